Context: an optimization exercise on an open-source flow, tuned for small area and a short achievable clock period. The choices shown serve that exercise and are no tape-out recipe.
Where RTL was checked, it was by simulation tests only, not by an equivalence proof against the original.
The runs stand in the order in which they began. Some may have run side by side, so a run need not build on the results above it, and the first need not be the original design.
The series may have gaps, and a smaller design here may also do less where the tests do not look.
For runs 2 and 3, only the layout was checked, not whether the RTL still works.
No activity file was given, so power comes from the tool's default toggle rates.

## config.mk

```make
export PLATFORM = sky130hd
export DESIGN_NAME = processor
export DESIGN_NICKNAME = processor
export VERILOG_FILES = /design/flow/design.v
export SDC_FILE = /design/flow/constraint.sdc
export NUM_CORES = 4
export LEC_CHECK = 0
export CAP_MARGIN = 20
export CORE_MARGIN = 2
export CORE_UTILIZATION = 40
export SETUP_SLACK_MARGIN = 0.5
export SLEW_MARGIN = 20
```

## constraint.sdc

```tcl
create_clock -name core_clock -period 16.0 [get_ports {clk}]
set_input_delay 3.2000 -clock core_clock [delete_from_list [all_inputs] [get_ports {clk}]]
set_output_delay 3.2000 -clock core_clock [all_outputs]
set_load 0.01 [all_outputs]
```

## design.v

```verilog
module processor(clk, clear_n, load, dload, laddr, insload,
                 pc, rf_we, rf_waddr, rf_wdata, dm_we, dm_addr, dm_wdata);
input clk, clear_n, load, dload;
input [15:0] laddr, insload;
output [15:0] pc;
output rf_we;
output [3:0] rf_waddr;
output [15:0] rf_wdata;
output dm_we;
output [4:0] dm_addr;
output [15:0] dm_wdata;
wire [15:0] pc_old,out_alu1,out_alu2,out_m3,out_m2,out_jump,A,B,w_extend,out_m0,out_alu0;
wire [15:0] mem_read,insout,out_m1,i2,i3;
wire cout,lt,eq,gt,of,s0,c_m2,c_m3,eqbit,c_m0,c_read,c_write,c_m1,lt1,eq1,gt1,of1,cout1;
wire cout0,lt0,gt0,of0,c_load;
wire [2:0]c_alu;
wire run_load, run_write;
	assign i2 = 16'd0;
	assign i3 = 16'd0;
	assign run_load = c_load & clear_n;
	assign run_write = c_write & clear_n;
	controller control({c_m2,c_m1,c_m0},c_m3,c_alu,c_read,c_write,c_load,insout[15:12]);
	pc progcounter(pc_old,out_m2,clear_n,clk);
	alu ALU1(out_alu1,cout,lt,eq,gt,of,pc_old,16'd2,1'b0,3'b010);
	alu ALU2(out_alu2,cout1,lt1,eq1,gt1,of1,out_alu1,w_extend,1'b0,3'b010);
	MUX M3(out_m3, out_alu1, out_alu2, i2, i3, 1'b0, s0);
	MUX M2(out_m2, out_m3, out_jump, i2, i3, 1'b0, c_m2);
	and m3(s0,c_m3,~eqbit);
	insmemory instrucmem(insout,insload,laddr,pc_old,load,clk);
	registerfile regfile(A,B,insout[11:8],insout[7:4],insout[3:0],out_m1,run_load,clear_n,clk);
	signextender signword(w_extend,{1'b0,insout[3:0]});
	MUX M0(out_m0,B,w_extend, i2, i3, 1'b0, c_m0);
	alu ALU0(out_alu0,cout0,lt0,eqbit,gt0,of0,A,out_m0,1'b0,c_alu);
	memory datamem(mem_read,out_alu0[4:0],B,laddr[4:0],insload,dload,run_write,clk);
	MUX M1(out_m1,mem_read,out_alu0, i2, i3, 1'b0, c_m1);
	jump jumpaddr(out_jump,insout[11:0],pc_old[15:13]);
	assign pc = pc_old;
	assign rf_we = run_load;
	assign rf_waddr = insout[3:0];
	assign rf_wdata = out_m1;
	assign dm_we = run_write;
	assign dm_addr = out_alu0[4:0];
	assign dm_wdata = B;
endmodule
module insmemory(ins_out,ins_load,l_addr,pc_addr,load,clock);
input  clock,load;
input  [15:0]ins_load;   
input  [15:0]l_addr;      
input  [15:0]pc_addr;     
output [15:0]ins_out;    
reg [7:0]mem_file[0:63];    
wire [5:0] la0, la1, pa0, pa1;
integer i;
assign la0 = l_addr[5:0];
assign la1 = l_addr[5:0] + 6'd1;
assign pa0 = pc_addr[5:0];
assign pa1 = pc_addr[5:0] + 6'd1;
always @(posedge clock)
begin
	for (i = 0; i < 64; i = i + 1)
	begin
		if (load && la0 == i[5:0]) mem_file[i] <= ins_load[15:8];
		if (load && la1 == i[5:0]) mem_file[i] <= ins_load[7:0];
	end
end
assign ins_out[15:0] = {mem_file[pa0],mem_file[pa1]};
endmodule
module registerfile(A,B,Aaddr,Baddr,Caddr,C,load,clear,clock);
input [3:0] Aaddr,Baddr,Caddr;
input [15:0]C;
input load,clear,clock;
output [15:0] A,B;
reg [15:0]reg_file[0:15];
integer count;
always @(posedge clock)
begin
	for ( count=0; count < 16; count = count + 1)
		begin
			if (!clear)
				reg_file[count] <= 16'd0;
			else if (load && Caddr == count[3:0])
				reg_file[count] <= C;
		end
end
assign A = reg_file[Aaddr];
assign B = reg_file[Baddr];
endmodule
module MUX(out, i0, i1, i2, i3, s1, s0);
	output [15:0]out;
	input [15:0]i0, i1, i2, i3;
	input s1, s0;
	reg [15:0]tempout;
	always @(*)
	begin	
		case ({s1,s0})
			2'd0 : tempout = i0;
			2'd1 : tempout = i1;
			2'd2 : tempout = i2;
			default : tempout = i3;
		endcase
	end	
	assign out=tempout;
endmodule
module signextender(out,in);
input [4:0]in;
output reg [15:0] out;
always @(*)
begin
	case(in[4])
		1'd0 : 	out = {11'b0,in};
		default :	out = {11'b11111111111,in};
	endcase	
end
endmodule
module alu(z,c_out,lt,eq,gt,overflow,x,y,c_in,c);
input c_in;
input [2:0] c;
input [15:0]x,y;
output reg [15:0] z;
output reg c_out,lt,eq,gt,overflow;
always @(*)
begin
	z = 16'd0;
	c_out = 1'b0;
	overflow = 1'b0;
	case(c)
		3'd0:	z = x & y;
		3'd1:	z = x | y;
		3'd2:	begin
				{c_out,z} = x + y + c_in; 	
				overflow = c_out;
			end
		3'd3:	z = x - y;
		3'd4:
		begin
        if(x[15]==0 && y[15]==0)
		   begin
           {c_out,z} = x + y + c_in ;
		   overflow = z[15]; 
           end  
        else if (x[15]==1 && y[15]==1)
           begin
           {c_out,overflow,z[14:0]} = x[14:0] + y[14:0] + c_in;
		   z[15] = 1'b1;  
           end  
        else if(x[15]==0 && y[15]==1)
           begin
                if(y[14:0] > x[14:0])   
                  begin 
                   z = {1'b1,y[14:0] - x[14:0] + c_in};
                   end  
                else if(y[14:0] == x[14:0])
		  begin
			z = 16'd0 + c_in;
		  end
		else
                   begin 
                   z = {1'b0,x[14:0] - y[14:0] + c_in};
                   end                       
           end
		else
           begin
                if(y[14:0] > x[14:0])   
                  begin 
                   z = {1'b0,y[14:0] - x[14:0] + c_in};
                   end 
		else if(y[14:0] == x[14:0])
		  begin
			z = 16'd0 + c_in;
		  end 
                else
                   begin 
                   z = {1'b1,x[14:0] - y[14:0] + c_in};
                   end                      
            end   
		end
		3'd5:
		begin
        if(x[15]==0 && y[15]==0)
		   begin
                if(y[14:0] > x[14:0])   
                  begin 
                   z = {1'b1,x[14:0] - y[14:0]};
                   end 
		else if(y[14:0] == x[14:0])
		  begin
			z = 16'd0;
		  end 
                else
                   begin 
                   z = {1'b0,x[14:0] - y[14:0]};
                   end                       
           end 
        else if (x[15]==1 && y[15]==1)
           begin
                if(y[14:0] > x[14:0])   
                  begin 
                   z = {1'b0,x[14:0] - y[14:0]};
                   end 
		else if(y[14:0] == x[14:0])
		  begin
			z = 16'd0;
		  end 
                else
                   begin 
                   z = {1'b1,x[14:0] - y[14:0]};
                   end                       
           end 
        else if(x[15]==0 && y[15]==1)
           begin
                {c_out,overflow,z[14:0]} = x[14:0] + y[14:0];   
				z[15] = 1'b0;
           end
		else
           begin
                {c_out,overflow,z[14:0]} = x[14:0] + y[14:0];   
				z[15] = 1'b1;                    
            end   
		end
		3'd7:	
			begin
				if(x < y)
					begin
					z = 16'd1;
					end
				else
					begin
					z = 16'd0;
					end
			end
		default: z = 16'd0;
	endcase
end
always @(*)
begin
	lt = (x < y);
	gt = (x > y);
	eq = (x == y);
end
endmodule 
module memory(read,addr,write,laddr,lwrite,lload,memwrite,clock);
input [4:0] addr, laddr;
input [15:0] write, lwrite;
input lload,memwrite,clock;
output [15:0] read;
reg [15:0]reg_file[0:31];
always @(posedge clock)
begin
	if(lload == 1)
		reg_file[laddr] <= lwrite;
	else if(memwrite == 1)
		reg_file[addr] <= write;
end
assign read = reg_file[addr];
endmodule
module pc(pc_old,pc_new,clear,clock);
input clock,clear;
input [15:0]pc_new;
output reg[15:0]pc_old;
always@(posedge clock)
begin
   if (!clear)
      pc_old <= 16'd0;
   else
      pc_old <= pc_new; 
  end
endmodule
module jump(out,offset,pc);
input [11:0] offset;
input [2:0] pc;
output [15:0] out;
assign out = {pc,offset,1'b0};
endmodule
module controller(muxinput,inputofand,aluinput,memread,memwrite,regload,opcode);
input [3:0] opcode;
output reg [2:0] muxinput;	 
output reg inputofand,memread,memwrite,regload;	 
output reg [2:0] aluinput;	 
always @(*)
begin
	regload = 0;
	memread = 0;
	memwrite = 0;
	inputofand = 0;
	aluinput = 3'd0;
	muxinput = 3'b000;
	case(opcode)
	4'd0:	begin
				regload = 1;
				aluinput = 3'd0;
				muxinput[1] = 1;
			end
	4'd1:	begin
				regload = 1;
				aluinput = 3'd1;
				muxinput[1] = 1;
			end
	4'd2:	begin
				regload = 1;
				aluinput = 3'd4;
				muxinput[1] = 1;
			end
	4'd6:	begin
				regload = 1;
				aluinput = 3'd5;
				muxinput[1] = 1;
			end
	4'd7:	begin
				regload = 1;
				aluinput = 3'd7;
				muxinput[1] = 1;
			end
	4'd8:	begin
				regload = 1;
				aluinput = 3'd2;
				memread = 1;
				muxinput[0] = 1;
			end
	4'd10:	begin
				aluinput = 3'd2;
				memwrite = 1;
				muxinput[0] = 1;
			end
	4'd14:	begin
				inputofand = 1;
				aluinput = 3'd7;
			end		
	4'd15:	begin
				muxinput[2] = 1;
			end	
	default: ;
	endcase
end
endmodule
```

## run.sh

```bash
#!/bin/bash
# synth_recipe.tcl (not shown) runs the flow's synth.tcl, then flattens the netlist and writes it again
# the make line also repeats each setting of config.mk as NAME=value (left out here)
make -C /OpenROAD-flow-scripts/flow DESIGN_CONFIG=/design/flow/config.mk WORK_HOME=/design/flow/orfs CLKGATE_MAP_FILE= SYNTH_SCRIPT=/design/flow/synth_recipe.tcl finish
```

==> results.toml, run 1 <==
[finish]
fin_util = 0.458
nets = 6231
synthToLayoutAreaGrowth_pct = 13.8
layout_commonest_cell = "edfxtp_1"
fin_area_um2 = 77500
layout_common_cells = "edfxtp_1 (1024), mux2_2 (531), nand2_1 (452), a22oi_1 (380), buf_4 (350)"
drive_gt1_frac = 0.218

[clock_network]
clk-insertion-delay-late_ns = 0.85
path_clk_slew_ns = 0.06
ctsHoldBuffers = 0
cts_tree = "built"
cts-root-buf = "clkbuf_16"
clockBufferDepth = 3
cts_sinks = 1296
cts_inserted_buffers = 146
cts_max_level = 4

[worst_setup_path]
reg2reg_slack_ns = 4.40
cp.arrival_ns = 12.29
r2r_cells = 33
critPathSlowestCell = "nand2b_1"
critPathMaxStageDelay_ns = 0.79
cpMostUsedCell = "buf_4"
crit_fanout = 35
critPathKind = "register to output pin"
r2r-end = "regfile.reg_file[6][8]"
required_ns = 12.80
startpoint = "progcounter.pc_old[1]"
start_kind = "register"
crit_path_end_kind = "output pin"
rr_startpoint = "progcounter.pc_old[1]"
critPathBufInv = 7
cp_top_family = "simple AND/OR/NAND/NOR gates"

[drt]
vias = 59789
drc = 0
via_per_inst = 7.06
ant_nets = 0
wl_per_cell_um = 41.8
first_iter_violations = 11488
routed_wl_um = 354000
drt_first_pass_iters = 9

[floorplan]
num_rows = 151
die_h_um = 417
die_area_um2 = 174000
ioPinCount = 95
fp.coreArea_um2 = 169000
start_util = 0.402
die_w_um = 417

[worst_hold_path]
hold_end = "regfile.reg_file[1][2]"
hp-start = "regfile.reg_file[1][2]"
hold_path_depth = 2
hp-class = "register to register"

[global_route]
globalRouteMet3Util = 0.140
grt.met2_usage = 0.552
grt_busiest_layer = "met2"
grt_pass1_wl_um = 471000
grt_pass1_vias = 53997
grt_use_total = 0.394
antenna_found_initial = 28
grt.overflow.total = 0
use_met1 = 0.542
grt_start_max_net_pins = 96

[timing]
setup_viol = 0
fmax_mhz = 64.5
relSlewSlack = 0.101
rsz0062_at_grt = "no"
worst_pin_slew_ns = 1.34
fin_worst_skew_ns = 0.0696
hold_viol = 0
layout_setup_ws_ns = 0.508
min_period_ns = 15.49
setup_tns_ns = 0
min_period_over_period = 0.968
finalMaxSlewViolations = 0

[yosys]
synth_area_um2 = 68100
synth_top_cell_area_share = 0.451
synth_area_per_cell_um2 = 11.2
netlist_top_cells_area = "edfxtp_1 (45%), mux2_2 (8.8%), dfxtp_1 (8.0%)"
ys.flop_type = "edfxtp_1"
async_flop_share = 0
synth_edf_count = 1024
synth.distinct_cells = 114
synth-seq-cells = 1296
synth_seq_area_share = 0.531
ys_warn_count = 10
syn_inst = 6063
synth_area_leader_cell = "edfxtp_1"

[run]
maxCapViolCount = 0

[place]
place.gp.congestion = 1.14
pre_cts_slack_ns = 0.981
hpwl_um = 249000
io_buffers = 84
placed_area_um2 = 72500

[run_status]
outcome = "no timing/DRC/antenna violations"
-- cells in the mapped netlist, types with 23 or more instances --
| master | count |
|---|---|
| edfxtp_1 | 1024 |
| mux2_2 | 531 |
| nand2_1 | 452 |
| clkbuf_1 | 391 |
| a22oi_1 | 380 |
| a21oi_1 | 338 |
| nor2_1 | 289 |
| o21ai_0 | 286 |
| dfxtp_1 | 272 |
| nand3_1 | 245 |
| and3_1 | 219 |
| mux2i_1 | 140 |
| a211oi_1 | 114 |
| nand4_1 | 106 |
| a221oi_1 | 96 |
| buf_2 | 71 |
| inv_1 | 71 |
| a22o_1 | 70 |
| ha_1 | 69 |
| nor3_1 | 65 |
| o22ai_1 | 47 |
| a2111oi_0 | 40 |
| a222oi_1 | 39 |
| and2_1 | 36 |
| a31oi_1 | 35 |
| xnor2_1 | 35 |
| buf_4 | 29 |
| buf_6 | 28 |
| o31ai_1 | 28 |
| a211o_1 | 25 |
| nand3b_1 | 24 |
| nand2b_1 | 23 |
-- registers in the layout, summed over array words and instances (netlist names) --
| signal | flops |
|---|---|
| datamem.reg_file | 512 |
| progcounter.pc_old | 16 |
| regfile.reg_file | 256 |
| instrucmem.mem_file | 512 |
-- layer usage --
layer  up-vias  share of wire
met4        22          0.056
met2      4741           0.41
li1      23813              -
met3       947           0.14
met1     30266           0.40
met5         -        0.00044
-- worst register-to-register path, delay by kind of cell (launching register included) --
kind,cells,cell delay [ns]
simple gates,11,4.87
compound gates,15,3.77
buf+inv,5,1.49
fa+ha+maj,2,0.81
flops,1,0.51
-- what timing repair did --
| item | in CTS | in global routing |
|---|---|---|
| endpoints found under the hold margin | 0 | 0 |
| gates resized for setup | 11 | 19 |
| pin swaps | 1 | 8 |
| setup endpoints to repair | 16 | 16 |
| setup buffers | 1 | 11 |
-- how the worst max path moves through the flow --
stage / slack, ns / end / cells after the start
floorplan: 3.92 / rf_wdata[8] / 38
global placement: 0.84 / rf_wdata[4] / 40
detailed placement: 0.98 / rf_wdata[4] / 36
CTS: 0.53 / rf_wdata[9] / 40
global route: 0.50 / rf_wdata[15] / 35
finish: 0.51 / rf_wdata[15] / 34
-- final cells by class --
| type | count | area, µm² |
|---|---|---|
| timing repair buffer | 449 | 3670 |
| tap | 2218 | 2780 |
| multi-input combinational | 4147 | 29900 |
| fill | 15578 | 91800 |
| inverter | 82 | 319 |
| sequential | 1296 | 36200 |
| clock inverter | 73 | 753 |
| antenna | 25 | 62.6 |
| clock buffer | 182 | 3870 |
-- cells by family (layout without fill, tap and decap cells) --
logic type	after synthesis	count (layout)	synth area share
compound gates	1732	1732	0.177
flops	1296	1296	0.531
xor+xnor	54	54	0.00694
fa+ha+maj	73	73	0.0138
simple gates	1613	1613	0.121
other cells	0	25	0
mux	675	675	0.110
buf+inv	620	786	0.0402
-- per-stage QoR --
step	hold WS (ns)	cells
after detailed placement	0.473	8176
after global routing	0.504	8447
after floorplan	0.449	6063
after global placement	0.464	8176
final	0.487	8472
after CTS	0.483	8432
Power of run 1 is left out: the tool's default activity adds up to more than one toggle a clock period on the data nets, which glitch-free logic cannot reach.
==> run 2: changes to the inputs <==
==> design.v (replaced) <==
module aoi22(a1, a2, b1, b2, y);
input a1, a2, b1, b2;
output y;
assign y = ~((a1 & a2) | (b1 & b2));
endmodule
module aoi222(a1, a2, b1, b2, c1, c2, y);
input a1, a2, b1, b2, c1, c2;
output y;
assign y = ~((a1 & a2) | (b1 & b2) | (c1 & c2));
endmodule
module sel32(s, d, y);
input [31:0] s, d;
output [10:0] y;
genvar g;
generate
	for (g = 0; g < 10; g = g + 1) begin : t
		aoi222 u(.a1(s[3*g]), .a2(d[3*g]), .b1(s[3*g+1]), .b2(d[3*g+1]),
		         .c1(s[3*g+2]), .c2(d[3*g+2]), .y(y[g]));
	end
endgenerate
aoi22 u10(.a1(s[30]), .a2(d[30]), .b1(s[31]), .b2(d[31]), .y(y[10]));
endmodule
module sel17(s, d, y);
input [16:0] s, d;
output [5:0] y;
genvar g;
generate
	for (g = 0; g < 5; g = g + 1) begin : t
		aoi222 u(.a1(s[3*g]), .a2(d[3*g]), .b1(s[3*g+1]), .b2(d[3*g+1]),
		         .c1(s[3*g+2]), .c2(d[3*g+2]), .y(y[g]));
	end
endgenerate
aoi22 u5(.a1(s[15]), .a2(d[15]), .b1(s[16]), .b2(d[16]), .y(y[5]));
endmodule
module processor(clk, clear_n, load, dload, laddr, insload,
                 pc, rf_we, rf_waddr, rf_wdata, dm_we, dm_addr, dm_wdata);
input clk, clear_n, load, dload;
input [15:0] laddr, insload;
output [15:0] pc;
output rf_we;
output [3:0] rf_waddr;
output [15:0] rf_wdata;
output dm_we;
output [4:0] dm_addr;
output [15:0] dm_wdata;
integer i;
genvar b, k;
reg [15:0] pc_r;      
reg [15:0] ir;        
reg [15:0] a_r, b_r;  
reg [7:0]  ime [0:31];  
reg [7:0]  imo [0:31];  
reg [15:0] rf  [0:15];  
reg [15:0] rvalid;      
reg [15:0] dm  [0:31];  
wire [3:0] op = ir[15:12];
wire [3:0] rd = ir[3:0];
wire is_add = (op == 4'd2);
wire is_sw  = (op == 4'd10);
wire is_bne = (op == 4'd14);
wire is_jmp = (op == 4'd15);
wire writes = (op == 4'd0) | (op == 4'd1) | is_add | (op == 4'd6) | (op == 4'd7) | (op == 4'd8);
wire rf_wen = writes & clear_n;
wire dm_wen = is_sw & clear_n;
wire [4:0]  daddr = a_r[4:0] + {1'b0, rd};
wire [31:0] dsel = 32'd1 << daddr;
wire [15:0] mrd;
generate
	for (b = 0; b < 16; b = b + 1) begin : dmr
		wire [31:0] col;
		wire [10:0] y;
		for (k = 0; k < 32; k = k + 1) begin : c
			assign col[k] = dm[k][b];
		end
		sel32 u(.s(dsel), .d(col), .y(y));
		assign mrd[b] = ~&y;
	end
endgenerate
wire        xs = a_r[15], ys = b_r[15];
wire [14:0] xm = a_r[14:0], ym = b_r[14:0];
wire        eff_add = is_add ^ xs ^ ys;          
wire [15:0] msum = {1'b0, xm} + {1'b0, ym};
wire [15:0] mdif = {1'b0, xm} - {1'b0, ym};      
wire [14:0] mrev = ym - xm;
wire        mgt = mdif[15];
wire        meq = (xm == ym);
wire [15:0] smres = eff_add ? {xs | (is_add & msum[15]), msum[14:0]}
                            : {~meq & (xs ^ mgt), (is_add & mgt) ? mrev : mdif[14:0]};
wire        ult = (a_r < b_r);
reg [15:0] wdata;
always @(*) begin
	case (op)
		4'd0: wdata = a_r & b_r;
		4'd1: wdata = a_r | b_r;
		4'd2, 4'd6: wdata = smres;
		4'd7: wdata = {15'd0, ult};
		default: wdata = mrd;
	endcase
end
wire taken = is_bne & (a_r != b_r);
wire [15:0] pc2 = pc_r + 16'd2;
wire [15:0] pcb = pc_r + 16'd2 + {12'd0, rd};
wire [15:0] pcj = {pc_r[15:13], ir[11:0], 1'b0};
wire [15:0] npc = is_jmp ? pcj : taken ? pcb : pc2;
wire [5:0] c3 = pc_r[5:0] + 6'd3;
wire [5:0] cb3 = pc_r[5:0] + 6'd3 + {2'd0, rd};
wire [4:0] oi = npc[5:1];
wire [4:0] ei = is_jmp ? ir[4:0] : taken ? cb3[5:1] : c3[5:1];
wire       swap = npc[0];
wire [31:0] esel = 32'd1 << ei;
wire [31:0] osel = 32'd1 << oi;
wire [7:0] ev, ov;
generate
	for (b = 0; b < 8; b = b + 1) begin : imr
		wire [31:0] ecol, ocol;
		wire [10:0] ey, oy;
		for (k = 0; k < 32; k = k + 1) begin : c
			assign ecol[k] = ime[k][b];
			assign ocol[k] = imo[k][b];
		end
		sel32 ue(.s(esel), .d(ecol), .y(ey));
		sel32 uo(.s(osel), .d(ocol), .y(oy));
		assign ev[b] = ~&ey;
		assign ov[b] = ~&oy;
	end
endgenerate
wire [5:0] la1 = laddr[5:0] + 6'd1;
wire [4:0] lo = laddr[5:1];
wire [4:0] le = la1[5:1];
wire [7:0] odat = laddr[0] ? insload[15:8] : insload[7:0];
wire [7:0] edat = laddr[0] ? insload[7:0] : insload[15:8];
wire [7:0] e0 = (load && le == 5'd0) ? edat : ime[0];
wire [7:0] o0 = (load && lo == 5'd0) ? odat : imo[0];
wire [15:0] ir_run = swap ? {ov, ev} : {ev, ov};
wire [15:0] ir_n = clear_n ? ir_run : {e0, o0};
wire [3:0]  rs_n = ir_run[11:8];
wire [3:0]  rt_n = ir_run[7:4];
wire [15:0] wm = writes ? (16'd1 << rd) : 16'd0;
wire [15:0] vm = rvalid & ~wm;
wire [15:0] das = 16'd1 << rs_n;
wire [15:0] dbs = 16'd1 << rt_n;
wire [16:0] asel = {|(das & wm), das & vm};
wire [16:0] bsel = {|(dbs & wm), dbs & vm};
wire [15:0] a_n, b_n;
generate
	for (b = 0; b < 16; b = b + 1) begin : rfr
		wire [16:0] col;
		wire [5:0] ay, by;
		for (k = 0; k < 16; k = k + 1) begin : c
			assign col[k] = rf[k][b];
		end
		assign col[16] = wdata[b];
		sel17 ua(.s(asel), .d(col), .y(ay));
		sel17 ub(.s(bsel), .d(col), .y(by));
		assign a_n[b] = clear_n & ~&ay;
		assign b_n[b] = clear_n & ~&by;
	end
endgenerate
always @(posedge clk) begin
	pc_r <= clear_n ? npc : 16'd0;
	ir <= ir_n;
	a_r <= a_n;
	b_r <= b_n;
end
always @(posedge clk) begin
	for (i = 0; i < 32; i = i + 1) begin
		if (load && le == i[4:0]) ime[i] <= edat;
		if (load && lo == i[4:0]) imo[i] <= odat;
	end
end
always @(posedge clk) begin
	for (i = 0; i < 16; i = i + 1)
		if (rf_wen && rd == i[3:0]) rf[i] <= wdata;
end
always @(posedge clk) begin
	if (!clear_n)
		rvalid <= 16'd0;
	else if (rf_wen)
		rvalid[rd] <= 1'b1;
end
always @(posedge clk) begin
	for (i = 0; i < 32; i = i + 1) begin
		if (dload) begin
			if (laddr[4:0] == i[4:0]) dm[i] <= insload;
		end else if (dm_wen && daddr == i[4:0])
			dm[i] <= b_r;
	end
end
assign pc = pc_r;
assign rf_we = rf_wen;
assign rf_waddr = rd;
assign rf_wdata = wdata;
assign dm_we = dm_wen;
assign dm_addr = daddr;
assign dm_wdata = b_r;
endmodule
==> flow/run.sh (new file) <==
#!/bin/bash
# The standard layout (standard.sh, unchanged synthesis and steps), with
# repair_timing aiming for more setup slack than the design's 0.5 ns, so the
# design is sized for a shorter achieved period. Clock period and SDC unchanged.
set -euo pipefail
export SETUP_SLACK_MARGIN=9.0
bash standard.sh > standard_make.log 2>&1
==> standard.sh (new file) <==
#!/bin/bash
# synth_recipe.tcl (not shown) runs the flow's synth.tcl, then flattens the netlist and writes it again
# the make line also repeats each setting of config.mk as NAME=value (left out here)
make -C /OpenROAD-flow-scripts/flow DESIGN_CONFIG=/design/flow/config.mk WORK_HOME=/design/flow/orfs CLKGATE_MAP_FILE= SYNTH_SCRIPT=/design/flow/synth_recipe.tcl "${@:-finish}"
--- a/config.mk
+++ b/config.mk
@@ -9,4 +9,5 @@
 export CORE_MARGIN = 2
 export CORE_UTILIZATION = 40
-export SETUP_SLACK_MARGIN = 0.5
 export SLEW_MARGIN = 20
+export SYNTH_HIERARCHICAL = 1
+export SYNTH_MINIMUM_KEEP_SIZE = 0
removed: run.sh
==> results.toml, run 2 <==
[floorplan]
start_util = 0.404
die_w_um = 375
ioPinCount = 95
die_h_um = 375
die_area_um2 = 140000
num_rows = 135
fp.coreArea_um2 = 136000

[drt]
met1_length_um = 66100
drt_first_pass_iters = 9
drc = 0
first_iter_violations = 6018
via_per_inst = 6.36
routed_wl_um = 166000
vias = 36549
met2WireLength_um = 77600
ant_nets = 0
wl_met3_um = 16400
dr.max_layer_used = "met5"
wl_per_cell_um = 28.9

[timing]
relSlewSlack = 0.222
fmax_mhz = 124
setup_tns_ns = 0
layout_setup_ws_ns = 7.90
finalMaxSlewViolations = 0
hold_viol = 0
fin_worst_skew_ns = 0.0376
rsz0062_at_grt = "yes"
worst_pin_slew_ns = 1.17
min_period_ns = 8.10
setup_viol = 0
min_period_over_period = 0.506

[finish]
layout_common_cells = "edfxtp_1 (1264), a222oi_1 (480), nor2_1 (215), buf_4 (185), nand2_1 (153)"
drive_gt1_frac = 0.208
largest_reg_flops = 512
nets = 3988
synthToLayoutAreaGrowth_pct = 20.4
fin_util = 0.487
num_antenna_cells = 0
regMostFlops = "dm"
layout_commonest_cell = "edfxtp_1"
num-fill-cells = 11439

[worst_hold_path]
hp-class = "register to register"
hold_path_depth = 2

[clock_network]
clockBufferDepth = 3
cts_inserted_buffers = 141
cts-root-buf = "clkbuf_16"
ctsHoldBuffers = 0
cts_max_level = 4
path_clk_slew_ns = 0.06
cts_tree = "built"
cts_sinks = 1360
clk-insertion-delay-late_ns = 0.79

[yosys]
synth_seq_area_share = 0.726
synth_area_um2 = 54900
synth-seq-cells = 1360
syn_inst = 3474
synth_edf_count = 1264
async_flop_share = 0
ys.flop_type = "edfxtp_1"
synth_area_leader_cell = "edfxtp_1"
netlist_top_cells_area = "edfxtp_1 (69%), a222oi_1 (8.7%), dfxtp_1 (3.5%)"
ys_warn_count = 11
synth_most_common_cell = "edfxtp_1"
synth_commonest_cells = "edfxtp_1 (1264), a222oi_1 (480), nor2_1 (278), nand2_1 (176), dfxtp_1 (96)"
synth.distinct_cells = 81
synth_area_per_cell_um2 = 15.8
synth_top_cell_area_share = 0.691

[worst_setup_path]
required_ns = 12.80
crit_path_end_kind = "output pin"
start_kind = "register"
crit_fanout = 6
r2r_cells = 23
cp.arrival_ns = 4.90
critPathKind = "register to output pin"

[global_route]
antenna_found_initial = 2
grt_use_total = 0.230
grt_pass1_vias = 35448
grt_start_max_net_pins = 44
grt.overflow.total = 0
grt_pass1_wl_um = 240000

[run_status]
outcome = "no timing/DRC/antenna violations"

[pwr]
powerDensity_nw_per_um2 = 179
leakage_nw = 20.9
vdd_drop_max_mv = 0.127

[place]
pre_cts_slack_ns = 6.95
hpwl_um = 105000
io_buffers = 84
place.gp.congestion = 0.922

[run]
maxCapViolCount = 0
## run 2: cell count changes in the layout (fill, tap and decap cells not counted), moves of 240 or more
cell,before,now
nand2_1,452,153
o21ai_0,284,36
mux2_2,531,41
edfxtp_1,1024,1264
a222oi_1,39,480
a21oi_1,332,83
a22oi_1,380,0
## run 2: area by class of cell
type                       instances  area (µm²)  area share
clock buffer                     172        3720      0.0562
clock inverter                    85         915      0.0138
inverter                          76         288     0.00435
multi-input combinational       1958       16100       0.243
sequential                      1360       39900       0.604
tap                             1781        2230      0.0337
timing repair buffer             319        2990      0.0452
## run 2: worst paths after layout
path | from | endpoint | slack, ns
max reg2reg | b_r[13] | a_r[8] | 9.06
min reg2reg | ir[8] | pc_r[9] | 0.44
min | ir[8] | pc_r[9] | 0.44
max | ir[0] | rf_wdata[10] | 7.90
## run 2: timing repair
item | in CTS | in global routing
resized for setup | 280 | 53
setup endpoints to repair | 51 | 49
cloned | 3 | 2
buffers inserted | 84 | 18
pin swaps | 96 | 76
## run 2: report_power, final
group | total (mW) | internal (mW) | switching, mW
logic | 4.08 | 1.37 | 2.71
clock network | 3.26 | 1.87 | 1.40
registers | 4.48 | 4.39 | 0.0892
## run 2: stage by stage
stage | total power [mW] | cell area, µm² | hold WS, ns | cells
floorplan | 6.35 | 54900 | 0.417 | 3474
global placement | 7.84 | 59200 | 0.436 | 5382
detailed placement | 7.87 | 59200 | 0.444 | 5385
CTS | 11.6 | 65700 | 0.452 | 5729
global route | 12.2 | 66100 | 0.483 | 5751
finish | 11.8 | 66100 | 0.444 | 5751
## run 2: per-layer routing
metal,global-route usage,vias to the layer above
li1,-,15749
met1,0.314,18442
met2,0.368,2024
met3,0.0461,332
met4,0.0790,2
met5,0,-
## run 2: kinds of logic (layout without fill, tap and decap cells)
kind of cell    count (synthesis)  in the layout  share of synthesized area
flops                        1360           1360                      0.726
compound gates                908            910                      0.145
simple gates                  840            840                     0.0737
buf+inv                       158            652                     0.0115
fa+ha+maj                      96             96                     0.0227
mux                            62             62                     0.0126
xor+xnor                       50             50                    0.00797
## run 2: critical path, stage by stage, from the launching register on
cell and delay (ns):
dfxtp_4 0.36, ha_4 0.16, fa_2 0.33, a21o_1 0.19
a21oi_4 0.22, xnor2_4 0.20, inv_4 0.11, nand3_4 0.10
nor2_4 0.04, buf_6 0.13, a222oi_1 0.66, nand4_1 0.45
nor3_4 0.39, a41oi_2 0.19, a31oi_1 0.18, nand2_1 0.12
buf_8 0.16, buf_6 0.11
## run 2: modules after synthesis (local to each module, per instance), a selection
module,times used,area [µm²],cells inside
aoi22,64,12.5,1
processor,1,49300,2930
aoi222,480,10.0,1
==> run 3: changes to the inputs <==
--- a/design.v
+++ b/design.v
@@ -1,6 +1,6 @@
-module aoi22(a1, a2, b1, b2, y);
-input a1, a2, b1, b2;
+module nd2(a, b, y);
+input a, b;
 output y;
-assign y = ~((a1 & a2) | (b1 & b2));
+assign y = ~(a & b);
 endmodule
 module aoi222(a1, a2, b1, b2, c1, c2, y);
@@ -11,5 +11,5 @@
 module sel32(s, d, y);
 input [31:0] s, d;
-output [10:0] y;
+output [11:0] y;
 genvar g;
 generate
@@ -19,9 +19,10 @@
 	end
 endgenerate
-aoi22 u10(.a1(s[30]), .a2(d[30]), .b1(s[31]), .b2(d[31]), .y(y[10]));
+nd2 u10(.a(s[30]), .b(d[30]), .y(y[10]));
+nd2 u11(.a(s[31]), .b(d[31]), .y(y[11]));
 endmodule
 module sel17(s, d, y);
 input [16:0] s, d;
-output [5:0] y;
+output [6:0] y;
 genvar g;
 generate
@@ -31,5 +32,6 @@
 	end
 endgenerate
-aoi22 u5(.a1(s[15]), .a2(d[15]), .b1(s[16]), .b2(d[16]), .y(y[5]));
+nd2 u5(.a(s[15]), .b(d[15]), .y(y[5]));
+nd2 u6(.a(s[16]), .b(d[16]), .y(y[6]));
 endmodule
 module processor(clk, clear_n, load, dload, laddr, insload,
@@ -57,17 +59,32 @@
 wire [3:0] rd = ir[3:0];
 wire is_add = (op == 4'd2);
+wire is_sub = (op == 4'd6);
 wire is_sw  = (op == 4'd10);
 wire is_bne = (op == 4'd14);
 wire is_jmp = (op == 4'd15);
-wire writes = (op == 4'd0) | (op == 4'd1) | is_add | (op == 4'd6) | (op == 4'd7) | (op == 4'd8);
+wire writes = (op == 4'd0) | (op == 4'd1) | is_add | is_sub | (op == 4'd7) | (op == 4'd8);
 wire rf_wen = writes & clear_n;
 wire dm_wen = is_sw & clear_n;
 wire [4:0]  daddr = a_r[4:0] + {1'b0, rd};
-wire [31:0] dsel = 32'd1 << daddr;
+wire [4:0]  dx = a_r[4:0] ^ {1'b0, rd};
+wire [4:0]  dand = a_r[4:0] & {1'b0, rd};
+wire [4:0]  dor = a_r[4:0] | {1'b0, rd};
+wire [31:0] dsel;
+generate
+	for (k = 0; k < 32; k = k + 1) begin : dsa
+		wire [4:0] kk = k;
+		wire [4:0] t;
+		assign t[0] = dx[0] ^ ~kk[0];
+		for (b = 1; b < 5; b = b + 1) begin : bt
+			assign t[b] = dx[b] ^ ~kk[b] ^ (kk[b-1] ? dand[b-1] : dor[b-1]);
+		end
+		assign dsel[k] = &t;
+	end
+endgenerate
 wire [15:0] mrd;
 generate
 	for (b = 0; b < 16; b = b + 1) begin : dmr
 		wire [31:0] col;
-		wire [10:0] y;
+		wire [11:0] y;
 		for (k = 0; k < 32; k = k + 1) begin : c
 			assign col[k] = dm[k][b];
@@ -79,13 +96,48 @@
 wire        xs = a_r[15], ys = b_r[15];
 wire [14:0] xm = a_r[14:0], ym = b_r[14:0];
-wire        eff_add = is_add ^ xs ^ ys;          
-wire [15:0] msum = {1'b0, xm} + {1'b0, ym};
-wire [15:0] mdif = {1'b0, xm} - {1'b0, ym};      
-wire [14:0] mrev = ym - xm;
-wire        mgt = mdif[15];
-wire        meq = (xm == ym);
-wire [15:0] smres = eff_add ? {xs | (is_add & msum[15]), msum[14:0]}
-                            : {~meq & (xs ^ mgt), (is_add & mgt) ? mrev : mdif[14:0]};
-wire        ult = (a_r < b_r);
+wire        sx = xs ^ ys;
+wire        sub = ~((is_add & ~sx) | (is_sub & sx));
+wire [14:0] bb = ym ^ {15{sub}};
+wire [14:0] g0 = xm & bb, p0 = xm ^ bb;
+wire [14:0] g1, p1, g2, p2, g3, p3, G, P;  
+generate
+	for (k = 0; k < 15; k = k + 1) begin : pf
+		if (k % 2 == 1) begin : a1
+			assign g1[k] = g0[k] | p0[k] & g0[k-1];
+			assign p1[k] = p0[k] & p0[k-1];
+		end else begin : b1
+			assign g1[k] = g0[k];
+			assign p1[k] = p0[k];
+		end
+		if (k % 4 >= 2) begin : a2
+			assign g2[k] = g1[k] | p1[k] & g1[(k/4)*4+1];
+			assign p2[k] = p1[k] & p1[(k/4)*4+1];
+		end else begin : b2
+			assign g2[k] = g1[k];
+			assign p2[k] = p1[k];
+		end
+		if (k % 8 >= 4) begin : a3
+			assign g3[k] = g2[k] | p2[k] & g2[(k/8)*8+3];
+			assign p3[k] = p2[k] & p2[(k/8)*8+3];
+		end else begin : b3
+			assign g3[k] = g2[k];
+			assign p3[k] = p2[k];
+		end
+		if (k >= 8) begin : a4
+			assign G[k] = g3[k] | p3[k] & g3[7];
+			assign P[k] = p3[k] & p3[7];
+		end else begin : b4
+			assign G[k] = g3[k];
+			assign P[k] = p3[k];
+		end
+	end
+endgenerate
+wire [14:0] s0 = p0 ^ {G[13:0], 1'b0};
+wire [14:0] s1 = p0 ^ {G[13:0] | P[13:0], 1'b1};
+wire        mgt = ~(G[14] | P[14]);    
+wire        meq = P[14];               
+wire [15:0] smres = ~sub ? {xs | (is_add & G[14]), s0}
+                         : {~meq & (xs ^ mgt), (is_add & mgt) ? ~s0 : s1};
+wire        ult = sx ? ys : mgt;       
 reg [15:0] wdata;
 always @(*) begin
@@ -114,5 +166,5 @@
 	for (b = 0; b < 8; b = b + 1) begin : imr
 		wire [31:0] ecol, ocol;
-		wire [10:0] ey, oy;
+		wire [11:0] ey, oy;
 		for (k = 0; k < 32; k = k + 1) begin : c
 			assign ecol[k] = ime[k][b];
@@ -146,5 +198,5 @@
 	for (b = 0; b < 16; b = b + 1) begin : rfr
 		wire [16:0] col;
-		wire [5:0] ay, by;
+		wire [6:0] ay, by;
 		for (k = 0; k < 16; k = k + 1) begin : c
 			assign col[k] = rf[k][b];
@@ -183,5 +235,5 @@
 		if (dload) begin
 			if (laddr[4:0] == i[4:0]) dm[i] <= insload;
-		end else if (dm_wen && daddr == i[4:0])
+		end else if (dm_wen && dsel[i])
 			dm[i] <= b_r;
 	end
==> flow/run.sh (replaced) <==
#!/bin/bash
# The standard layout (standard.sh: unchanged synthesis and steps) with two
# additions: repair_timing aims for more setup slack than the design's 0.5 ns,
# so the design is sized for a shorter achieved period (clock period and SDC are
# unchanged), and the reset input is placed next to the outputs it gates.
set -euo pipefail
here=$(pwd)
export SETUP_SLACK_MARGIN=9.0
export IO_CONSTRAINTS=$here/flow/io.tcl
bash standard.sh > standard_make.log 2>&1
==> flow/io.tcl (new file) <==
# keep the reset input next to the two write-enable outputs it gates
set_io_pin_constraint -group -order -pin_names {rf_we clear_n dm_we}
--- a/config.mk
+++ b/config.mk
@@ -8,5 +8,7 @@
 export CAP_MARGIN = 20
 export CORE_MARGIN = 2
-export CORE_UTILIZATION = 40
+export CORE_UTILIZATION = 60
+export CTS_BUF_LIST = sky130_fd_sc_hd__clkbuf_8
+export PLACE_DENSITY = 0.7
 export SLEW_MARGIN = 20
 export SYNTH_HIERARCHICAL = 1
==> results.toml, run 3 <==
[pwr]
powerDensity_nw_per_um2 = 180
leakage_nw = 20.3
vdd_drop_max_mv = 0.198

[finish]
synthToLayoutAreaGrowth_pct = 17.4
drive_gt1_frac = 0.205
largest_reg_flops = 512
layout_commonest_cell = "edfxtp_1"
final-instance-count-excl-fill = 5168
fin_area_um2 = 63200
layout_common_cells = "edfxtp_1 (1264), a222oi_1 (480), nand2_1 (277), buf_4 (218), clkbuf_8 (216)"
regMostFlops = "dm"
num-fill-cells = 5697
nets = 3965

[clock_network]
cts_sinks = 1360
cts-root-buf = "clkbuf_8"
path_clk_slew_ns = 0.06
clk-insertion-delay-late_ns = 0.89
ctsHoldBuffers = 0
clockBufferDepth = 3
cts_tree = "built"
cts_inserted_buffers = 201
cts_max_level = 4

[place]
placed_area_um2 = 57400
io_buffers = 84
hpwl_um = 102000
pre_cts_slack_ns = 6.97
dp.cells = 4688
place.gp.congestion = 0.970

[yosys]
synth_area_um2 = 53800
syn_inst = 3368
synth_area_per_cell_um2 = 16.0
netlist_top_cells_area = "edfxtp_1 (71%), a222oi_1 (8.9%), dfxtp_1 (3.6%)"
synth_most_common_cell = "edfxtp_1"
synth_seq_area_share = 0.741
synth_area_leader_cell = "edfxtp_1"
ys.flop_type = "edfxtp_1"
synth_edf_count = 1264
async_flop_share = 0
ys_warn_count = 11
synth-seq-cells = 1360
synth_top_cell_area_share = 0.705
synth.distinct_cells = 64
synth_commonest_cells = "edfxtp_1 (1264), a222oi_1 (480), nand2_1 (296), nor2_1 (232), nand4_1 (108)"

[drt]
first_iter_violations = 6940
vias = 36460
drc = 0
routed_wl_um = 156000
wl_per_cell_um = 30.2
ant_nets = 0
drt_first_pass_iters = 11
via_per_inst = 7.05

[timing]
layout_setup_ws_ns = 8.04
setup_viol = 0
worst_pin_slew_ns = 1.18
hold_viol = 0
setup_tns_ns = 0
fin_worst_skew_ns = 0.0372
rsz0062_at_grt = "yes"
min_period_over_period = 0.498
fmax_mhz = 126
finalMaxSlewViolations = 0
relSlewSlack = 0.208
min_period_ns = 7.96

[global_route]
grt_pass1_wl_um = 226000
antenna_found_initial = 3
grt.overflow.total = 0
grt_start_max_net_pins = 84
grt_pass1_vias = 34987
grt_use_total = 0.338

[worst_setup_path]
critPathKind = "register to output pin"
start_kind = "register"
r2r_cells = 24
crit_path_end_kind = "output pin"
crit_fanout = 8
cp.arrival_ns = 4.76
required_ns = 12.80

[floorplan]
ioPinCount = 95
die_h_um = 303
start_util = 0.607
die_w_um = 303
num_rows = 109
fp.coreArea_um2 = 88600
die_area_um2 = 92100

[worst_hold_path]
hold_path_depth = 2
hp-class = "register to register"

[run]
maxCapViolCount = 0

[run_status]
outcome = "no timing/DRC/antenna violations"
-- run 3: kinds of logic after synthesis --
family,synth area share
compound gates,0.123
xor+xnor,0.0119
fa+ha+maj,0.0219
buf+inv,0.00942
flops,0.741
mux,0.0132
simple gates,0.0797
-- run 3: timing repair --
action                                  CTS  global route
resized for setup                       250           100
setup buffers                            80            33
endpoints found under the setup margin   50            50
pin swaps                                75            56
cloned                                    1             0
-- run 3: critical path: stages, from the launching register on --
cell and delay, ns:
dfxtp_2 0.35, inv_4 0.05, ha_4 0.26, xor2_4 0.16
nor2_4 0.21, buf_12 0.17, xnor2_2 0.07, ha_1 0.35
nand3_4 0.11, or2_4 0.28, or3_4 0.37, o2111a_2 0.17
buf_6 0.13, o31a_1 0.26, mux2i_1 0.17, xnor2_1 0.18
a21oi_2 0.11, a21oi_4 0.29, buf_2 0.19
-- run 3: modules after synthesis, one instance, submodules excluded, a selection --
module	flip-flops and latches	cells inside	cell area [µm²]
nd2	0	1	3.75
processor	1360	2760	48500
aoi222	0	1	10.0
-- run 3: path summary, 6_finish.rpt --
check / from / endpoint / slack (ns)
setup / recovery: a_r[15] / rf_wdata[5] / 8.04
hold / removal: ir[10] / pc_r[11] / 0.44
setup reg to reg: b_r[7] / a_r[6] / 9.15
hold reg to reg: ir[10] / pc_r[11] / 0.44
-- run 3: final cells by class --
type	instances	area, µm²	share of cell area
antenna	2	5.00	0.0000792
clock buffer	216	2970	0.0471
clock inverter	148	703	0.0111
inverter	65	260	0.00412
multi-input combinational	1883	15000	0.237
sequential	1360	39900	0.632
tap	1165	1460	0.0231
timing repair buffer	329	2890	0.0457
-- run 3: power by group --
part           internal [mW]  switching (mW)
Combinational           1.50            2.81
Clock                   1.27            1.29
Sequential              4.41           0.110
Total                   7.19            4.21
-- run 3: per-stage QoR --
step / total power [mW] / hold WS [ns] / utilization
after global placement: 7.89 / 0.445 / 0.647
after CTS: 11.0 / 0.450 / 0.704
after floorplan: 6.48 / 0.417 / -
final: 11.4 / 0.444 / 0.713
after detailed placement: 7.99 / 0.437 / 0.647
after global routing: 11.8 / 0.464 / 0.713
-- run 3: metal layers --
layer | routed length [µm] | track usage | vias to the layer above
met5 | 25 | 0 | -
met4 | 5010 | 0.120 | 4
li1 | - | - | 15418
met3 | 20800 | 0.0867 | 292
met2 | 71300 | 0.508 | 2672
met1 | 59000 | 0.484 | 18074
==> run 4: changes to the inputs <==
--- a/design.v
+++ b/design.v
@@ -60,4 +60,5 @@
 wire is_add = (op == 4'd2);
 wire is_sub = (op == 4'd6);
+wire is_lw  = (op == 4'd8);
 wire is_sw  = (op == 4'd10);
 wire is_bne = (op == 4'd14);
@@ -82,14 +83,13 @@
 	end
 endgenerate
-wire [15:0] mrd;
+wire [31:0] rsel = dsel & {32{is_lw}};
+wire [11:0] mry [0:15];
 generate
 	for (b = 0; b < 16; b = b + 1) begin : dmr
 		wire [31:0] col;
-		wire [11:0] y;
 		for (k = 0; k < 32; k = k + 1) begin : c
 			assign col[k] = dm[k][b];
 		end
-		sel32 u(.s(dsel), .d(col), .y(y));
-		assign mrd[b] = ~&y;
+		sel32 u(.s(rsel), .d(col), .y(mry[b]));
 	end
 endgenerate
@@ -140,14 +140,14 @@
                          : {~meq & (xs ^ mgt), (is_add & mgt) ? ~s0 : s1};
 wire        ult = sx ? ys : mgt;       
-reg [15:0] wdata;
-always @(*) begin
-	case (op)
-		4'd0: wdata = a_r & b_r;
-		4'd1: wdata = a_r | b_r;
-		4'd2, 4'd6: wdata = smres;
-		4'd7: wdata = {15'd0, ult};
-		default: wdata = mrd;
-	endcase
-end
+wire [15:0] alu = ({16{op == 4'd0}} & a_r & b_r)
+                | ({16{op == 4'd1}} & (a_r | b_r))
+                | ({16{is_add | is_sub}} & smres)
+                | {15'd0, (op == 4'd7) & ult};
+wire [15:0] wdata;
+generate
+	for (b = 0; b < 16; b = b + 1) begin : wd
+		assign wdata[b] = ~&{mry[b], ~alu[b]};
+	end
+endgenerate
 wire taken = is_bne & (a_r != b_r);
 wire [15:0] pc2 = pc_r + 16'd2;
==> results.toml, run 4 <==
[run_status]
outcome = "no timing/DRC/antenna violations"

[yosys]
ys.flop_type = "edfxtp_1"
synth_edf_count = 1264
netlist_top_cells_area = "edfxtp_1 (71%), a222oi_1 (8.9%), dfxtp_1 (3.6%)"
async_flop_share = 0
syn_inst = 3324
synth_commonest_cells = "edfxtp_1 (1264), a222oi_1 (480), nand2_1 (262), nor2_1 (210), nand4_1 (114)"
synth_area_per_cell_um2 = 16.2
synth_area_um2 = 53700
synth_area_leader_cell = "edfxtp_1"
synth_most_common_cell = "edfxtp_1"
synth-seq-cells = 1360
ys_warn_count = 15
synth_top_cell_area_share = 0.706
synth.distinct_cells = 78
synth_seq_area_share = 0.742

[finish]
nets = 3879
layout_commonest_cell = "edfxtp_1"
layout_common_cells = "edfxtp_1 (1264), a222oi_1 (480), nand2_1 (256), clkbuf_8 (211), buf_4 (188)"
largest_reg_flops = 512
regMostFlops = "dm"
drive_gt1_frac = 0.201
synthToLayoutAreaGrowth_pct = 17.2

[worst_setup_path]
crit_chain = "inv_2 -> ha_4 -> xnor2_4 -> nand2_8 -> xnor2_4 -> ha_4 -> fa_2 -> a21o_1 -> a221oi_4 -> buf_6 -> o21ai_4 -> o221ai_4 -> nand3_4 -> buf_6 -> buf_6 -> o21ai_1 -> a21oi_1 -> o21ai_4 -> buf_6"
cp.arrival_ns = 4.86
reg2reg_slack_ns = 8.96
critPathBufInv = 5
r2r-end = "a_r[6]"
crit_path_end_kind = "output pin"
cpMostUsedCell = "buf_6"
worstSetupPathDepth = 19
startpoint = "a_r[15]"
critPathKind = "register to output pin"
required_ns = 12.80
rr_startpoint = "b_r[8]"
r2r_cells = 24
critPathSlowestCell = "fa_2"
critPathMaxStageDelay_ns = 0.35
start_kind = "register"
cp_top_family = "compound AO/OA/AOI/OAI gates"
crit_fanout = 6

[global_route]
grt_use_total = 0.343
antenna_found_initial = 4
grt_pass1_vias = 35268
grt.overflow.total = 0
grt.met2_usage = 0.524
globalRouteMet3Util = 0.100
grt_start_max_net_pins = 68
grt_pass1_wl_um = 228000
use_met1 = 0.479
grt_busiest_layer = "met2"

[timing]
fin_worst_skew_ns = 0.0422
rsz0062_at_grt = "yes"
finalMaxSlewViolations = 0
hold_viol = 0
min_period_over_period = 0.504
setup_tns_ns = 0
worst_pin_slew_ns = 1.26
setup_viol = 0
relSlewSlack = 0.158
hold_ws_ns = 0.447
min_period_ns = 8.06
fmax_mhz = 124

[drt]
first_iter_violations = 7027
routed_wl_um = 159000
drc = 0
wl_per_cell_um = 31.2
via_per_inst = 7.14
drt_first_pass_iters = 10
ant_nets = 0
vias = 36450

[clock_network]
clk-insertion-delay-late_ns = 0.90
cts_inserted_buffers = 205
cts_tree = "built"
cts_max_level = 4
path_clk_slew_ns = 0.06
clockBufferDepth = 3
cts-root-buf = "clkbuf_8"
cts_sinks = 1360

[floorplan]
die_w_um = 303
fp.coreArea_um2 = 88500
num_rows = 109
die_h_um = 303
start_util = 0.607
ioPinCount = 95
die_area_um2 = 92000

[worst_hold_path]
hp-start = "ir[8]"
hold_path_depth = 2
hp-class = "register to register"
hold_end = "pc_r[9]"

[place]
hpwl_um = 103000
place.gp.congestion = 0.932
io_buffers = 84

[run]
maxCapViolCount = 0

[pwr]
vdd_drop_max_mv = 0.156
leakage_nw = 20.2
powerDensity_nw_per_um2 = 182
## run 4: changes by cell type after synthesis, moves of 13 or more
cell,delta
o32ai_1,+16
nor2_1,-22
nand2_1,-34
nor3_1,-22
a21oi_1,-14
ha_1,-16
mux2_2,-13
## run 4: repair_timing
| action | CTS | global route |
|---|---|---|
| hold buffers | 0 | 0 |
| cloned | 3 | 0 |
| buffers inserted | 73 | 18 |
| endpoints found under the setup margin | 53 | 49 |
| pin swaps | 74 | 44 |
| gates resized for setup | 255 | 78 |
## run 4: cell families (layout without fill, tap and decap cells)
| group | Yosys count | count (layout) | share of synthesized area |
|---|---|---|---|
| muxes | 60 | 60 | 0.0127 |
| buffers and inverters | 134 | 745 | 0.0105 |
| DFF | 1360 | 1360 | 0.742 |
| adders and majority gates | 73 | 73 | 0.0183 |
| xor gates and xnor gates | 76 | 76 | 0.0125 |
| AOI/OAI and AO/OA | 748 | 748 | 0.123 |
| other | 0 | 1 | 0 |
| and+or+nand+nor | 873 | 874 | 0.0809 |
## run 4: worst reg2reg max path, delay by kind of cell (launching register included)
family | cells | cell delay [ns]
buf+inv | 3 | 0.67
xor+xnor | 1 | 0.10
fa+ha+maj | 1 | 0.30
flops | 1 | 0.33
compound gates | 5 | 1.54
mux | 1 | 0.24
simple gates | 13 | 3.73
## run 4: final cells by class
class / instances / area (µm²)
sequential: 1360 / 39900
fill: 5599 / 25500
multi-input combinational: 1831 / 14700
clock buffer: 211 / 2900
timing repair buffer: 309 / 2800
tap: 1165 / 1460
clock inverter: 162 / 927
inverter: 63 / 250
antenna: 1 / 2.50
## run 4: per-stage QoR
step	util	total power, mW	cells	worst slack, ns	instance area (µm²)
floorplan	-	6.50	3324	8.98	53900
global placement	0.644	7.73	4629	6.98	57000
detailed placement	0.645	7.84	4633	6.94	57100
CTS	0.705	11.1	5082	7.99	62400
global route	0.711	11.8	5102	7.79	63000
finish	0.711	11.4	5102	7.94	63000
## run 4: layer usage
metal | wire length, µm | part of all wire
met4 | 5000 | 0.031
met1 | 59400 | 0.37
met3 | 22400 | 0.14
met5 | 22 | 0.00014
met2 | 72400 | 0.45
## run 4: how the worst max path moves through the flow
stage / to / slack (ns)
final: rf_wdata[2] / 7.94
after CTS: rf_wdata[3] / 7.99
after global placement: rf_wdata[10] / 6.98
after floorplan: rf_wdata[9] / 8.98
after global routing: rf_wdata[9] / 7.79
after detailed placement: rf_wdata[12] / 6.94
## run 4: modules after synthesis (local to each module, per instance), a selection
module | cell area, µm² | times used | flip-flops and latches | cells
aoi222 | 10.0 | 480 | 0 | 1
nd2 | 3.75 | 128 | 0 | 1
processor | 48400 | 1 | 1360 | 2716
## run 4: where the power goes
group | total (mW) | switching [mW] | leakage [nW] | internal (mW)
logic | 4.32 | 2.79 | 5.70 | 1.53
registers | 4.47 | 0.107 | 12.3 | 4.36
clock network | 2.66 | 1.31 | 2.23 | 1.34
total | 11.4 | 4.21 | 20.2 | 7.24
==> run 5: changes to the inputs <==
==> design.v (replaced) <==
module nd2(a, b, y);
input a, b;
output y;
assign y = ~(a & b);
endmodule
module iv1(a, y);
input a;
output y;
assign y = ~a;
endmodule
module xr2(a, b, y);
input a, b;
output y;
assign y = a ^ b;
endmodule
module xn2(a, b, y);
input a, b;
output y;
assign y = ~(a ^ b);
endmodule
module an2(a, b, y);
input a, b;
output y;
assign y = a & b;
endmodule
module an2b(a, b, y);  
input a, b;
output y;
assign y = a & ~b;
endmodule
module or2(a, b, y);
input a, b;
output y;
assign y = a | b;
endmodule
module nr2(a, b, y);
input a, b;
output y;
assign y = ~(a | b);
endmodule
module orb(a, b, y);  
input a, b;
output y;
assign y = a | ~b;
endmodule
module nd3(a, b, c, y);
input a, b, c;
output y;
assign y = ~(a & b & c);
endmodule
module nd3o(a, b, c, y);
input a, b, c;
output y;
assign y = ~(a & b & c);
endmodule
module nr2c(a, b, y);
input a, b;
output y;
assign y = ~(a | b);
endmodule
module nr4(a, b, c, d, y);
input a, b, c, d;
output y;
assign y = ~(a | b | c | d);
endmodule
module mx2n(a, b, s, y);  
input a, b, s;
output y;
assign y = ~(s ? b : a);
endmodule
module ao21(a, b, c, y);  
input a, b, c;
output y;
assign y = (a & b) | c;
endmodule
module aoi222(a1, a2, b1, b2, c1, c2, y);
input a1, a2, b1, b2, c1, c2;
output y;
assign y = ~((a1 & a2) | (b1 & b2) | (c1 & c2));
endmodule
module ao8(s, d, y);
input [7:0] s, d;
output y;
assign y = |(s & d);
endmodule
module sel32(s, d, y);
input [31:0] s, d;
output [11:0] y;
genvar g;
generate
	for (g = 0; g < 10; g = g + 1) begin : t
		aoi222 u(.a1(s[3*g]), .a2(d[3*g]), .b1(s[3*g+1]), .b2(d[3*g+1]),
		         .c1(s[3*g+2]), .c2(d[3*g+2]), .y(y[g]));
	end
endgenerate
nd2 u10(.a(s[30]), .b(d[30]), .y(y[10]));
nd2 u11(.a(s[31]), .b(d[31]), .y(y[11]));
endmodule
module sel17(s, d, y);
input [16:0] s, d;
output [6:0] y;
genvar g;
generate
	for (g = 0; g < 5; g = g + 1) begin : t
		aoi222 u(.a1(s[3*g]), .a2(d[3*g]), .b1(s[3*g+1]), .b2(d[3*g+1]),
		         .c1(s[3*g+2]), .c2(d[3*g+2]), .y(y[g]));
	end
endgenerate
nd2 u5(.a(s[15]), .b(d[15]), .y(y[5]));
nd2 u6(.a(s[16]), .b(d[16]), .y(y[6]));
endmodule
module pfx15(g, p, G, P);
input [14:0] g, p;
output [14:0] G, P;
wire [14:0] g1, p1, g2, p2, g3, p3;
genvar k;
generate
	for (k = 0; k < 15; k = k + 1) begin : l
		if (k % 2 == 1) begin : a1
			ao21 ug(.a(p[k]), .b(g[k-1]), .c(g[k]), .y(g1[k]));
			an2  up(.a(p[k]), .b(p[k-1]), .y(p1[k]));
		end else begin : b1
			assign g1[k] = g[k];
			assign p1[k] = p[k];
		end
		if (k % 4 >= 2) begin : a2
			ao21 ug(.a(p1[k]), .b(g1[(k/4)*4+1]), .c(g1[k]), .y(g2[k]));
			an2  up(.a(p1[k]), .b(p1[(k/4)*4+1]), .y(p2[k]));
		end else begin : b2
			assign g2[k] = g1[k];
			assign p2[k] = p1[k];
		end
		if (k % 8 >= 4) begin : a3
			ao21 ug(.a(p2[k]), .b(g2[(k/8)*8+3]), .c(g2[k]), .y(g3[k]));
			an2  up(.a(p2[k]), .b(p2[(k/8)*8+3]), .y(p3[k]));
		end else begin : b3
			assign g3[k] = g2[k];
			assign p3[k] = p2[k];
		end
		if (k >= 8) begin : a4
			ao21 ug(.a(p3[k]), .b(g3[7]), .c(g3[k]), .y(G[k]));
			an2  up(.a(p3[k]), .b(p3[7]), .y(P[k]));
		end else begin : b4
			assign G[k] = g3[k];
			assign P[k] = p3[k];
		end
	end
endgenerate
endmodule
module smalu(a, b, is_add, is_sub, y, r15, mgt, padd);
input [15:0] a, b;
input is_add, is_sub;
output [14:0] y;     
output r15;          
output mgt;          
output [14:0] padd;  
wire [14:0] xm = a[14:0], ym = b[14:0];
wire xs = a[15], ys = b[15];
wire [14:0] ga, gs, ps, Ga, Pa, Gs, Ps, c1;
wire [14:0] sa, sam, sbm;
genvar k;
generate
	for (k = 0; k < 15; k = k + 1) begin : pg
		xr2  ux(.a(xm[k]), .b(ym[k]), .y(padd[k]));
		xn2  un(.a(xm[k]), .b(ym[k]), .y(ps[k]));
		an2  ua(.a(xm[k]), .b(ym[k]), .y(ga[k]));
		an2b us(.a(xm[k]), .b(ym[k]), .y(gs[k]));
	end
endgenerate
pfx15 tadd(.g(ga), .p(padd), .G(Ga), .P(Pa));
pfx15 tsub(.g(gs), .p(ps), .G(Gs), .P(Ps));
assign sa[0] = padd[0];
assign sam[0] = padd[0];
assign sbm[0] = padd[0];
generate
	for (k = 1; k < 15; k = k + 1) begin : sm
		xr2 u1(.a(padd[k]), .b(Ga[k-1]), .y(sa[k]));     
		xr2 u2(.a(padd[k]), .b(Gs[k-1]), .y(sam[k]));    
		or2 u3(.a(Gs[k-1]), .b(Ps[k-1]), .y(c1[k]));
		xn2 u4(.a(padd[k]), .b(c1[k]), .y(sbm[k]));      
	end
endgenerate
wire sx = xs ^ ys;
wire meq = Ps[14];
nr2 ug(.a(Gs[14]), .b(Ps[14]), .y(mgt));
wire addsel = (is_add & ~sx) | (is_sub & sx);
wire selA = is_add & sx & mgt;
wire selB = (is_sub & ~sx) | (is_add & sx & ~mgt);
generate
	for (k = 0; k < 15; k = k + 1) begin : o
		aoi222 u(.a1(addsel), .a2(sa[k]), .b1(selA), .b2(sam[k]), .c1(selB), .c2(sbm[k]), .y(y[k]));
	end
endgenerate
assign r15 = (addsel & (xs | (is_add & Ga[14]))) | ((selA | selB) & ~meq & (xs ^ mgt));
endmodule
module processor(clk, clear_n, load, dload, laddr, insload,
                 pc, rf_we, rf_waddr, rf_wdata, dm_we, dm_addr, dm_wdata);
input clk, clear_n, load, dload;
input [15:0] laddr, insload;
output [15:0] pc;
output rf_we;
output [3:0] rf_waddr;
output [15:0] rf_wdata;
output dm_we;
output [4:0] dm_addr;
output [15:0] dm_wdata;
integer i;
genvar b, k;
reg [15:0] pc_r;      
reg [15:0] ir;        
reg [15:0] a_r, b_r;  
reg        wr_r;      
reg        sw_r;      
reg [3:0]  rdn_r;     
reg [7:0]  ime [0:31];  
reg [7:0]  imo [0:31];  
reg [15:0] rf  [0:15];  
reg [15:0] rvalid;      
reg [15:0] dm  [0:31];  
wire rst;
iv1 urst(.a(clear_n), .y(rst));
wire run = ~rst;
wire [3:0] op = ir[15:12];
wire [3:0] rd = ir[3:0];
wire is_and = (op == 4'd0);
wire is_or  = (op == 4'd1);
wire is_add = (op == 4'd2);
wire is_sub = (op == 4'd6);
wire is_slt = (op == 4'd7);
wire is_lw  = (op == 4'd8);
wire is_mem = is_lw | (op == 4'd10);
wire is_bne = (op == 4'd14);
wire is_jmp = (op == 4'd15);
wire rf_wen = wr_r & run;
wire dm_wen = sw_r & run;
wire [4:0]  daddr = a_r[4:0] + {1'b0, rd};
wire [4:0]  dx;
wire [3:0]  dandn, dor;    
assign dx[4] = a_r[4];
generate
	for (b = 0; b < 4; b = b + 1) begin : dg
		xn2  ux(.a(a_r[b]), .b(rdn_r[b]), .y(dx[b]));
		orb  ua(.a(rdn_r[b]), .b(a_r[b]), .y(dandn[b]));
		orb  uo(.a(a_r[b]), .b(rdn_r[b]), .y(dor[b]));
	end
endgenerate
wire [4:1]  vand, vor, vandn, vorn;
generate
	for (b = 1; b < 5; b = b + 1) begin : dv
		xn2 u1(.a(dx[b]), .b(dandn[b-1]), .y(vand[b]));
		xr2 u2(.a(dx[b]), .b(dor[b-1]), .y(vor[b]));
		xr2 u3(.a(dx[b]), .b(dandn[b-1]), .y(vandn[b]));
		xn2 u4(.a(dx[b]), .b(dor[b-1]), .y(vorn[b]));
	end
endgenerate
wire [31:0] rsel, rsel2;
generate
	for (k = 0; k < 32; k = k + 1) begin : dsa
		wire [4:0] kk = k;
		wire [4:0] t;
		wire tl, th;
		assign t[0] = kk[0] ? dx[0] : ~dx[0];
		for (b = 1; b < 5; b = b + 1) begin : bt
			assign t[b] = kk[b] ? (kk[b-1] ? vand[b] : vor[b]) : (kk[b-1] ? vandn[b] : vorn[b]);
		end
		nd3  ul(.a(t[0]), .b(t[1]), .c(t[2]), .y(tl));
		nd3  uh(.a(t[3]), .b(t[4]), .c(is_mem), .y(th));
		nr2  ur(.a(tl), .b(th), .y(rsel[k]));
		nr2c ur2(.a(tl), .b(th), .y(rsel2[k]));
	end
endgenerate
wire [3:0] mrq [0:15];
generate
	for (b = 0; b < 16; b = b + 1) begin : dmr
		wire [31:0] col;
		for (k = 0; k < 32; k = k + 1) begin : c
			assign col[k] = dm[k][b];
		end
		for (k = 0; k < 4; k = k + 1) begin : q
			ao8 u(.s(b < 8 ? rsel[8*k+7:8*k] : rsel2[8*k+7:8*k]), .d(col[8*k+7:8*k]), .y(mrq[b][k]));
		end
	end
endgenerate
wire [14:0] smy;
wire        r15, mgt;
wire [14:0] padd;
smalu usm(.a(a_r), .b(b_r), .is_add(is_add), .is_sub(is_sub), .y(smy), .r15(r15), .mgt(mgt), .padd(padd));
wire sx = a_r[15] ^ b_r[15];
wire ult = sx ? b_r[15] : mgt;           
wire ne = sx | (|padd);                  
wire [15:0] lg = ({16{is_and}} & a_r & b_r)
               | ({16{is_or}} & (a_r | b_r))
               | {(is_add | is_sub) & r15, 14'd0, is_slt & ult};
wire [15:0] wdata, wdata_o;  
wire [15:0] smyf = {1'b1, smy};
wire [15:0] lgn = ~lg;
generate
	for (b = 0; b < 16; b = b + 1) begin : wd
		wire mn;
		nr4  um(.a(mrq[b][0]), .b(mrq[b][1]), .c(mrq[b][2]), .d(mrq[b][3]), .y(mn));
		nd3  u(.a(smyf[b]), .b(lgn[b]), .c(mn), .y(wdata[b]));
		nd3o uo(.a(smyf[b]), .b(lgn[b]), .c(mn), .y(wdata_o[b]));
	end
endgenerate
wire taken = is_bne & ne;
wire [15:0] pc2 = pc_r + 16'd2;
wire [15:0] pcb = pc_r + 16'd2 + {12'd0, rd};
wire [15:0] pcj = {pc_r[15:13], ir[11:0], 1'b0};
wire [15:0] npc = is_jmp ? pcj : taken ? pcb : pc2;
wire [5:0] c3 = pc_r[5:0] + 6'd3;
wire [5:0] cb3 = pc_r[5:0] + 6'd3 + {2'd0, rd};
wire [4:0] oin = is_jmp ? ir[4:0] : pc2[5:1];
wire [4:0] ein = is_jmp ? ir[4:0] : c3[5:1];
wire [31:0] osn = 32'd1 << oin;
wire [31:0] esn = 32'd1 << ein;
wire [31:0] osb = 32'd1 << pcb[5:1];
wire [31:0] esb = 32'd1 << cb3[5:1];
wire       swap = npc[0];
wire [31:0] esel, osel;
generate
	for (k = 0; k < 32; k = k + 1) begin : fs
		mx2n ue(.a(~esn[k]), .b(~esb[k]), .s(taken), .y(esel[k]));
		mx2n uo(.a(~osn[k]), .b(~osb[k]), .s(taken), .y(osel[k]));
	end
endgenerate
wire [7:0] ev, ov;
generate
	for (b = 0; b < 8; b = b + 1) begin : imr
		wire [31:0] ecol, ocol;
		wire [11:0] ey, oy;
		for (k = 0; k < 32; k = k + 1) begin : c
			assign ecol[k] = ime[k][b];
			assign ocol[k] = imo[k][b];
		end
		sel32 ue(.s(esel), .d(ecol), .y(ey));
		sel32 uo(.s(osel), .d(ocol), .y(oy));
		assign ev[b] = ~&ey;
		assign ov[b] = ~&oy;
	end
endgenerate
wire [5:0] la1 = laddr[5:0] + 6'd1;
wire [4:0] lo = laddr[5:1];
wire [4:0] le = la1[5:1];
wire [7:0] odat = laddr[0] ? insload[15:8] : insload[7:0];
wire [7:0] edat = laddr[0] ? insload[7:0] : insload[15:8];
wire [7:0] e0 = (load && le == 5'd0) ? edat : ime[0];
wire [7:0] o0 = (load && lo == 5'd0) ? odat : imo[0];
wire [15:0] ir_run = swap ? {ov, ev} : {ev, ov};
wire [15:0] ir_n = run ? ir_run : {e0, o0};
wire [3:0] op_n = ir_n[15:12];
wire [3:0]  rs_n = ir_run[11:8];
wire [3:0]  rt_n = ir_run[7:4];
wire [15:0] wm = wr_r ? (16'd1 << rd) : 16'd0;
wire [15:0] vm = rvalid & ~wm;
wire [15:0] das = 16'd1 << rs_n;
wire [15:0] dbs = 16'd1 << rt_n;
wire [16:0] asel = {|(das & wm), das & vm};
wire [16:0] bsel = {|(dbs & wm), dbs & vm};
wire [15:0] a_n, b_n;
generate
	for (b = 0; b < 16; b = b + 1) begin : rfr
		wire [16:0] col;
		wire [6:0] ay, by;
		for (k = 0; k < 16; k = k + 1) begin : c
			assign col[k] = rf[k][b];
		end
		assign col[16] = wdata[b];
		sel17 ua(.s(asel), .d(col), .y(ay));
		sel17 ub(.s(bsel), .d(col), .y(by));
		assign a_n[b] = run & ~&ay;
		assign b_n[b] = run & ~&by;
	end
endgenerate
always @(posedge clk) begin
	pc_r <= run ? npc : 16'd0;
	ir <= ir_n;
	rdn_r <= ~ir_n[3:0];
	a_r <= a_n;
	b_r <= b_n;
	wr_r <= (op_n == 4'd0) | (op_n == 4'd1) | (op_n == 4'd2) | (op_n == 4'd6) | (op_n == 4'd7) | (op_n == 4'd8);
	sw_r <= (op_n == 4'd10);
end
always @(posedge clk) begin
	for (i = 0; i < 32; i = i + 1) begin
		if (load && le == i[4:0]) ime[i] <= edat;
		if (load && lo == i[4:0]) imo[i] <= odat;
	end
end
always @(posedge clk) begin
	for (i = 0; i < 16; i = i + 1)
		if (rf_wen && rd == i[3:0]) rf[i] <= wdata;
end
always @(posedge clk) begin
	if (rst)
		rvalid <= 16'd0;
	else if (wr_r)
		rvalid[rd] <= 1'b1;
end
always @(posedge clk) begin
	for (i = 0; i < 32; i = i + 1) begin
		if (dload) begin
			if (laddr[4:0] == i[4:0]) dm[i] <= insload;
		end else if (dm_wen && rsel2[i])
			dm[i] <= b_r;
	end
end
assign pc = pc_r;
assign rf_we = wr_r & clear_n;
assign rf_waddr = rd;
assign rf_wdata = wdata_o;
assign dm_we = sw_r & clear_n;
assign dm_addr = daddr;
assign dm_wdata = b_r;
endmodule
==> flow/run.sh (replaced) <==
#!/bin/bash
# The standard layout (standard.sh: unchanged synthesis and steps) with
# these changes to how the layout is made; the clock period and SDC are unchanged:
#  - repair_timing aims for more setup slack than the design's 0.5 ns, so the
#    design is sized for a shorter achieved period;
#  - the reset input is placed next to the two outputs it gates;
#  - ports are buffered with buf_2 (the default pick can be a delay cell);
#  - CTS inserts no dummy loads and clusters up to 15 flip-flops per leaf buffer.
set -euo pipefail
here=$(pwd)
export SETUP_SLACK_MARGIN=9.3
export IO_CONSTRAINTS=$here/flow/io.tcl
export BUFFER_PORTS_ARGS="-buffer_cell sky130_fd_sc_hd__buf_2"
export CTS_ARGS="-sink_clustering_enable -repair_clock_nets -dont_use_dummy_load -buf_list sky130_fd_sc_hd__clkbuf_8 -sink_clustering_size 15 -sink_clustering_max_diameter 50"
bash standard.sh > standard_make.log 2>&1
==> results.toml, run 5 <==
[pwr]
powerDensity_nw_per_um2 = 171
power_switching_mw = 4.13
pwr-share-seq = 0.429
clock_power_share = 0.159
combPwrFrac = 0.412
leakage_nw = 20.1
p_int_mw = 6.67
p_sw_frac = 0.383
vdd_drop_max_mv = 0.146
total_power_mw = 10.8

[clock_network]
clk-insertion-delay-late_ns = 0.83
clockBufferDepth = 3
cts_tree = "built"
cts_inserted_buffers = 121
cts-root-buf = "clkbuf_8"
cts_max_level = 3
cts_sinks = 1366
path_clk_slew_ns = 0.09
ctsHoldBuffers = 0

[place]
dp.cells = 5209
hpwl_um = 105000
io_buffers = 84
place.gp.congestion = 0.936
placed_area_um2 = 59400
pre_cts_slack_ns = 7.69

[timing]
layout_setup_ws_ns = 9.08
fin_worst_skew_ns = 0.0841
hold_ws_ns = 0.411
min_period_ns = 6.92
relSlewSlack = 0.210
setup_viol = 0
setup_tns_ns = 0
fmax_mhz = 145
finalMaxSlewViolations = 0
rsz0062_at_grt = "yes"
worst_pin_slew_ns = 1.18
hold_viol = 0
min_period_over_period = 0.432

[global_route]
grt_start_max_net_pins = 62
antenna_found_initial = 13
grt_use_total = 0.313
grt_pass1_wl_um = 228000
grt_pass1_vias = 35797
grt.overflow.total = 0

[worst_setup_path]
r2r-end = "a_r[12]"
required_ns = 12.80
r2r_cells = 23
crit_fanout = 9
reg2reg_slack_ns = 9.33
start_kind = "register"
rr_startpoint = "pc_r[2]"
crit_path_end_kind = "output pin"
cp.arrival_ns = 3.72
critPathSlowestCell = "nor4_4"
cpMostUsedCell = "xnor2_4"
crit_chain = "buf_12 -> xnor2_4 -> buf_4 -> xnor2_4 -> nand3_1 -> nor2_4 -> a22oi_1 -> nand4_1 -> nor4_4 -> nand3_2 -> buf_2"
critPathMaxStageDelay_ns = 0.53
critPathKind = "register to output pin"

[drt]
vias = 38026
wl_per_cell_um = 29.1
first_iter_violations = 7040
via_per_inst = 7.03
routed_wl_um = 157000
drc = 0
drt_first_pass_iters = 10
ant_nets = 0

[floorplan]
fp.coreArea_um2 = 93600
die_area_um2 = 97200
num_rows = 112
die_w_um = 312
die_h_um = 312
start_util = 0.607
ioPinCount = 95

[finish]
regMostFlops = "dm"
layout_common_cells = "edfxtp_1 (1264), nand2_1 (386), a222oi_1 (335), a22oi_1 (254), buf_4 (155)"
layout_commonest_cell = "edfxtp_1"
num-fill-cells = 6504
final-instance-count-excl-fill = 5409
synthToLayoutAreaGrowth_pct = 11.0
fin_util = 0.674
drive_gt1_frac = 0.175
largest_reg_flops = 512
nets = 4218
fin_area_um2 = 63100

[worst_hold_path]
hold_end = "pc_r[8]"
hp-class = "register to register"
hold_path_depth = 2
hp-start = "ir[7]"

[yosys]
synth_area_um2 = 56800
syn_inst = 3852
ys_warn_count = 15
synth_area_per_cell_um2 = 14.8

[run]
maxCapViolCount = 0

[run_status]
outcome = "no timing/DRC/antenna violations"
-- run 5: worst max-delay path, delay by kind of cell (launching register included) --
family          cells  cell delay [ns]
flops               1             0.40
buf+inv             3             0.54
compound gates      1             0.22
simple gates        5             1.36
xor+xnor            2             0.36
-- run 5: repair_timing --
action	in CTS	in global routing
setup buffers	41	22
endpoints found under the setup margin	50	50
pin swaps	46	58
endpoints found under the hold margin	0	0
gates resized for setup	178	125
gates cloned	1	6
-- run 5: layout make-up --
cell class	instances	area [µm²]	area share
multi-input combinational	2364	17700	0.280
inverter	40	155	0.00246
tap	1254	1570	0.0249
sequential	1366	40100	0.635
clock buffer	121	1670	0.0264
timing repair buffer	257	1910	0.0302
antenna	7	17.5	0.000278
-- run 5: layer usage --
layer  vias to the layer above  part of all wire  GRT usage
met4                        14             0.034      0.110
met2                      2296              0.47      0.488
li1                      16429                 -          -
met5                         -           0.00053          0
met3                       344              0.11     0.0605
met1                     18943              0.39      0.444
-- run 5: worst max path at each step --
stage / start / endpoint / slack, ns / depth (start not counted)
after global placement: a_r[3] / a_r[6] / 7.79 / 18
final: a_r[3] / rf_wdata[14] / 9.08 / 11
after detailed placement: a_r[3] / a_r[6] / 7.69 / 18
after global routing: a_r[3] / rf_wdata[14] / 9.01 / 11
after CTS: a_r[2] / rf_wdata[9] / 9.10 / 13
after floorplan: ir[12] / rf_wdata[10] / 9.37 / 8
-- run 5: power groups by stage --
stage	Sequential [mW]	Clock (mW)	Combinational [mW]
6_report	4.63	1.72	4.45
5_1_grt	4.65	1.86	4.72
4_1_cts	4.62	1.74	4.07
3_5_place_dp	4.69	0	3.74
3_3_place_gp	4.68	0	3.66
2_1_floorplan	4.62	0	2.54
==> run 6: changes to the inputs <==
--- a/config.mk
+++ b/config.mk
@@ -8,7 +8,7 @@
 export CAP_MARGIN = 20
 export CORE_MARGIN = 2
-export CORE_UTILIZATION = 60
+export CORE_UTILIZATION = 70
 export CTS_BUF_LIST = sky130_fd_sc_hd__clkbuf_8
-export PLACE_DENSITY = 0.7
+export PLACE_DENSITY = 0.8
 export SLEW_MARGIN = 20
 export SYNTH_HIERARCHICAL = 1
==> results.toml, run 6 <==
[clock_network]
cts_max_level = 3
cts_inserted_buffers = 121
path_clk_slew_ns = 0.07
cts_sinks = 1366
cts-root-buf = "clkbuf_8"
clk-insertion-delay-late_ns = 0.79
ctsHoldBuffers = 0
clockBufferDepth = 3
cts_tree = "built"

[drt]
drc = 0
via_per_inst = 7.46
wl_per_cell_um = 29.7
routed_wl_um = 154000
ant_nets = 0
drt_first_pass_iters = 10
first_iter_violations = 6988
vias = 38641

[yosys]
synth_area_um2 = 56800
ys_warn_count = 15
syn_inst = 3852
synth_area_per_cell_um2 = 14.8

[pwr]
powerDensity_nw_per_um2 = 171
vdd_drop_max_mv = 0.131
leakage_nw = 20.1
total_power_mw = 10.8

[finish]
final-instance-count-excl-fill = 5182
layout_common_cells = "edfxtp_1 (1264), nand2_1 (386), a222oi_1 (335), a22oi_1 (256), nor2_1 (154)"
drive_gt1_frac = 0.178
synthToLayoutAreaGrowth_pct = 10.7
fin_area_um2 = 62900
largest_reg_flops = 512
fin_util = 0.782
layout_commonest_cell = "edfxtp_1"
regMostFlops = "dm"
nets = 4190

[worst_setup_path]
start_kind = "register"
startpoint = "a_r[0]"
critPathMaxStageDelay_ns = 0.49
crit_fanout = 9
cp_top_family = "simple AND/OR/NAND/NOR gates"
critPathSlowestCell = "xnor2_4"
rr_startpoint = "pc_r[1]"
crit_path_end_kind = "output pin"
required_ns = 12.80
critPathBufInv = 3
crit_chain = "buf_4 -> nand2b_1 -> xnor2_4 -> nand3_1 -> nor2_4 -> a22oi_1 -> nand4_1 -> nor4_4 -> buf_4 -> nand3_1 -> buf_2"
cp.arrival_ns = 3.73
critPathKind = "register to output pin"

[timing]
finalMaxSlewViolations = 0
min_period_ns = 6.93
rsz0062_at_grt = "yes"
fin_worst_skew_ns = 0.128
setup_viol = 0
relSlewSlack = 0.262
hold_ws_ns = 0.436
hold_viol = 0
fmax_mhz = 144
setup_tns_ns = 0
layout_setup_ws_ns = 9.07
worst_pin_slew_ns = 1.11
min_period_over_period = 0.433

[worst_hold_path]
hp-class = "register to register"
hp-start = "ir[8]"

[global_route]
grt_pass1_vias = 36369
grt_use_total = 0.360
grt.overflow.total = 0
antenna_found_initial = 7
grt_start_max_net_pins = 94
grt_pass1_wl_um = 225000

[place]
hpwl_um = 103000
io_buffers = 84
placed_area_um2 = 59000
place.gp.congestion = 0.986
dp.cells = 4997
pre_cts_slack_ns = 8.04

[floorplan]
num_rows = 104
ioPinCount = 95
fp.coreArea_um2 = 80400
die_h_um = 289
start_util = 0.707
die_w_um = 289
die_area_um2 = 83500

[run]
maxCapViolCount = 0

[run_status]
outcome = "no timing/DRC/antenna violations"
[run 6: worst paths after layout]
path | end | slack, ns | cells after the start
max reg2reg | b_r[1] | 9.46 | 21
min | pc_r[9] | 0.44 | 2
max | rf_wdata[8] | 9.07 | 11
min reg2reg | pc_r[9] | 0.44 | 2
[run 6: where the power goes]
part / leakage, nW / internal [mW] / switching, mW
registers: 12.4 / 4.44 / 0.210
logic: 6.91 / 1.54 / 2.89
clock network: 0.870 / 0.668 / 1.05
[run 6: cell type report]
| type | count | area, µm² |
|---|---|---|
| flip-flops and latches | 1366 | 40100 |
| multi-input cells | 2359 | 18000 |
| fillers | 4491 | 17500 |
| repair buffers | 234 | 1690 |
| clock buffers | 121 | 1670 |
| well taps | 1060 | 1330 |
| inverters | 40 | 155 |
| diodes | 2 | 5.00 |
[run 6: what timing repair did]
item / in CTS / in global routing
endpoints found under the setup margin: 50 / 50
resized for setup: 197 / 151
pin swaps: 39 / 40
setup buffers: 38 / 23
cloned: 0 / 1
[run 6: metal layers]
| layer | vias to the layer above | global-route usage | wire, µm |
|---|---|---|---|
| met5 | - | 0 | 52 |
| met4 | 8 | 0.138 | 6790 |
| met3 | 437 | 0.0749 | 20000 |
| met2 | 3029 | 0.563 | 71300 |
| met1 | 18791 | 0.508 | 55600 |
| li1 | 16376 | - | - |
[run 6: worst min-delay path: stages, from the launching register on]
cell     delay, ns
dfxtp_1       0.30
nand2_1       0.05
a21oi_1       0.05
==> run 7: changes to the inputs <==
--- a/config.mk
+++ b/config.mk
@@ -6,10 +6,10 @@
 export NUM_CORES = 4
 export LEC_CHECK = 0
-export CAP_MARGIN = 20
+export CAP_MARGIN = 10
 export CORE_MARGIN = 2
-export CORE_UTILIZATION = 70
+export CORE_UTILIZATION = 60
 export CTS_BUF_LIST = sky130_fd_sc_hd__clkbuf_8
-export PLACE_DENSITY = 0.8
-export SLEW_MARGIN = 20
+export PLACE_DENSITY = 0.7
+export SLEW_MARGIN = 10
 export SYNTH_HIERARCHICAL = 1
 export SYNTH_MINIMUM_KEEP_SIZE = 0
==> results.toml, run 7 <==
[run_status]
outcome = "no timing/DRC/antenna violations"

[worst_setup_path]
critPathKind = "register to output pin"
crit_path_end_kind = "output pin"
cp.arrival_ns = 3.68
required_ns = 12.80
crit_fanout = 8
start_kind = "register"

[timing]
setup_viol = 0
worst_pin_slew_ns = 1.22
min_period_over_period = 0.430
fmax_mhz = 145
relSlewSlack = 0.178
hold_viol = 0
fin_worst_skew_ns = 0.0900
setup_tns_ns = 0
rsz0062_at_grt = "yes"
min_period_ns = 6.88
finalMaxSlewViolations = 0

[clock_network]
cts_tree = "built"
path_clk_slew_ns = 0.09
cts_sinks = 1366
cts_max_level = 3
clockBufferDepth = 3
ctsHoldBuffers = 0
cts_inserted_buffers = 120
cts-root-buf = "clkbuf_8"
clk-insertion-delay-late_ns = 0.82

[worst_hold_path]
hp-class = "register to register"

[run]
maxCapViolCount = 0

[drt]
first_iter_violations = 6494
via_per_inst = 7.03
ant_nets = 0
routed_wl_um = 157000
drt_first_pass_iters = 13
wl_per_cell_um = 29.0
drc = 0
vias = 38009

[yosys]
synth_area_um2 = 56800
ys_warn_count = 15
syn_inst = 3852
synth_area_per_cell_um2 = 14.8

[floorplan]
die_area_um2 = 97200
die_h_um = 312
start_util = 0.607
num_rows = 112
fp.coreArea_um2 = 93600
die_w_um = 312
ioPinCount = 95

[global_route]
grt_start_max_net_pins = 62
antenna_found_initial = 9
grt.overflow.total = 0
grt_pass1_wl_um = 228000
grt_use_total = 0.313
grt_pass1_vias = 35560

[pwr]
powerDensity_nw_per_um2 = 170
vdd_drop_max_mv = 0.142
total_power_mw = 10.7
leakage_nw = 20.1

[finish]
num-fill-cells = 6555
drive_gt1_frac = 0.181
ff_latch_area_um2 = 40000
largest_reg_flops = 512
regMostFlops = "dm"
layout_commonest_cell = "edfxtp_1"
nets = 4212
synthToLayoutAreaGrowth_pct = 11.0
multiInputGateArea_um2 = 17800
layout_common_cells = "edfxtp_1 (1264), nand2_1 (386), a222oi_1 (335), a22oi_1 (253), buf_4 (161)"

[place]
place.gp.congestion = 0.936
hpwl_um = 105000
io_buffers = 84
[run 7: timing repair]
action	CTS	global route
setup buffers	30	35
setup endpoints to repair	50	50
gates cloned	0	2
hold endpoints to repair	0	0
pin swaps	42	55
gates resized for setup	170	155
[run 7: layer usage]
metal  global-route usage  wire length (µm)  part of all wire
met1                0.447             60700              0.39
met2                0.486             73100              0.47
met3               0.0626             17900              0.11
met4                0.103              5160             0.033
met5                    0                29           0.00018
[run 7: where the power goes]
group          internal, mW  switching (mW)  leakage, nW
combinational          1.52            2.88         6.88
clock                 0.662            1.05        0.863
sequential             4.43           0.198         12.4
total                  6.61            4.13         20.1
[run 7: final timing paths]
| check | from | end | slack, ns | depth (start not counted) |
|---|---|---|---|---|
| max | a_r[1] | rf_wdata[0] | 9.12 | 11 |
| min | ir[7] | pc_r[8] | 0.42 | 2 |
| max reg2reg | a_r[2] | b_r[3] | 9.45 | 20 |
| min reg2reg | ir[7] | pc_r[8] | 0.42 | 2 |
[run 7: worst max-delay path, stage by stage (launching register included)]
cell and delay, ns:
dfxtp_4 0.38, buf_4 0.19, xnor2_4 0.20, buf_4 0.20, xor2_4 0.35, nand3_1 0.27, nor2_2 0.46, a22oi_1 0.17
nand4_1 0.21, nor4_4 0.09, nand3_1 0.18, buf_2 0.17
[run 7: metrics by stage]
| stage | instances | setup WS [ns] | instance area, µm² | hold slack (ns) | util |
|---|---|---|---|---|---|
| after floorplan | 3853 | 9.37 | 56800 | 0.417 | - |
| after global placement | 5209 | 7.79 | 59400 | 0.424 | 0.634 |
| after detailed placement | 5209 | 7.70 | 59400 | 0.430 | 0.634 |
| after CTS | 5359 | 9.15 | 62000 | 0.419 | 0.663 |
| after global routing | 5399 | 9.03 | 63100 | 0.440 | 0.674 |
| final | 5403 | 9.12 | 63100 | 0.417 | 0.674 |
[run 7: final cells by class]
| type | instances | share of cell area |
|---|---|---|
| flip-flops and latches | 1366 | 0.635 |
| multi-input cells | 2359 | 0.282 |
| repair buffers | 257 | 0.0291 |
| clock buffers | 120 | 0.0262 |
| well taps | 1254 | 0.0249 |
| inverters | 40 | 0.00246 |
| diodes | 7 | 0.000278 |
==> run 8: changes to the inputs <==
--- a/design.v
+++ b/design.v
@@ -44,4 +44,14 @@
 assign y = a | ~b;
 endmodule
+module nd4(a, b, c, d, y);
+input a, b, c, d;
+output y;
+assign y = ~(a & b & c & d);
+endmodule
+module nd4o(a, b, c, d, y);
+input a, b, c, d;
+output y;
+assign y = ~(a & b & c & d);
+endmodule
 module nd3(a, b, c, y);
 input a, b, c;
@@ -297,8 +307,9 @@
 generate
 	for (b = 0; b < 16; b = b + 1) begin : wd
-		wire mn;
-		nr4  um(.a(mrq[b][0]), .b(mrq[b][1]), .c(mrq[b][2]), .d(mrq[b][3]), .y(mn));
-		nd3  u(.a(smyf[b]), .b(lgn[b]), .c(mn), .y(wdata[b]));
-		nd3o uo(.a(smyf[b]), .b(lgn[b]), .c(mn), .y(wdata_o[b]));
+		wire mn0, mn1;
+		nr2  um0(.a(mrq[b][0]), .b(mrq[b][1]), .y(mn0));
+		nr2  um1(.a(mrq[b][2]), .b(mrq[b][3]), .y(mn1));
+		nd4  u(.a(smyf[b]), .b(lgn[b]), .c(mn0), .d(mn1), .y(wdata[b]));
+		nd4o uo(.a(smyf[b]), .b(lgn[b]), .c(mn0), .d(mn1), .y(wdata_o[b]));
 	end
 endgenerate
--- a/config.mk
+++ b/config.mk
@@ -6,10 +6,10 @@
 export NUM_CORES = 4
 export LEC_CHECK = 0
-export CAP_MARGIN = 10
+export CAP_MARGIN = 20
 export CORE_MARGIN = 2
 export CORE_UTILIZATION = 60
 export CTS_BUF_LIST = sky130_fd_sc_hd__clkbuf_8
 export PLACE_DENSITY = 0.7
-export SLEW_MARGIN = 10
+export SLEW_MARGIN = 20
 export SYNTH_HIERARCHICAL = 1
 export SYNTH_MINIMUM_KEEP_SIZE = 0
==> results.toml, run 8 <==
[floorplan]
die_area_um2 = 97100
die_h_um = 312
num_rows = 112
die_w_um = 312
fp.coreArea_um2 = 93600
start_util = 0.607
ioPinCount = 95

[yosys]
synth_area_um2 = 56800
synth_area_per_cell_um2 = 14.7
syn_inst = 3868
ys_warn_count = 15

[finish]
ff_latch_area_um2 = 40100
layout_common_cells = "edfxtp_1 (1264), nand2_1 (386), a222oi_1 (335), a22oi_1 (257), nor2_1 (178)"
drive_gt1_frac = 0.174
synthToLayoutAreaGrowth_pct = 10.7
nets = 4242
regMostFlops = "dm"
fin_area_um2 = 62800
largest_reg_flops = 512
num-fill-cells = 6585
multiInputGateArea_um2 = 17400
layout_commonest_cell = "edfxtp_1"

[global_route]
grt_start_max_net_pins = 79
antenna_found_initial = 15
grt_use_total = 0.328
grt_pass1_vias = 36250
grt.overflow.total = 0
grt_pass1_wl_um = 235000

[run]
maxCapViolCount = 0

[worst_setup_path]
critPathKind = "register to output pin"
start_kind = "register"
crit_fanout = 5
crit_path_end_kind = "output pin"
crit_chain = "buf_6 -> nor2b_4 -> a21o_1 -> a21o_4 -> a21o_4 -> a21o_1 -> nor2_4 -> nand3b_1 -> o21ai_2 -> buf_6 -> a222oi_1 -> nand4_1 -> buf_2"
cp.arrival_ns = 3.90
r2r_cells = 19
critPathSlowestCell = "nand4_1"
required_ns = 12.80
critPathMaxStageDelay_ns = 0.44

[place]
place.gp.congestion = 0.967
placed_area_um2 = 59500
io_buffers = 84
hpwl_um = 108000

[worst_hold_path]
hp-class = "register to register"
hold_path_depth = 2

[timing]
fin_worst_skew_ns = 0.0977
setup_viol = 0
worst_pin_slew_ns = 1.11
min_period_over_period = 0.444
hold_viol = 0
min_period_ns = 7.10
fmax_mhz = 141
hold_ws_ns = 0.439
finalMaxSlewViolations = 0
setup_tns_ns = 0
relSlewSlack = 0.252
rsz0062_at_grt = "yes"

[drt]
via_per_inst = 7.11
first_iter_violations = 7002
wl_per_cell_um = 30.0
routed_wl_um = 163000
drt_first_pass_iters = 10
drc = 0
vias = 38633
ant_nets = 0

[clock_network]
clk-insertion-delay-late_ns = 0.85
clockBufferDepth = 3
cts-root-buf = "clkbuf_8"
ctsHoldBuffers = 0
cts_sinks = 1366
cts_tree = "built"
cts_inserted_buffers = 131
cts_max_level = 4
path_clk_slew_ns = 0.08

[pwr]
combPwrFrac = 0.399
pwr-share-seq = 0.433
p_int_mw = 6.60
p_sw_frac = 0.384
leakage_nw = 20.0
clock_power_share = 0.168
total_power_mw = 10.7
power_switching_mw = 4.12
powerDensity_nw_per_um2 = 171
vdd_drop_max_mv = 0.197

[run_status]
outcome = "no timing/DRC/antenna violations"
==> run 8: final cells by class <==
type                       count  share of cell area
antenna                        6            0.000239
tap                         1254              0.0250
multi-input combinational   2375               0.277
timing repair buffer         260              0.0289
sequential                  1366               0.638
clock buffer                 131              0.0287
inverter                      40             0.00247
==> run 8: worst paths after layout <==
path / from / end / slack, ns
max: a_r[2] / rf_wdata[3] / 8.90
min: ir[7] / pc_r[8] / 0.44
max reg2reg: a_r[2] / b_r[2] / 9.21
min reg2reg: ir[7] / pc_r[8] / 0.44
==> run 8: what timing repair did <==
action	4_1_cts	5_1_grt
gates resized for setup	170	120
buffers inserted	35	12
pin swaps	36	24
gates cloned	1	2
endpoints found under the setup margin	50	50
hold endpoints to repair	0	0
==> run 8: critical path: cells and delay by family, from the launching register on <==
kind / cells / cell delay [ns]
buf+inv: 3 / 0.60
compound gates: 6 / 1.27
flops: 1 / 0.40
simple gates: 4 / 0.83
==> run 8: power by group through the flow <==
| stage | Clock (mW) | Combinational (mW) | Sequential, mW |
|---|---|---|---|
| 5_1_grt | 1.95 | 4.52 | 4.66 |
| 2_1_floorplan | 0 | 2.51 | 4.62 |
| 3_3_place_gp | 0 | 3.67 | 4.69 |
| 4_1_cts | 1.82 | 3.98 | 4.63 |
| 3_5_place_dp | 0 | 3.72 | 4.70 |
| 6_report | 1.80 | 4.28 | 4.64 |
==> run 8: per-layer routing <==
layer	GRT usage	up-vias	wire length [µm]
met5	0	-	125
met4	0.108	20	5180
met3	0.0888	364	22100
met2	0.489	2595	73000
met1	0.472	19174	62400
li1	-	16480	-
==> run 8: stage by stage <==
step	util	setup slack, ns	cells
2_1_floorplan	-	9.38	3869
3_3_place_gp	0.635	7.48	5244
3_5_place_dp	0.635	7.41	5245
4_1_cts	0.663	8.98	5412
5_1_grt	0.671	8.83	5428
6_report	0.671	8.90	5432
==> run 9: changes to the inputs <==
--- a/design.v
+++ b/design.v
@@ -44,14 +44,4 @@
 assign y = a | ~b;
 endmodule
-module nd4(a, b, c, d, y);
-input a, b, c, d;
-output y;
-assign y = ~(a & b & c & d);
-endmodule
-module nd4o(a, b, c, d, y);
-input a, b, c, d;
-output y;
-assign y = ~(a & b & c & d);
-endmodule
 module nd3(a, b, c, y);
 input a, b, c;
@@ -307,9 +297,8 @@
 generate
 	for (b = 0; b < 16; b = b + 1) begin : wd
-		wire mn0, mn1;
-		nr2  um0(.a(mrq[b][0]), .b(mrq[b][1]), .y(mn0));
-		nr2  um1(.a(mrq[b][2]), .b(mrq[b][3]), .y(mn1));
-		nd4  u(.a(smyf[b]), .b(lgn[b]), .c(mn0), .d(mn1), .y(wdata[b]));
-		nd4o uo(.a(smyf[b]), .b(lgn[b]), .c(mn0), .d(mn1), .y(wdata_o[b]));
+		wire mn;
+		nr4  um(.a(mrq[b][0]), .b(mrq[b][1]), .c(mrq[b][2]), .d(mrq[b][3]), .y(mn));
+		nd3  u(.a(smyf[b]), .b(lgn[b]), .c(mn), .y(wdata[b]));
+		nd3o uo(.a(smyf[b]), .b(lgn[b]), .c(mn), .y(wdata_o[b]));
 	end
 endgenerate
--- a/flow/run.sh
+++ b/flow/run.sh
@@ -9,5 +9,5 @@
 set -euo pipefail
 here=$(pwd)
-export SETUP_SLACK_MARGIN=9.3
+export SETUP_SLACK_MARGIN=9.5
 export IO_CONSTRAINTS=$here/flow/io.tcl
 export BUFFER_PORTS_ARGS="-buffer_cell sky130_fd_sc_hd__buf_2"
--- a/config.mk
+++ b/config.mk
@@ -6,10 +6,10 @@
 export NUM_CORES = 4
 export LEC_CHECK = 0
-export CAP_MARGIN = 20
+export CAP_MARGIN = 10
 export CORE_MARGIN = 2
 export CORE_UTILIZATION = 60
 export CTS_BUF_LIST = sky130_fd_sc_hd__clkbuf_8
 export PLACE_DENSITY = 0.7
-export SLEW_MARGIN = 20
+export SLEW_MARGIN = 10
 export SYNTH_HIERARCHICAL = 1
 export SYNTH_MINIMUM_KEEP_SIZE = 0
==> results.toml, run 9 <==
[finish]
final-instance-count-excl-fill = 5408
nets = 4220
layout_commonest_cell = "edfxtp_1"
synthToLayoutAreaGrowth_pct = 11.6
regMostFlops = "dm"
fin_area_um2 = 63400
drive_gt1_frac = 0.186
layout_common_cells = "edfxtp_1 (1264), nand2_1 (386), a222oi_1 (335), a22oi_1 (256), buf_4 (156)"
largest_reg_flops = 512
fin_util = 0.677

[timing]
finalMaxSlewViolations = 0
setup_viol = 0
setup_tns_ns = 0
relSlewSlack = 0.172
hold_viol = 0
min_period_ns = 6.95
fin_worst_skew_ns = 0.0804
fmax_mhz = 144
worst_pin_slew_ns = 1.23
min_period_over_period = 0.434
rsz0062_at_grt = "yes"

[drt]
wl_per_cell_um = 29.4
drt_first_pass_iters = 10
via_per_inst = 7.06
drc = 0
ant_nets = 0
routed_wl_um = 159000
vias = 38200
first_iter_violations = 7290

[worst_setup_path]
r2r-end = "b_r[4]"
crit_path_end_kind = "output pin"
rr_startpoint = "a_r[2]"
critPathMaxStageDelay_ns = 0.55
reg2reg_slack_ns = 9.64
critPathKind = "register to output pin"
startpoint = "a_r[1]"
critPathSlowestCell = "nor4_4"
required_ns = 12.80
r2r_cells = 20
start_kind = "register"
cp.arrival_ns = 3.75
crit_fanout = 9
crit_chain = "xnor2_4 -> buf_4 -> xnor2_1 -> buf_4 -> nand3_1 -> nor2_4 -> a22oi_1 -> nand4_1 -> nor4_4 -> nand3_1 -> buf_2"

[place]
place.gp.congestion = 0.969
dp.cells = 5199
placed_area_um2 = 59300
io_buffers = 84
hpwl_um = 106000

[clock_network]
path_clk_slew_ns = 0.09
cts-root-buf = "clkbuf_8"
cts_inserted_buffers = 131
clk-insertion-delay-late_ns = 0.84
cts_max_level = 4
cts_tree = "built"
cts_sinks = 1366
clockBufferDepth = 3

[global_route]
grt_start_max_net_pins = 70
grt_use_total = 0.320
antenna_found_initial = 11
grt_pass1_vias = 36050
grt.overflow.total = 0
grt_pass1_wl_um = 232000

[floorplan]
fp.coreArea_um2 = 93600
ioPinCount = 95
start_util = 0.607
die_w_um = 312
die_area_um2 = 97200
die_h_um = 312
num_rows = 112

[worst_hold_path]
hp-class = "register to register"
hold_end = "pc_r[11]"
hold_path_depth = 2
hp-start = "ir[10]"

[run_status]
outcome = "no timing/DRC/antenna violations"

[yosys]
syn_inst = 3852
ys_warn_count = 15
synth_area_per_cell_um2 = 14.8
synth_area_um2 = 56800

[pwr]
leakage_nw = 20.2
total_power_mw = 10.9
vdd_drop_max_mv = 0.160
powerDensity_nw_per_um2 = 172

[run]
maxCapViolCount = 0
-- run 9: final cells by class --
class                           instances  area, µm²
Sequential cell                      1366      40100
Fill cell                            6527      30200
Multi-Input combinational cell       2360      18000
Timing Repair Buffer                  253       1820
Clock buffer                          131       1800
Tap cell                             1254       1570
Inverter                               40        155
Antenna cell                            4       10.0
-- run 9: critical path: cells and delay by family (launching register included) --
family | cells | cell delay [ns]
simple gates | 5 | 1.38
flops | 1 | 0.42
xor+xnor | 2 | 0.34
buf+inv | 3 | 0.59
compound gates | 1 | 0.17
-- run 9: worst max-delay path by stage --
stage              endpoint  slack [ns]  depth (start not counted)
5_1_grt         rf_wdata[0]        8.95                         12
3_5_place_dp         a_r[4]        7.38                         17
3_3_place_gp         a_r[4]        7.51                         17
6_report       rf_wdata[10]        9.05                         11
2_1_floorplan         rf_we        9.46                          1
4_1_cts        rf_wdata[12]        9.06                         12
-- run 9: layer usage --
metal	track usage	vias up	part of all wire
li1	-	16435	-
met1	0.455	19022	0.38
met2	0.493	2411	0.46
met3	0.0686	320	0.12
met4	0.111	12	0.032
met5	0	-	0.00050
-- run 9: through the flow --
| step | setup slack [ns] | hold slack [ns] |
|---|---|---|
| after CTS | 9.06 | 0.415 |
| after global routing | 8.95 | 0.443 |
| final | 9.05 | 0.414 |
| after detailed placement | 7.38 | 0.427 |
| after global placement | 7.51 | 0.424 |
| after floorplan | 9.46 | 0.417 |
-- run 9: where the power goes --
part	switching, mW	internal [mW]	leakage [nW]
logic	2.91	1.57	6.90
registers	0.207	4.44	12.4
clock network	1.08	0.730	0.942
-- run 9: repair_timing --
item	CTS	global route
pin swaps	48	66
setup endpoints to repair	56	50
setup buffers	46	25
hold buffers	0	0
gates resized for setup	215	148
cloned	1	1
==> run 10: changes to the inputs <==
--- a/flow/run.sh
+++ b/flow/run.sh
@@ -9,5 +9,5 @@
 set -euo pipefail
 here=$(pwd)
-export SETUP_SLACK_MARGIN=9.5
+export SETUP_SLACK_MARGIN=9.1
 export IO_CONSTRAINTS=$here/flow/io.tcl
 export BUFFER_PORTS_ARGS="-buffer_cell sky130_fd_sc_hd__buf_2"
==> results.toml, run 10 <==
[clock_network]
cts_sinks = 1366
cts_max_level = 3
cts_tree = "built"
clockBufferDepth = 3
cts-root-buf = "clkbuf_8"
path_clk_slew_ns = 0.09
clk-insertion-delay-late_ns = 0.83
ctsHoldBuffers = 0
cts_inserted_buffers = 120

[timing]
setup_tns_ns = 0
min_period_over_period = 0.432
rsz0062_at_grt = "yes"
worst_pin_slew_ns = 1.21
min_period_ns = 6.91
finalMaxSlewViolations = 0
setup_viol = 0
hold_viol = 0
fin_worst_skew_ns = 0.0973
layout_setup_ws_ns = 9.09
relSlewSlack = 0.185
hold_ws_ns = 0.416
fmax_mhz = 145

[run]
maxCapViolCount = 0

[finish]
layout_commonest_cell = "edfxtp_1"
regMostFlops = "dm"
drive_gt1_frac = 0.166
layout_common_cells = "edfxtp_1 (1264), nand2_1 (386), a222oi_1 (335), a22oi_1 (256), nor2_1 (161)"
synthToLayoutAreaGrowth_pct = 10.4
num-fill-cells = 6604
largest_reg_flops = 512
nets = 4201

[drt]
drc = 0
vias = 37767
first_iter_violations = 6747
drt_first_pass_iters = 10
wl_per_cell_um = 28.9
via_per_inst = 7.01
routed_wl_um = 156000
ant_nets = 0

[global_route]
grt_pass1_vias = 35358
grt_pass1_wl_um = 227000
grt.overflow.total = 0
grt_start_max_net_pins = 62
antenna_found_initial = 9
grt_use_total = 0.312

[worst_setup_path]
crit_fanout = 9
critPathKind = "register to output pin"
start_kind = "register"
required_ns = 12.80
crit_path_end_kind = "output pin"
cp.arrival_ns = 3.71

[place]
hpwl_um = 105000
pre_cts_slack_ns = 7.70
place.gp.congestion = 0.936
io_buffers = 84

[floorplan]
num_rows = 112
fp.coreArea_um2 = 93600
die_h_um = 312
ioPinCount = 95
die_w_um = 312
die_area_um2 = 97200
start_util = 0.607

[pwr]
powerDensity_nw_per_um2 = 170
vdd_drop_max_mv = 0.170
leakage_nw = 20.0

[yosys]
synth_area_per_cell_um2 = 14.8
synth_area_um2 = 56800
ys_warn_count = 15
syn_inst = 3852

[worst_hold_path]
hp-class = "register to register"

[run_status]
outcome = "no timing/DRC/antenna violations"
## run 10: repair_timing
item | CTS | global route
pin swaps | 22 | 42
buffers inserted | 13 | 41
gates resized for setup | 116 | 139
endpoints found under the setup margin | 48 | 48
gates cloned | 0 | 2
endpoints found under the hold margin | 0 | 0
## run 10: final cells by class
class | count | area (µm²) | share of cell area
tap | 1254 | 1570 | 0.0250
inverter | 40 | 155 | 0.00247
antenna | 6 | 15.0 | 0.000239
sequential | 1366 | 40000 | 0.638
multi-input combinational | 2359 | 17500 | 0.280
clock buffer | 120 | 1650 | 0.0263
timing repair buffer | 246 | 1760 | 0.0280
## run 10: per-stage QoR
| step | std cells | power (mW) | instance area, µm² | utilization |
|---|---|---|---|---|
| 2_1_floorplan | 3853 | 7.16 | 56800 | - |
| 3_3_place_gp | 5209 | 8.34 | 59400 | 0.634 |
| 3_5_place_dp | 5209 | 8.42 | 59400 | 0.634 |
| 4_1_cts | 5342 | 10.3 | 61700 | 0.659 |
| 5_1_grt | 5388 | 11.1 | 62700 | 0.670 |
| 6_report | 5391 | 10.7 | 62700 | 0.670 |
## run 10: metal layers
metal / track usage / share of wire / wire [µm] / vias to the layer above
met5: 0 / 0.00034 / 53 / -
met4: 0.0989 / 0.032 / 5010 / 10
li1: - / - / - / 16402
met3: 0.0592 / 0.11 / 16600 / 328
met1: 0.448 / 0.40 / 61700 / 18805
met2: 0.487 / 0.47 / 72500 / 2222
## run 10: path summary, 6_finish.rpt
| path | from | end | slack (ns) | cells after the start |
|---|---|---|---|---|
| max | a_r[2] | rf_wdata[14] | 9.09 | 12 |
| min | ir[7] | pc_r[8] | 0.42 | 2 |
| max reg2reg | pc_r[2] | a_r[11] | 9.41 | 23 |
| min reg2reg | ir[7] | pc_r[8] | 0.42 | 2 |
## run 10: worst max-delay path: stages, from the launching register on
cell and delay [ns]:
dfxtp_4 0.36, buf_12 0.16, xnor2_4 0.22, buf_4 0.20, xor2_4 0.35, nand3_1 0.25, nor2_4 0.34, a22oi_1 0.17
nand4_1 0.27, nor4_4 0.07, buf_4 0.16, nand3_2 0.15, buf_2 0.17
## run 10: power by group
part / internal, mW / switching (mW)
Combinational: 1.51 / 2.82
Clock: 0.662 / 1.05
Sequential: 4.43 / 0.199

port drivers added, routing unchanged:
No port has a modelled driver above. Below, the same layouts with a new extraction and two added sets of constraints.
Step 1 (the two cells are an assumption about what drives the block):
set clk [get_ports {clk}]
set_driving_cell -lib_cell sky130_fd_sc_hd__clkbuf_16 $clk
set_driving_cell -lib_cell sky130_fd_sc_hd__buf_2 [delete_from_list [all_inputs] $clk]
Step 2 times the ports against the registers' clock, not the clock port: input delays grow and output delays shrink by t, the midpoint of the rising clock arrivals with the driver on.
Slacks: no drivers / after step 1 / after step 2; pairs: no drivers / after step 1.
| run | t, ns | slack for setup (ns) | latest minus earliest clock arrival (ns) |
|---|---|---|---|
| run 1 | 0.891 | 0.508 / 0.429 / 1.320 | 0.070 / 0.070 |
| run 2 | 0.853 | 7.905 / 7.820 / 8.672 | 0.038 / 0.039 |
| run 3 | 0.932 | 8.036 / 7.972 / 8.597 | 0.044 / 0.045 |
| run 4 | 0.943 | 7.940 / 7.871 / 8.567 | 0.046 / 0.045 |
| run 5 | 0.848 | 9.085 / 9.015 / 9.038 | 0.103 / 0.104 |
| run 6 | 0.798 | 9.066 / 8.995 / 9.187 | 0.128 / 0.128 |
| run 7 | 0.842 | 9.123 / 9.053 / 9.035 | 0.099 / 0.099 |
| run 8 | 0.869 | 8.898 / 8.834 / 9.094 | 0.098 / 0.097 |
| run 9 | 0.868 | 9.051 / 8.983 / 9.040 | 0.088 / 0.088 |
| run 10 | 0.841 | 9.092 / 9.024 / 9.010 | 0.107 / 0.107 |
After both steps every run listed still meets setup and hold. The setup slack of run 7, which loses most, moves by -0.070 ns with the drivers and by -0.088 ns with both steps.
